This design comes from an exercise in tuning for small area on the open sky130 flow, not from production work.
At most, simulation tests tie the RTL to the original design; equivalence was not proved.
Order is by start time. A run may have started before the one above it ended, and the first run may already hold edits.
Some runs may be left out. An edit can pass the tests and still lose a function that they never use.
No functional check of the RTL was part of run 1.
In runs 8 to 11 the design's own scripts or RTL, not TritonCTS, make the clock network.
No driver is modelled on the clock port, so clock power and skew are understated where the tree is cut down; a real chip needs a root buffer or a tree.
Power figures rest on the tool's default switching activity, not on a simulated workload.

$ cat design/flow/config.mk
export PLATFORM = sky130hd
export DESIGN_NAME = guessing_game
export DESIGN_NICKNAME = guessing_game
export VERILOG_FILES = /design/flow/design.v
export SDC_FILE = /design/flow/constraint.sdc
export NUM_CORES = 4
export LEC_CHECK = 0
export CAP_MARGIN = 20
export CORE_MARGIN = 2
export CORE_UTILIZATION = 40
export SLEW_MARGIN = 20
$ cat design/flow/constraint.sdc
create_clock -name core_clock -period 10.0 [get_ports {clk}]
set_input_delay 2.0000 -clock core_clock [delete_from_list [all_inputs] [get_ports {clk}]]
set_output_delay 2.0000 -clock core_clock [all_outputs]
set_load 0.01 [all_outputs]
$ cat design/flow/run.sh
#!/bin/bash
# synth_recipe.tcl (not shown) runs the flow's synth.tcl, then flattens the netlist and writes it again
# the make line also repeats each setting of config.mk as NAME=value (left out here)
make -C /OpenROAD-flow-scripts/flow DESIGN_CONFIG=/design/flow/config.mk WORK_HOME=/design/flow/orfs CLKGATE_MAP_FILE= SYNTH_SCRIPT=/design/flow/synth_recipe.tcl finish
$ cat design/flow/design.v
module debounce (
    input  clk,
    input  reset,
    input  in,
    output out
);
   reg        lvl, wt;
   reg [11:0] q;
   wire [11:0] d;
   genvar i;
   generate
      for (i = 1; i < 12; i = i + 1) begin : stage
         if (i % 2) assign d[i] = ~(wt & q[i-1]);
         else       assign d[i] = ~(~wt | q[i-1]);
      end
   endgenerate
   wire z9   = ~(q[0] | d[2] | q[2] | q[4] | d[6] | d[8] | q[8] | d[10] | q[10]);
   wire fb   = ~q[11] ^ (d[4] | q[6] | z9);        
   assign d[0] = wt & fb;
   wire flip = wt & z9 & ~d[4] & ~q[6] & ~q[11];   
   always @(posedge clk or posedge reset)
      if (reset) begin
         lvl <= 1'b0;
         wt  <= 1'b0;
      end else begin
         lvl <= lvl ^ flip;
         wt  <= (in ^ lvl) & ~flip;
      end
   always @(posedge clk)
      q <= d;
   assign out = lvl;
endmodule
module counter (
    input  clk,
    input  rst,
    input  hard,      
    output en
);
   reg [14:0] y;
   reg        c15;
   wire z13  = ~|y[12:0];
   wire fb   = y[14] ^ (y[13] | z13);
   wire wrap = z13 & ~y[13] & y[14];      
   always @(posedge clk or posedge rst)
      if (rst) begin
         y   <= 15'd0;
         c15 <= 1'b0;
      end else begin
         y   <= {y[13:0], fb};
         c15 <= c15 ^ wrap;
      end
   assign en = wrap & (hard | c15);
endmodule
module guess_FSM (
    input        clk,
    input        en,
    input        reset,
    input  [3:0] b,
    output       s0, s1, s2, s3,
    output       win,
    output       lose
);
   reg       p;
   reg [1:0] a;
   wire any  = |b;
   wire hit  = (b == (4'b0001 << a));     
   always @(posedge clk or posedge reset)
      if (reset) begin
         p <= 1'b0;
         a <= 2'b00;
      end else if (en) begin
         p <= any;
         if (any) begin
            if (!p) a[0] <= ~hit;
         end else begin
            a <= p ? 2'b00 : {a[1] ^ a[0], ~a[0]};
         end
      end
   assign s0   = ~p & (a == 2'd0);
   assign s1   = ~p & (a == 2'd1);
   assign s2   = ~p & (a == 2'd2);
   assign s3   = ~p & (a == 2'd3);
   assign win  = p & ~a[0];
   assign lose = p & a[0];
endmodule
module guessing_game (
    input         btnU, btnD, btnR, btnL, clk, btnC,
    input  [15:0] sw,
    output [6:0]  seg,
    output [3:0]  an,
    output [15:0] led,
    output        dp
);
   wire [3:0] b;
   wire       en;
   wire       s0, s1, s2, s3, win, lose;
   debounce db0 (.clk(clk), .reset(btnC), .in(btnR), .out(b[0]));
   debounce db1 (.clk(clk), .reset(btnC), .in(btnD), .out(b[1]));
   debounce db2 (.clk(clk), .reset(btnC), .in(btnL), .out(b[2]));
   debounce db3 (.clk(clk), .reset(btnC), .in(btnU), .out(b[3]));
   counter step (.clk(clk), .rst(btnC), .hard(sw[0]), .en(en));
   guess_FSM fsm (.clk(clk), .en(en), .reset(btnC), .b(b),
                  .s0(s0), .s1(s1), .s2(s2), .s3(s3), .win(win), .lose(lose));
   assign seg = {~s1, ~s2, 3'b111, ~s0, ~s3};
   assign led = {8{win | lose, win}};
   assign an  = 4'b1110;
   assign dp  = 1'b1;
endmodule
==> metrics.md, run 1 <==
| Metric | Value |
|---|---|
| Req. time, crit path | `8000 ps` |
| Clock power share | `41.3%` |
| Max transition margin | `63.6%` |
| Fmax | `250 MHz` |
| Syn avg cell area | `11.4 um2` |
| Reg power frac | `54.6%` |
| Wire length of the first global-routing pass | `6580 um` |
| Final setup skew | `9.20 ps` |
| DR iter-0 viols | `33` |
| GRT overflow | `0` |
| Post-route ant nets | `0` |
| Setup TNS | `0 ps` |
| Post-CTS Repair Setup Buffers | `0` |
| Most frequent cells in the layout | `48 x dfxtp_1, 36 x nand2_1, 27 x dfrtp_1, 26 x clkdlybuf4s50_1, 23 x nor2_1` |
| Residual DRC | `0` |
| Setup violations, final | `0` |
| Vias per inst | `4.45` |
| Critical path cell sequence | `inv_1 > nor2_1 > clkdlybuf4s50_1` |
| Placement Setup Slack | `6290 ps` |
| CTS root buffer | `clkbuf_8` |
| DR WL/cell | `11.1 um` |
| MaxCap Viol Count | `0` |
| Crit-path max FO | `11` |
| Multi-input gate area | `910 um2` |
| Tcrit/Tclk final | `40.1%` |
| Initial Utilization | `41.1%` |
| Top post-synthesis cells by area | `dfxtp_1 35%, dfrtp_1 24%, buf_4 6.2%, nand2_1 4.9%, nor2_1 3.1%` |
| Synth Cell Area | `2780 um2` |
| Area delta synth->final | `13.4%` |
| # IOs | `50` |
| Power density cells | `181 nW/um2` |
| DIE AREA | `7620 um2` |
| Final Hold Fails | `0` |
| Synth Warn # | `3` |
| RSZ-0062 raised after global routing | `no` |
| Port Buffer Count | `26` |
| Drt total wl | `3820 um` |
| CTS Buf Count | `9` |
| Shortest period the worst path allows | `4010 ps` |
| Leakage | `1.39 nW` |
| Crit path largest cell delay | `620 ps` |
| Gate power share | `4.0%` |
| Largest net degree at the start of global routing | `28` |
| Crit. End Element | `primary output` |
| CTS HTree Levels | `3` |
| Peak supply drop | `0.0000554 V` |
| Hold WC Path Type | `register to register` |
| Vias | `1525` |
| Post-route design area | `3150 um2` |
| Number of fillers in the final layout | `617` |
| Clock latency (worst-skew pair) | `330 ps` |
| Initial antenna violation count | `0` |
| Int Power | `0.000448 W` |
| Die width | `87.3 um` |
| Psw | `0.000121 W` |
| Die Y | `87.3 um` |
| Vias in the first global route | `1512` |
| Startpoint types | `register` |
| FP Rows | `30` |
| Clock slew at reported path FFs | `70 ps` |
| Hpwl dp | `2690 um` |
| CP arrival | `2010 ps` |
| Core area | `6760 um2` |
| GRT Total Usage | `11.1%` |
| Status | `complete, no violations` |
| Switch share | `21.2%` |
| Worst-margin pin slew | `545 ps` |
| Post-CTS Resized | `0` |
| # clock sinks | `75` |
| Area share of the largest cell type after synthesis | `34.6%` |
| Number of library cell types mapped by synthesis | `30` |
| CTS tree | `built` |
| Dpl cell area | `2940 um2` |
| Post-synthesis sequential area ratio | `59.0%` |
| Critical path's slowest cell | `clkdlybuf4s50_1` |
| Crit path kind | `register to primary output` |
| Most common cell after layout, fill and taps aside | `dfxtp_1` |
| Hold-fix buffers, CTS | `0` |
| Yosys top cell by area | `dfxtp_1` |
| N_diodes | `0` |
| Total power | `0.000569 W` |
| Cells after Synth | `243` |
| 1st-pass router iterations | `4` |
| FF+latch count, synth | `75` |
| CTS max path bufs | `2` |
| Layout Nets | `284` |
| Share of post-route cells with drive strength above 1 | `15.6%` |
| Setup WS post-layout | `5990 ps` |
| Sequential cell area | `1640 um2` |
| Utilization after layout | `46.6%` |
| Final Max Tran Viols | `0` |
| RD Place Congestion | `0.730` |
path summary, 6_finish.rpt:
kind	slack, ps	cells past startpoint	startpoint	endpoint
min in group asynchronous	2040	2	btnC	db0.wt$_DFF_PP0_
worst max-delay path	5990	3	fsm.p$_DFFE_PP0P_	led[2]
max in group asynchronous	7590	2	btnC	step.y[5]$_DFF_PP0_
worst min-delay path	380	0	step.y[10]$_DFF_PP0_	step.y[11]$_DFF_PP0_
worst min register to register	380	0	step.y[10]$_DFF_PP0_	step.y[11]$_DFF_PP0_
worst max register to register	8330	5	db2.wt$_DFF_PP0_	db2.lvl$_DFF_PP0_
logic make-up after synthesis:
logic type	share of synthesized area (%)
DFF	59.0
and+or+nand+nor	20.6
adders and majority gates	1.80
AOI/OAI and AO/OA	2.21
muxes	0.361
xor gates and xnor gates	6.76
buffers and inverters	9.06
other	0.271
worst max-delay path: cells and delay by family (launching register included):
kind	cells	cell delay [ps]
DFF	1	510
and+or+nand+nor	1	360
buffers and inverters	2	810
cell usage after synthesis:
cell type  instances
nand2_1           36
nor3_4             4
ha_1               4
and2_4             4
buf_4             23
o41ai_1            1
dfxtp_1           48
a21oi_1            2
xnor2_2            4
nor2b_4            4
a31oi_1            4
xor2_1             5
nand3_1            9
nand2b_1           4
buf_6              4
dfrtp_1           27
mux2i_1            1
or4_4              4
o21a_1             1
nor4_1             3
and4_1             1
nor2_1            23
nor3_1             1
nor3_2             4
xnor2_1            9
inv_1              8
clkbuf_1           1
nor2b_1            1
o211a_2            1
conb_1             2
through the flow:
stage,std cells,hold WS [ps]
detailed placement,327,365
floorplan,249,354
CTS,343,382
finish,343,379
global route,343,393
global placement,327,359
power by group through the flow:
stage	logic [W]	registers, W	clock network [W]
after floorplan	0.0000232	0.000315	0
after global placement	0.0000228	0.000318	0
after detailed placement	0.0000232	0.000318	0
after CTS	0.0000234	0.000311	0.000244
after global routing	0.0000260	0.000312	0.000257
final	0.0000230	0.000311	0.000235
routing by layer:
layer	up-vias	global-route usage, %	part of all wire, %
met3	7	2.09	3.8
met1	702	14.5	52
met2	38	16.9	42
met5	-	0	0
li1	778	-	-
met4	0	6.71	1.9
state kept, by name, summed over array words and instances (netlist names), 2 cells and up:
| signal | flops |
|---|---|
| step.y | 15 |
| db3.q | 12 |
| db2.q | 12 |
| db1.q | 12 |
| fsm.a | 2 |
| db0.q | 12 |
cell type report:
class,instances,area share (%)
clock buffers,11,4.85
clock inverters,5,1.87
inverters,8,0.954
multi-input cells,138,28.9
flip-flops and latches,75,52.0
well taps,80,3.18
repair buffers,26,8.27
==> inputs of run 2 (changes only) <==
--- a/design/flow/design.v
+++ b/design/flow/design.v
@@ -4,20 +4,14 @@
     input  in,
     output out
 );
+   localparam [11:0] P = 12'hAAA;
    reg        lvl, wt;
    reg [11:0] q;
-   wire [11:0] d;
-   genvar i;
-   generate
-      for (i = 1; i < 12; i = i + 1) begin : stage
-         if (i % 2) assign d[i] = ~(wt & q[i-1]);
-         else       assign d[i] = ~(~wt | q[i-1]);
-      end
-   endgenerate
-   wire z9   = ~(q[0] | d[2] | q[2] | q[4] | d[6] | d[8] | q[8] | d[10] | q[10]);
-   wire fb   = ~q[11] ^ (d[4] | q[6] | z9);        
-   assign d[0] = wt & fb;
-   wire flip = wt & z9 & ~d[4] & ~q[6] & ~q[11];   
+   wire [11:0] y    = q ^ P;
+   wire        z9   = ~|{y[10:7], y[5:4], y[2:0]};
+   wire        fb   = y[11] ^ (y[3] | y[6] | z9);
+   wire        done = z9 & ~y[3] & ~y[6] & y[11];
+   wire        flip = wt & done;
    always @(posedge clk or posedge reset)
       if (reset) begin
          lvl <= 1'b0;
@@ -27,7 +21,7 @@
          wt  <= (in ^ lvl) & ~flip;
       end
    always @(posedge clk)
-      q <= d;
+      q <= wt ? ({y[10:0], fb} ^ P) : P;
    assign out = lvl;
 endmodule
 module counter (
@@ -73,7 +67,7 @@
          if (any) begin
             if (!p) a[0] <= ~hit;
          end else begin
-            a <= p ? 2'b00 : {a[1] ^ a[0], ~a[0]};
+            a <= p ? 2'b00 : a + 2'b01;
          end
       end
    assign s0   = ~p & (a == 2'd0);
==> metrics.md, run 2 <==
| Metric | Value |
|---|---|
| Final Hold Slack | `377 ps` |
| Critical path cell sequence | `inv_1 > nor2_1 > clkdlybuf4s50_1` |
| FF+latch count, synth | `75` |
| Most common cell after layout, fill and taps aside | `dfxtp_1` |
| Hold-fix buffers, CTS | `0` |
| Post-route ant nets | `0` |
| Met1 Resource Use GR | `16.9%` |
| Post-synthesis sequential area ratio | `60.5%` |
| Yosys top cell by area | `dfxtp_1` |
| MaxCap Viol Count | `0` |
| Status | `complete, no violations` |
| Hpwl dp | `2710 um` |
| RSZ-0062 raised after global routing | `no` |
| Max transition margin | `62.7%` |
| Layout Nets | `272` |
| Multi-input gate area | `883 um2` |
| Initial Utilization | `41.9%` |
| Most frequent cells in the layout | `48 x dfxtp_1, 34 x nand2_1, 27 x dfrtp_1, 26 x clkdlybuf4s50_1, 20 x nor2b_1` |
| Startpoint types | `register` |
| Port Buffer Count | `26` |
| Initial antenna violation count | `0` |
| Clock slew at reported path FFs | `70 ps` |
| Setup TNS | `0 ps` |
| Power density cells | `195 nW/um2` |
| Critical path's slowest cell | `clkdlybuf4s50_1` |
| Core area | `6460 um2` |
| Final setup skew | `4.99 ps` |
| Number of library cell types mapped by synthesis | `31` |
| Sequential cell area | `1640 um2` |
| DIE AREA | `7430 um2` |
| CTS max path bufs | `2` |
| Clock latency (worst-skew pair) | `330 ps` |
| Vias per inst | `4.59` |
| Met2 Use GR | `16.6%` |
| FP Rows | `29` |
| Residual DRC | `0` |
| # IOs | `50` |
| Drt total wl | `3950 um` |
| Top post-synthesis cells by area | `dfxtp_1 36%, dfrtp_1 25%, buf_4 6.4%, nand2_1 4.7%, nor2b_1 4.6%` |
| CTS HTree Levels | `3` |
| Area delta synth->final | `14.3%` |
| Crit path kind | `register to primary output` |
| Number of fillers in the final layout | `619` |
| Die Y | `86.2 um` |
| Final Max Tran Viols | `0` |
| Synth Warn # | `3` |
| Worst-margin pin slew | `558 ps` |
| Top FF cell, synth | `dfxtp_1` |
| GRT busiest layer | `met1` |
| Area share of the largest cell type after synthesis | `35.5%` |
| Dpl cell area | `2890 um2` |
| Number of enable flip-flop cells after synthesis | `0` |
| Tcrit/Tclk final | `41.2%` |
| N_diodes | `0` |
| Leakage | `1.26 nW` |
| Largest net degree at the start of global routing | `28` |
| Post-CTS Repair Setup Buffers | `0` |
| Post-route design area | `3090 um2` |
| Leading cell types by count after synthesis | `48 x dfxtp_1, 34 x nand2_1, 27 x dfrtp_1` |
| Final Hold Fails | `0` |
| Die width | `86.2 um` |
| CTS Buf Count | `9` |
| Reg with most FFs | `step.y` |
| Count leader, synth | `dfxtp_1` |
| Share of post-route cells with drive strength above 1 | `9.16%` |
| GRT Total Usage | `12.4%` |
| CP arrival | `2120 ps` |
| Ys async rst share | `36.0%` |
| 1st-pass router iterations | `6` |
| CTS root buffer | `clkbuf_8` |
| Cells after Synth | `231` |
| Peak supply drop | `0.000104 V` |
| # clock sinks | `75` |
| Crit path largest cell delay | `630 ps` |
| Placed cells | `312` |
| Syn avg cell area | `11.7 um2` |
| Crit. End Element | `primary output` |
| Fmax | `243 MHz` |
| Wire length of the first global-routing pass | `6880 um` |
| Crit-path max FO | `10` |
| Met3 usage | `5.43%` |
| GRT overflow | `0` |
| Hold WC Path Type | `register to register` |
| Post-CTS Resized | `0` |
| Shortest period the worst path allows | `4120 ps` |
| Req. time, crit path | `8000 ps` |
| CTS tree | `built` |
| DR iter-0 viols | `52` |
| Vias | `1504` |
| Utilization after layout | `47.8%` |
| Vias in the first global route | `1437` |
| Synth Cell Area | `2700 um2` |
| RD Place Congestion | `0.717` |
| Setup violations, final | `0` |
| Max FFs per register | `15` |
| Final cell count without fillers | `328` |
| DR WL/cell | `12.0 um` |
## run 2: area by class of cell
class,instances,area share [%]
tap,77,3.12
clock inverter,2,1.13
timing repair buffer,26,8.42
multi-input combinational,130,28.6
inverter,4,0.486
sequential,75,53.0
clock buffer,14,5.27
## run 2: path summary, 6_finish.rpt
| check | from | endpoint | cells past startpoint | slack (ps) |
|---|---|---|---|---|
| worst max-delay path | fsm.p$_DFFE_PP0P_ | led[2] | 3 | 5880 |
| worst min-delay path | step.y[10]$_DFF_PP0_ | step.y[11]$_DFF_PP0_ | 0 | 380 |
| worst max register to register | fsm.a[0]$_DFFE_PP0P_ | fsm.a[0]$_DFFE_PP0P_ | 6 | 8080 |
| worst min register to register | step.y[10]$_DFF_PP0_ | step.y[11]$_DFF_PP0_ | 0 | 380 |
| max in group asynchronous | btnC | db3.lvl$_DFF_PP0_ | 2 | 7600 |
| min in group asynchronous | btnC | step.y[9]$_DFF_PP0_ | 2 | 2030 |
## run 2: layer usage
layer | up-vias | wire, um
li1 | 747 | -
met1 | 711 | 2080
met2 | 42 | 1610
met3 | 4 | 189
met4 | 0 | 68
met5 | - | 0
## run 2: through the flow
stage | setup slack (ps) | power [W]
floorplan | 7060 | 0.000371
global placement | 6260 | 0.000380
detailed placement | 6210 | 0.000380
CTS | 5830 | 0.000612
global route | 5640 | 0.000633
finish | 5880 | 0.000602
## run 2: where the power goes
part           internal (W)  switching (W)
registers          0.000312      0.0000117
clock network      0.000129       0.000101
logic             0.0000289      0.0000205
total              0.000470       0.000133
## run 2: cell families after synthesis
logic type               Yosys count  share of synthesized area (%)
AO/OA/AOI/OAI                      9                           2.45
XOR/XNOR                          18                           5.83
other                              2                          0.278
buffers and inverters             32                           7.64
flip-flops                        75                           60.5
AND/OR/NAND/NOR                   90                           21.1
adder cells (fa/ha/maj)            4                           1.85
multiplexers                       1                          0.370
## run 2: worst max-delay path, delay by kind of cell, from the launching register on
family | cells | cell delay (ps)
flip-flops | 1 | 530
buffers and inverters | 2 | 840
AND/OR/NAND/NOR | 1 | 420
==> inputs of run 3 (changes only) <==
--- a/design/flow/config.mk
+++ b/design/flow/config.mk
@@ -8,4 +8,6 @@
 export CAP_MARGIN = 20
 export CORE_MARGIN = 2
 export CORE_UTILIZATION = 40
+export CTS_BUF_LIST = sky130_fd_sc_hd__clkbuf_4
+export CTS_CLUSTER_SIZE = 30
 export SLEW_MARGIN = 20
==> metrics.md, run 3 <==
| Metric | Value |
|---|---|
| Wire length of the first global-routing pass | `6770 um` |
| 1st-pass router iterations | `4` |
| Top post-synthesis cells by area | `dfxtp_1 36%, dfrtp_1 25%, buf_4 6.4%, nand2_1 4.7%, nor2b_1 4.6%` |
| Vias in the first global route | `1415` |
| Most frequent cells in the layout | `48 x dfxtp_1, 34 x nand2_1, 27 x dfrtp_1, 26 x clkdlybuf4s50_1, 20 x nor2b_1` |
| Synth Warn # | `3` |
| FF+latch count, synth | `75` |
| Post-synthesis sequential area ratio | `60.5%` |
| Reg with most FFs | `step.y` |
| Setup WS post-layout | `5810 ps` |
| Final setup skew | `12.0 ps` |
| Worst-margin pin slew | `551 ps` |
| FP Rows | `29` |
| Status | `complete, no violations` |
| Layout Nets | `272` |
| Max FFs per register | `15` |
| N_diodes | `0` |
| DR WL/cell | `11.8 um` |
| Final Hold Fails | `0` |
| Count leader, synth | `dfxtp_1` |
| Port Buffer Count | `26` |
| CTS HTree Levels | `3` |
| Vias per inst | `4.59` |
| Core area | `6460 um2` |
| MaxCap Viol Count | `0` |
| Post-route ant nets | `0` |
| Setup violations, final | `0` |
| Area delta synth->final | `11.8%` |
| Setup TNS | `0 ps` |
| Critical path cell sequence | `inv_1 > nor2_1 > clkdlybuf4s50_1` |
| Leakage | `1.24 nW` |
| # IOs | `50` |
| Clock slew at reported path FFs | `120 ps` |
| Residual DRC | `0` |
| Placement Setup Slack | `6210 ps` |
| Hold-fix buffers, CTS | `0` |
| Req. time, crit path | `8000 ps` |
| Met2 Use GR | `16.5%` |
| Fmax | `239 MHz` |
| Placed cells | `312` |
| Hold WC Path Type | `register to register` |
| Final cell count without fillers | `328` |
| GRT busiest layer | `met1` |
| Crit-path max FO | `10` |
| GRT overflow | `0` |
| # clock sinks | `75` |
| Clock latency (worst-skew pair) | `400 ps` |
| Tcrit/Tclk final | `41.9%` |
| Cells after Synth | `231` |
| Final Max Tran Viols | `0` |
| CTS Buf Count | `9` |
| Yosys top cell by area | `dfxtp_1` |
| Synth Cell Area | `2700 um2` |
| RSZ-0062 raised after global routing | `no` |
| Largest net degree at the start of global routing | `28` |
| Met1 Resource Use GR | `16.8%` |
| Die Y | `86.2 um` |
| CP arrival | `2190 ps` |
| DR iter-0 viols | `40` |
| Syn avg cell area | `11.7 um2` |
| Top FF cell, synth | `dfxtp_1` |
| Met3 usage | `5.14%` |
| CTS max path bufs | `2` |
| Startpoint types | `register` |
| Drt total wl | `3880 um` |
| Number of library cell types mapped by synthesis | `31` |
| Max transition margin | `63.2%` |
| Power density cells | `182 nW/um2` |
| Hpwl dp | `2710 um` |
| Initial antenna violation count | `0` |
| Post-CTS Resized | `0` |
| Share of post-route cells with drive strength above 1 | `9.56%` |
| Ys async rst share | `36.0%` |
| Crit. End Element | `primary output` |
| Crit path largest cell delay | `630 ps` |
| Initial Utilization | `41.9%` |
| Leading cell types by count after synthesis | `48 x dfxtp_1, 34 x nand2_1, 27 x dfrtp_1` |
| CTS root buffer | `clkbuf_4` |
| GRT Total Usage | `12.0%` |
| CTS tree | `built` |
| Crit path kind | `register to primary output` |
| Die width | `86.2 um` |
| Shortest period the worst path allows | `4190 ps` |
| Vias | `1507` |
| Peak supply drop | `0.000116 V` |
| Number of enable flip-flop cells after synthesis | `0` |
| DIE AREA | `7430 um2` |
| Area share of the largest cell type after synthesis | `35.5%` |
| Post-CTS Repair Setup Buffers | `0` |
| Most common cell after layout, fill and taps aside | `dfxtp_1` |
| Critical path's slowest cell | `clkdlybuf4s50_1` |
| RD Place Congestion | `0.717` |
## run 3: cell types whose count changed in the layout (fill, tap and decap cells not counted)
cell,change
clkbuf_1,-3
clkbuf_4,+12
clkbuf_8,-11
clkinv_1,+2
## run 3: kinds of logic (layout without fill, tap and decap cells)
logic type / Yosys count / after routing / share of synthesized area [%]
AND/OR/NAND/NOR: 90 / 90 / 21.1
flip-flops: 75 / 75 / 60.5
buffers and inverters: 32 / 46 / 7.64
XOR/XNOR: 18 / 18 / 5.83
AO/OA/AOI/OAI: 9 / 9 / 2.45
adder cells (fa/ha/maj): 4 / 4 / 1.85
other: 2 / 8 / 0.278
multiplexers: 1 / 1 / 0.370
## run 3: path summary, 6_finish.rpt
| path | slack [ps] | from | depth (start not counted) | to |
|---|---|---|---|---|
| setup / recovery | 5810 | fsm.p$_DFFE_PP0P_ | 3 | led[2] |
| hold / removal | 380 | step.y[10]$_DFF_PP0_ | 0 | step.y[11]$_DFF_PP0_ |
| setup reg to reg | 8080 | fsm.a[0]$_DFFE_PP0P_ | 6 | fsm.a[0]$_DFFE_PP0P_ |
| max in group asynchronous | 7670 | btnC | 2 | db0.lvl$_DFF_PP0_ |
| hold reg to reg | 380 | step.y[10]$_DFF_PP0_ | 0 | step.y[11]$_DFF_PP0_ |
| min in group asynchronous | 1950 | btnC | 2 | step.y[9]$_DFF_PP0_ |
## run 3: per-layer routing
metal | vias up | wire length (um)
li1 | 752 | -
met1 | 712 | 2060
met2 | 38 | 1580
met3 | 5 | 184
met4 | 0 | 56
met5 | - | 0
## run 3: area by class of cell
| type | instances | area (um2) |
|---|---|---|
| clock buffers | 12 | 90.1 |
| flip-flops and latches | 75 | 1640 |
| repair buffers | 26 | 260 |
| multi-input cells | 130 | 883 |
| inverters | 4 | 15.0 |
| clock inverters | 4 | 42.5 |
| fillers | 622 | 3430 |
| well taps | 77 | 96.3 |
## run 3: worst max-delay path, delay by kind of cell (launching register included)
kind,cells,cell delay (ps)
simple gates,1,420
buf+inv,2,840
flops,1,540
## run 3: power breakdown
part           switching (W)  internal, W  leakage, nW   total, W
sequential         0.0000117     0.000312        0.725   0.000323
combinational      0.0000206    0.0000289        0.439  0.0000495
clock              0.0000936    0.0000830       0.0764   0.000177
## run 3: stage by stage
stage	instance area (um2)	util, %	hold WS [ps]	power (W)
3_5_place_dp	2890	44.8	365	0.000380
6_report	3020	46.8	377	0.000550
5_1_grt	3020	46.8	381	0.000579
3_3_place_gp	2890	44.8	362	0.000380
4_1_cts	3020	46.8	378	0.000559
2_1_floorplan	2730	-	353	0.000371
==> inputs of run 4 (changes only) <==
--- a/design/flow/design.v
+++ b/design/flow/design.v
@@ -56,8 +56,17 @@
 );
    reg       p;
    reg [1:0] a;
-   wire any  = |b;
-   wire hit  = (b == (4'b0001 << a));     
+   assign s0   = ~p & ~a[1] & ~a[0];
+   assign s1   = ~p & ~a[1] &  a[0];
+   assign s2   = ~p &  a[1] &  a[0];
+   assign s3   = ~p &  a[1] & ~a[0];
+   assign win  =  p & ~a[0];
+   assign lose =  p &  a[0];
+   wire any = |b;
+   wire hit = (~a[1] & ~a[0] & (b == 4'b0001)) |
+              (~a[1] &  a[0] & (b == 4'b0010)) |
+              ( a[1] &  a[0] & (b == 4'b0100)) |
+              ( a[1] & ~a[0] & (b == 4'b1000));
    always @(posedge clk or posedge reset)
       if (reset) begin
          p <= 1'b0;
@@ -67,15 +76,9 @@
          if (any) begin
             if (!p) a[0] <= ~hit;
          end else begin
-            a <= p ? 2'b00 : a + 2'b01;
+            a <= p ? 2'b00 : {a[0], ~a[1]};
          end
       end
-   assign s0   = ~p & (a == 2'd0);
-   assign s1   = ~p & (a == 2'd1);
-   assign s2   = ~p & (a == 2'd2);
-   assign s3   = ~p & (a == 2'd3);
-   assign win  = p & ~a[0];
-   assign lose = p & a[0];
 endmodule
 module guessing_game (
     input         btnU, btnD, btnR, btnL, clk, btnC,
==> design/flow/flow/run.sh (new file) <==
#!/bin/bash
# Own layout flow: the standard ORFS flow, with three changes that only
# affect cell sizes and the clock tree:
#  1. after the standard synthesis, every logic cell is set to its smallest
#     drive strength (the repair steps later upsize where timing or slew needs it);
#  2. ports are buffered with sky130_fd_sc_hd__buf_1;
#  3. CTS uses clkbuf_4 buffers and inserts no dummy loads.
# Each tool's output goes to a log file of its own in this folder.
set -euo pipefail
WORK=$(pwd)
RES=$WORK/orfs/results/$FLOW_PLATFORM/guessing_game/base

bash standard.sh synth > "$WORK/log_1_synth.txt" 2>&1

WORK_RES=$RES openroad -no_init -exit "$WORK/flow/downsize.tcl" > "$WORK/log_1_downsize.txt" 2>&1

bash standard.sh \
  "BUFFER_PORTS_ARGS=-buffer_cell sky130_fd_sc_hd__buf_1" \
  "CTS_ARGS=-sink_clustering_enable -repair_clock_nets -dont_use_dummy_load -buf_list sky130_fd_sc_hd__clkbuf_4" \
  finish > "$WORK/log_2_layout.txt" 2>&1
==> design/flow/flow/downsize.tcl (new file) <==
# Set every combinational cell of the synthesized netlist to the smallest
# drive strength of its kind.  Registers keep their cell type.
set res $::env(WORK_RES)
read_db $res/1_synth.odb
set db [ord::get_db]
set libs [$db getLibs]
array set area {}
foreach lib $libs {
  foreach m [$lib getMasters] {
    set area([$m getName]) [expr {[$m getWidth] * [$m getHeight]}]
  }
}
set n 0
foreach inst [[ord::get_db_block] getInsts] {
  set mname [[$inst getMaster] getName]
  if {![regexp {^(sky130_fd_sc_hd__[a-z0-9]+)_([0-9]+)$} $mname -> base drive]} { continue }
  if {[regexp {^sky130_fd_sc_hd__(df|sdf|edf|dl|sdl|conb|tap|fill|decap)} $base]} { continue }
  set best $mname
  foreach cand [array names area ${base}_*] {
    if {![regexp "^${base}_\[0-9\]+\$" $cand]} { continue }
    if {$area($cand) < $area($best)} { set best $cand }
  }
  if {$best ne $mname} {
    set newm [$db findMaster $best]
    if {[$inst swapMaster $newm]} {
      puts "downsize [$inst getName] $mname -> $best"
      incr n
    } else {
      puts "could not swap [$inst getName] $mname -> $best"
    }
  }
}
puts "downsized $n cells"
write_db $res/1_synth.odb
==> design/flow/standard.sh (new file) <==
#!/bin/bash
# synth_recipe.tcl (not shown) runs the flow's synth.tcl, then flattens the netlist and writes it again
# the make line also repeats each setting of config.mk as NAME=value (left out here)
make -C /OpenROAD-flow-scripts/flow DESIGN_CONFIG=/design/flow/config.mk WORK_HOME=/design/flow/orfs CLKGATE_MAP_FILE= SYNTH_SCRIPT=/design/flow/synth_recipe.tcl "${@:-finish}"
--- a/design/flow/config.mk
+++ b/design/flow/config.mk
@@ -8,6 +8,4 @@
 export CAP_MARGIN = 20
 export CORE_MARGIN = 2
 export CORE_UTILIZATION = 40
-export CTS_BUF_LIST = sky130_fd_sc_hd__clkbuf_4
-export CTS_CLUSTER_SIZE = 30
 export SLEW_MARGIN = 20
removed: design/flow/run.sh
==> metrics.md, run 4 <==
| Metric | Value |
|---|---|
| Area delta synth->final | `7.49%` |
| Delay-heaviest family, CP | `flip-flops` |
| Req. time, crit path | `8000 ps` |
| Port Buffer Count | `26` |
| WP depth | `3` |
| CP arrival | `1580 ps` |
| Hold-fix buffers, CTS | `0` |
| Share of post-route cells with drive strength above 1 | `4.03%` |
| Startpoint types | `register` |
| Post-route ant nets | `0` |
| Status | `complete, no violations` |
| DR WL/cell | `11.1 um` |
| CTS root buffer | `clkbuf_4` |
| Clock slew at reported path FFs | `120 ps` |
| Peak supply drop | `0.0000993 V` |
| Final Max Tran Viols | `0` |
| Cells after Synth | `233` |
| Wire length of the first global-routing pass | `6090 um` |
| RD Place Congestion | `0.726` |
| Most common cell after layout, fill and taps aside | `dfxtp_1` |
| Fmax | `279 MHz` |
| 1st-pass router iterations | `4` |
| Vias | `1448` |
| Placed cells | `314` |
| Leakage | `1.09 nW` |
| CTS tree | `built` |
| CTS max path bufs | `2` |
| Crit. End Element | `primary output` |
| N_diodes | `0` |
| WP buf/inv | `2` |
| Post-CTS Resized | `0` |
| R2R cell count | `4` |
| Final cell count without fillers | `323` |
| Largest net degree at the start of global routing | `28` |
| Worst-margin pin slew | `933 ps` |
| DR iter-0 viols | `47` |
| CTS HTree Levels | `3` |
| DIE AREA | `6780 um2` |
| Synth Warn # | `3` |
| Crit path kind | `register to primary output` |
| Tcrit/Tclk final | `35.8%` |
| Vias per inst | `4.48` |
| Die width | `82.3 um` |
| Power density cells | `194 nW/um2` |
| Initial Utilization | `41.5%` |
| # IOs | `50` |
| Final setup skew | `31.0 ps` |
| FP Rows | `28` |
| Utilization after layout | `44.6%` |
| Syn avg cell area | `10.5 um2` |
| GRT overflow | `0` |
| Synth Cell Area | `2450 um2` |
| Layout Nets | `272` |
| Max transition margin | `37.4%` |
| Drt total wl | `3600 um` |
| Shortest period the worst path allows | `3580 ps` |
| Setup violations, final | `0` |
| RSZ-0062 raised after global routing | `no` |
| Reg with most FFs | `step.y` |
| Final Hold Fails | `0` |
| GRT Total Usage | `12.4%` |
| Clock latency (worst-skew pair) | `400 ps` |
| Crit-path max FO | `14` |
| Hpwl dp | `2570 um` |
| Crit path largest cell delay | `560 ps` |
| CTS Buf Count | `9` |
| Setup TNS | `0 ps` |
| # clock sinks | `75` |
| Hold depth | `0` |
| Most frequent cells in the layout | `48 x dfxtp_1, 29 x nor2_1, 28 x nand2_1, 27 x dfrtp_1, 26 x buf_1` |
| Critical path's slowest cell | `dfrtp_1` |
| Hold WC Path Type | `register to register` |
| Initial antenna violation count | `0` |
| Vias in the first global route | `1381` |
| Residual DRC | `0` |
| MaxCap Viol Count | `0` |
| Max FFs per register | `15` |
| Critical path cell sequence | `inv_1 > nor2_1 > buf_1` |
| Die Y | `82.3 um` |
| Core area | `5920 um2` |
| Post-CTS Repair Setup Buffers | `0` |
## run 4: cell count changes in the layout (fill, tap and decap cells not counted), moves of 5 or more
| cell | delta |
|---|---|
| buf_1 | +26 |
| nor2b_1 | -10 |
| nand2_1 | -6 |
| clkdlybuf4s50_1 | -26 |
| nor2_1 | +26 |
| a21oi_1 | -5 |
| nand2b_1 | +5 |
| nor4_1 | +7 |
## run 4: worst paths after layout
| check | from | endpoint | slack, ps |
|---|---|---|---|
| worst max-delay path | fsm.p$_DFFE_PP0P_ | led[2] | 6420 |
| worst min-delay path | step.y[3]$_DFF_PP0_ | step.y[4]$_DFF_PP0_ | 360 |
| worst max register to register | step.y[1]$_DFF_PP0_ | fsm.a[0]$_DFFE_PP0P_ | 8190 |
| worst min register to register | step.y[3]$_DFF_PP0_ | step.y[4]$_DFF_PP0_ | 360 |
| max in group asynchronous | btnC | db3.lvl$_DFF_PP0_ | 7890 |
| min in group asynchronous | btnC | step.y[12]$_DFF_PP0_ | 1640 |
## run 4: power breakdown
group	internal (W)	total (W)	switching, W
Sequential	0.000318	0.000334	0.0000155
Clock	0.0000419	0.000125	0.0000834
Combinational	0.0000250	0.0000538	0.0000288
Total	0.000385	0.000513	0.000128
## run 4: cell type report
cell class | count | area, um2
timing repair buffer | 26 | 97.6
clock buffer | 9 | 67.6
sequential | 75 | 1640
inverter | 6 | 22.5
tap | 75 | 93.8
fill | 555 | 3280
multi-input combinational | 132 | 721
## run 4: stage by stage
step	setup WS, ps	total power, W	hold slack [ps]	area, um2
6_report	6420	0.000513	358	2640
5_1_grt	6130	0.000545	364	2640
4_1_cts	6370	0.000521	368	2640
3_5_place_dp	6830	0.000395	365	2570
3_3_place_gp	6850	0.000394	358	2570
2_1_floorplan	7030	0.000384	353	2480
## run 4: layer usage
metal	track usage (%)	wire length (um)
met5	0	0
met2	17.7	1590
met3	6.85	148
met1	15.9	1820
met4	4.00	39
==> inputs of run 5 (changes only) <==
==> design/flow/flow/run.sh (replaced) <==
#!/bin/bash
# Own layout flow: the standard ORFS flow (standard.sh), with changes that
# only affect how the logic is mapped to cells, cell sizes and the clock tree:
#  1. synthesis is ORFS's standard synthesis (synth_recipe.tcl) with an
#     area-oriented ABC script (flow/abc_area.script); the registers are
#     untouched, as ABC maps only the logic between them;
#  2. after synthesis every logic cell is set to its smallest drive strength
#     (the repair steps later upsize where timing or slew needs it);
#  3. ports are buffered with sky130_fd_sc_hd__buf_1;
#  4. CTS uses clkbuf_4 buffers and inserts no dummy loads.
# Each tool's output goes to a log file of its own in this folder.
set -euo pipefail
WORK=$(pwd)
RES=$WORK/orfs/results/$FLOW_PLATFORM/guessing_game/base

# ORFS's scripts with the area ABC script replaced
rm -rf "$WORK/scripts"
cp -r "$FLOW_HOME/scripts" "$WORK/scripts"
cp "$WORK/flow/abc_area.script" "$WORK/scripts/abc_area.script"

bash standard.sh "SCRIPTS_DIR=$WORK/scripts" ABC_AREA=1 synth > "$WORK/log_1_synth.txt" 2>&1

WORK_RES=$RES openroad -no_init -exit "$WORK/flow/downsize.tcl" > "$WORK/log_1_downsize.txt" 2>&1

bash standard.sh \
  "BUFFER_PORTS_ARGS=-buffer_cell sky130_fd_sc_hd__buf_1" \
  "CTS_ARGS=-sink_clustering_enable -repair_clock_nets -dont_use_dummy_load -buf_list sky130_fd_sc_hd__clkbuf_4" \
  finish > "$WORK/log_2_layout.txt" 2>&1
==> design/flow/flow/abc_area.script (new file) <==
strash
dc2
dch -f
amap
topo
==> metrics.md, run 5 <==
| Metric | Value |
|---|---|
| CTS tree | `built` |
| Status | `complete, no violations` |
| Post-CTS Resized | `0` |
| Die width | `81.3 um` |
| Clock power share | `26.8%` |
| RD Place Congestion | `0.742` |
| Max FFs per register | `15` |
| Reg power frac | `67.6%` |
| Crit. End Element | `primary output` |
| Psw | `0.000107 W` |
| Req. time, crit path | `8000 ps` |
| Residual DRC | `0` |
| Area delta synth->final | `8.01%` |
| Gate power share | `5.6%` |
| Vias in the first global route | `1367` |
| DR iter-0 viols | `96` |
| Post-route design area | `2580 um2` |
| Crit path from | `fsm.p$_DFFE_PP0P_` |
| Final Max Tran Viols | `0` |
| Int Power | `0.000362 W` |
| Post-route ant nets | `0` |
| Crit Reg-Reg Startpoint | `step.y[1]$_DFF_PP0_` |
| Crit path kind | `register to primary output` |
| Sequential cell area | `1640 um2` |
| N_diodes | `0` |
| Die Y | `81.3 um` |
| Number of fillers in the final layout | `564` |
| Final Hold Fails | `0` |
| CTS Buf Count | `9` |
| # clock sinks | `75` |
| Critical path's slowest cell | `dfrtp_1` |
| CP arrival | `1770 ps` |
| GRT Total Usage | `13.0%` |
| CTS max path bufs | `2` |
| Startpoint types | `register` |
| Most frequent cells in the layout | `48 x dfxtp_1, 34 x nor2_1, 30 x nand2_1, 27 x dfrtp_1, 26 x buf_1` |
| MaxCap Viol Count | `0` |
| Leakage | `1.05 nW` |
| Max transition margin | `63.6%` |
| Synth Cell Area | `2390 um2` |
| 1st-pass router iterations | `4` |
| FP Rows | `28` |
| Post-CTS Repair Setup Buffers | `0` |
| Critical path cell sequence | `clkinv_1 > nor2_1 > buf_1` |
| Port Buffer Count | `26` |
| Worst-margin pin slew | `545 ps` |
| Vias per inst | `4.74` |
| Switch share | `22.8%` |
| Clock latency (worst-skew pair) | `410 ps` |
| Setup TNS | `0 ps` |
| Initial Utilization | `40.9%` |
| Shortest period the worst path allows | `3770 ps` |
| Setup violations, final | `0` |
| Most common cell after layout, fill and taps aside | `dfxtp_1` |
| DIE AREA | `6610 um2` |
| Tcrit/Tclk final | `37.7%` |
| GRT overflow | `0` |
| Reg with most FFs | `step.y` |
| CTS HTree Levels | `3` |
| Power density cells | `182 nW/um2` |
| Wire length of the first global-routing pass | `6140 um` |
| Fmax | `266 MHz` |
| Multi-input gate area | `649 um2` |
| Total power | `0.000469 W` |
| Final setup skew | `28.0 ps` |
| Hpwl dp | `2570 um` |
| CTS root buffer | `clkbuf_4` |
| Cells after Synth | `231` |
| Dpl cell area | `2510 um2` |
| Share of post-route cells with drive strength above 1 | `4.03%` |
| Peak supply drop | `0.0000918 V` |
| Clock slew at reported path FFs | `90 ps` |
| Largest net degree at the start of global routing | `28` |
| Hold Path Origin | `step.y[2]$_DFF_PP0_` |
| Syn avg cell area | `10.4 um2` |
| Utilization after layout | `44.1%` |
| Core area | `5850 um2` |
| Vias | `1530` |
| Drt total wl | `3610 um` |
| Crit path largest cell delay | `580 ps` |
| Initial antenna violation count | `0` |
| Synth Warn # | `3` |
| RSZ-0062 raised after global routing | `no` |
| Layout Nets | `272` |
| Hold WC Path Type | `register to register` |
| DR WL/cell | `11.2 um` |
| Crit-path max FO | `12` |
| # IOs | `50` |
| Hold-fix buffers, CTS | `0` |
run 5: layout make-up:
| cell class | instances | share of cell area [%] |
|---|---|---|
| Inverter | 10 | 1.45 |
| Timing Repair Buffer | 26 | 3.78 |
| Sequential cell | 75 | 63.4 |
| Clock buffer | 9 | 2.62 |
| Tap cell | 75 | 3.63 |
| Multi-Input combinational cell | 128 | 25.1 |
run 5: worst max-delay path: cells and delay by family (launching register included):
kind                   cells  cell delay [ps]
AND/OR/NAND/NOR            1              390
flip-flops                 1              580
buffers and inverters      2              420
run 5: path summary, 6_finish.rpt:
kind                                        endpoint  slack, ps  cells after the start
worst min-delay path             step.y[3]$_DFF_PP0_        380                      0
worst max register to register  fsm.a[0]$_DFFE_PP0P_       8120                      7
worst min register to register   step.y[3]$_DFF_PP0_        380                      0
min in group asynchronous           db3.wt$_DFF_PP0_       1600                      2
worst max-delay path                          led[4]       6230                      3
max in group asynchronous          db3.lvl$_DFF_PP0_       8010                      2
run 5: stage by stage:
stage / std cells / hold WS [ps] / setup WS (ps)
after global routing: 323 / 396 / 5960
after detailed placement: 314 / 360 / 6610
after floorplan: 237 / 353 / 7060
after CTS: 323 / 384 / 6170
final: 323 / 378 / 6230
after global placement: 314 / 362 / 6670
run 5: routing by layer:
metal	GRT usage [%]	wire, um	up-vias
li1	-	-	778
met1	17.9	1880	704
met2	16.6	1420	37
met3	4.67	187	11
met4	9.66	118	0
met5	0	0	-
run 5: power groups by stage:
| stage | Sequential, W | Combinational [W] | Clock [W] |
|---|---|---|---|
| 3_5_place_dp | 0.000324 | 0.0000265 | 0 |
| 3_3_place_gp | 0.000324 | 0.0000259 | 0 |
| 6_report | 0.000317 | 0.0000261 | 0.000126 |
| 5_1_grt | 0.000319 | 0.0000303 | 0.000144 |
| 2_1_floorplan | 0.000322 | 0.0000221 | 0 |
| 4_1_cts | 0.000317 | 0.0000266 | 0.000133 |
==> inputs of run 6 (changes only) <==
--- a/design/flow/flow/run.sh
+++ b/design/flow/flow/run.sh
@@ -24,5 +24,5 @@
 
 bash standard.sh \
   "BUFFER_PORTS_ARGS=-buffer_cell sky130_fd_sc_hd__buf_1" \
-  "CTS_ARGS=-sink_clustering_enable -repair_clock_nets -dont_use_dummy_load -buf_list sky130_fd_sc_hd__clkbuf_4" \
+  "CTS_ARGS=-sink_clustering_enable -repair_clock_nets -dont_use_dummy_load -buf_list sky130_fd_sc_hd__clkbuf_16 -sink_clustering_size 40 -sink_clustering_max_diameter 300" \
   finish > "$WORK/log_2_layout.txt" 2>&1
==> metrics.md, run 6 <==
| Metric | Value |
|---|---|
| Status | `complete, no violations` |
| Final setup skew | `11.3 ps` |
| Wire length of the first global-routing pass | `6200 um` |
| R2R cell count | `7` |
| Residual DRC | `0` |
| Synth Cell Area | `2390 um2` |
| Startpoint types | `register` |
| # clock sinks | `75` |
| Share of post-route cells with drive strength above 1 | `4.03%` |
| Crit path kind | `register to primary output` |
| Post-CTS Repair Setup Buffers | `0` |
| Max transition margin | `63.8%` |
| Fmax | `272 MHz` |
| CTS tree | `built` |
| DR WL/cell | `11.3 um` |
| Hold depth | `1` |
| Shortest period the worst path allows | `3680 ps` |
| Largest net degree at the start of global routing | `28` |
| GRT Total Usage | `13.2%` |
| Die width | `81.3 um` |
| Cells after Synth | `231` |
| Critical path's slowest cell | `dfrtp_1` |
| DIE AREA | `6610 um2` |
| Synth Warn # | `3` |
| CTS root buffer | `clkbuf_16` |
| WP depth | `3` |
| Setup violations, final | `0` |
| Power density cells | `219 nW/um2` |
| FP Rows | `28` |
| Hold-fix buffers, CTS | `0` |
| Final Max Tran Viols | `0` |
| Crit path largest cell delay | `560 ps` |
| Area delta synth->final | `14.6%` |
| MaxCap Viol Count | `0` |
| Hold WC Path Type | `register to register` |
| CP arrival | `1680 ps` |
| Hpwl dp | `2570 um` |
| Syn avg cell area | `10.4 um2` |
| Leakage | `1.11 nW` |
| Post-route ant nets | `0` |
| Req. time, crit path | `8000 ps` |
| Post-route design area | `2740 um2` |
| Initial antenna violation count | `0` |
| Vias per inst | `4.66` |
| Utilization after layout | `46.8%` |
| 1st-pass router iterations | `4` |
| Clock latency (worst-skew pair) | `330 ps` |
| Most common cell after layout, fill and taps aside | `dfxtp_1` |
| Initial Utilization | `40.9%` |
| Setup TNS | `0 ps` |
| Drt total wl | `3650 um` |
| Core area | `5850 um2` |
| Total power | `0.000600 W` |
| Reg with most FFs | `step.y` |
| RSZ-0062 raised after global routing | `no` |
| Crit. End Element | `primary output` |
| GRT overflow | `0` |
| Final Hold Fails | `0` |
| RD Place Congestion | `0.742` |
| Number of fillers in the final layout | `545` |
| Port Buffer Count | `26` |
| Critical path cell sequence | `clkinv_1 > nor2_1 > buf_1` |
| Vias in the first global route | `1380` |
| Post-CTS Resized | `0` |
| Dpl cell area | `2510 um2` |
| CTS Buf Count | `9` |
| Tcrit/Tclk final | `36.8%` |
| DR iter-0 viols | `66` |
| Die Y | `81.3 um` |
| Clock slew at reported path FFs | `50 ps` |
| # IOs | `50` |
| CTS HTree Levels | `3` |
| Crit-path max FO | `12` |
| Peak supply drop | `0.000107 V` |
| CTS max path bufs | `2` |
| Layout Nets | `272` |
| Most frequent cells in the layout | `48 x dfxtp_1, 34 x nor2_1, 30 x nand2_1, 27 x dfrtp_1, 26 x buf_1` |
| Delay-heaviest family, CP | `flip-flops` |
| Worst-margin pin slew | `543 ps` |
| N_diodes | `0` |
| Max FFs per register | `15` |
| Vias | `1506` |
| WP buf/inv | `2` |
==> run 6: path summary, 6_finish.rpt <==
kind / endpoint / startpoint / slack, ps
max in group asynchronous: db0.lvl$_DFF_PP0_ / btnC / 7930
setup / recovery: led[4] / fsm.p$_DFFE_PP0P_ / 6320
setup reg to reg: fsm.a[0]$_DFFE_PP0P_ / step.y[1]$_DFF_PP0_ / 8120
hold / removal: db3.q[5]$_SDFF_PN1_ / db3.q[4]$_SDFF_PN0_ / 380
hold reg to reg: db3.q[5]$_SDFF_PN1_ / db3.q[4]$_SDFF_PN0_ / 380
min in group asynchronous: db3.wt$_DFF_PP0_ / btnC / 1700
==> run 6: layout make-up <==
type	count	area, um2	share of cell area [%]
tap	75	93.8	3.42
multi-input combinational	128	649	23.7
inverter	10	37.5	1.37
timing repair buffer	26	97.6	3.56
sequential	75	1640	59.7
clock buffer	9	225	8.22
==> run 6: metal layers <==
layer  GRT usage [%]  share of wire, %  up-vias
met4            12.2               3.5        0
li1                -                 -      777
met3            3.33               4.4        9
met5               0                 0        -
met2            16.9                40       30
met1            17.9                53      690
==> run 6: per-stage QoR <==
stage	hold WS (ps)	cells	setup WS (ps)
floorplan	353	237	7060
global placement	362	314	6670
detailed placement	360	314	6610
CTS	376	323	6270
global route	384	323	6070
finish	376	323	6320
==> run 6: worst register-to-register path, stage by stage (launching register included) <==
cell	delay, ps
dfrtp_1	370
nor4_1	270
nand4_1	140
nor3b_1	310
o21ai_0	260
a21oi_1	230
clkinv_1	90
o22ai_1	120
==> run 6: power by group <==
part	switching, W	internal, W	total, W
Combinational	0.0000160	0.0000102	0.0000262
Sequential	0.00000719	0.000311	0.000318
Clock	0.0000984	0.000157	0.000255
Total	0.000122	0.000478	0.000600
==> inputs of run 7 (changes only) <==
--- a/design/flow/flow/run.sh
+++ b/design/flow/flow/run.sh
@@ -24,5 +24,5 @@
 
 bash standard.sh \
   "BUFFER_PORTS_ARGS=-buffer_cell sky130_fd_sc_hd__buf_1" \
-  "CTS_ARGS=-sink_clustering_enable -repair_clock_nets -dont_use_dummy_load -buf_list sky130_fd_sc_hd__clkbuf_16 -sink_clustering_size 40 -sink_clustering_max_diameter 300" \
+  "CTS_ARGS=-sink_clustering_enable -repair_clock_nets -dont_use_dummy_load -buf_list sky130_fd_sc_hd__clkbuf_8 -sink_clustering_size 25" \
   finish > "$WORK/log_2_layout.txt" 2>&1
==> metrics.md, run 7 <==
| Metric | Value |
|---|---|
| WP buf/inv | `2` |
| Most common cell after layout, fill and taps aside | `dfxtp_1` |
| Die Y | `81.3 um` |
| Crit. End Element | `primary output` |
| Post-CTS Repair Setup Buffers | `0` |
| Setup violations, final | `0` |
| Placement Setup Slack | `6610 ps` |
| CTS max path bufs | `2` |
| Residual DRC | `0` |
| Hold WC Path Type | `register to register` |
| Synth Warn # | `3` |
| Share of post-route cells with drive strength above 1 | `4.03%` |
| Final Hold Fails | `0` |
| Core area | `5850 um2` |
| Vias per inst | `4.68` |
| # clock sinks | `75` |
| CTS root buffer | `clkbuf_8` |
| Crit-path max FO | `12` |
| Shortest period the worst path allows | `3710 ps` |
| Max transition margin | `63.6%` |
| RSZ-0062 raised after global routing | `no` |
| GRT Total Usage | `13.0%` |
| Hpwl dp | `2570 um` |
| Synth Cell Area | `2390 um2` |
| Cells after Synth | `231` |
| Port Buffer Count | `26` |
| Initial Utilization | `40.9%` |
| Max FFs per register | `15` |
| CTS tree | `built` |
| MaxCap Viol Count | `0` |
| Req. time, crit path | `8000 ps` |
| Layout Nets | `272` |
| Startpoint types | `register` |
| Area delta synth->final | `10.4%` |
| Worst R2R Setup Slack | `8130 ps` |
| RD Place Congestion | `0.742` |
| Critical path cell sequence | `clkinv_1 > nor2_1 > buf_1` |
| Final Max Tran Viols | `0` |
| Clock slew at reported path FFs | `60 ps` |
| Power density cells | `194 nW/um2` |
| Clock latency (worst-skew pair) | `340 ps` |
| Fmax | `269 MHz` |
| Crit path to | `led[4]` |
| FF-to-FF End | `fsm.a[0]$_DFFE_PP0P_` |
| Wire length of the first global-routing pass | `6180 um` |
| DR WL/cell | `11.2 um` |
| Hold depth | `0` |
| Drt total wl | `3630 um` |
| DIE AREA | `6610 um2` |
| Critical path's slowest cell | `dfrtp_1` |
| Tcrit/Tclk final | `37.1%` |
| Setup TNS | `0 ps` |
| WP depth | `3` |
| Peak supply drop | `0.000108 V` |
| Post-route ant nets | `0` |
| Syn avg cell area | `10.4 um2` |
| Final setup skew | `17.0 ps` |
| Delay-heaviest family, CP | `flip-flops` |
| Setup WS post-layout | `6290 ps` |
| DR iter-0 viols | `88` |
| Vias | `1513` |
| Final Hold Slack | `377 ps` |
| N_diodes | `0` |
| Leakage | `1.07 nW` |
| Initial antenna violation count | `0` |
| Total power | `0.000512 W` |
| R2R cell count | `7` |
| Reg with most FFs | `step.y` |
| Crit path largest cell delay | `580 ps` |
| CP arrival | `1710 ps` |
| # IOs | `50` |
| Crit path kind | `register to primary output` |
| Most frequent cells in the layout | `48 x dfxtp_1, 34 x nor2_1, 30 x nand2_1, 27 x dfrtp_1, 26 x buf_1` |
| Largest net degree at the start of global routing | `28` |
| CTS Buf Count | `9` |
| Status | `complete, no violations` |
| Worst-margin pin slew | `545 ps` |
| Die width | `81.3 um` |
| GRT overflow | `0` |
| FP Rows | `28` |
| Hold-fix buffers, CTS | `0` |
| Vias in the first global route | `1374` |
| CTS HTree Levels | `3` |
| Crit path from | `fsm.p$_DFFE_PP0P_` |
| Number of fillers in the final layout | `562` |
| Post-CTS Resized | `0` |
| 1st-pass router iterations | `4` |
| Crit Reg-Reg Startpoint | `step.y[1]$_DFF_PP0_` |
run 7: worst min-delay path by stage:
stage / start / endpoint / slack (ps)
global route: step.y[5]$_DFF_PP0_ / step.y[6]$_DFF_PP0_ / 390
CTS: step.y[2]$_DFF_PP0_ / step.y[3]$_DFF_PP0_ / 380
floorplan: db3.q[0]$_SDFF_PN0_ / db3.q[1]$_SDFF_PN1_ / 350
global placement: step.y[11]$_DFF_PP0_ / step.y[12]$_DFF_PP0_ / 360
finish: step.y[2]$_DFF_PP0_ / step.y[3]$_DFF_PP0_ / 380
detailed placement: step.y[1]$_DFF_PP0_ / step.y[2]$_DFF_PP0_ / 360
run 7: cell type report:
class / instances / area, um2 / area share (%)
sequential: 75 / 1640 / 62.0
multi-input combinational: 128 / 649 / 24.6
clock buffer: 9 / 124 / 4.69
timing repair buffer: 26 / 97.6 / 3.70
tap: 75 / 93.8 / 3.56
inverter: 10 / 37.5 / 1.42
run 7: power by group:
group,internal (W),total (W),switching [W]
combinational,0.0000102,0.0000264,0.0000162
clock,0.0000802,0.000168,0.0000882
sequential,0.000310,0.000318,0.00000710
total,0.000401,0.000512,0.000112
run 7: per-stage QoR:
step	instances	utilization, %	instance area [um2]
6_report	323	45.1	2640
5_1_grt	323	45.1	2640
4_1_cts	323	45.1	2640
3_5_place_dp	314	43.0	2510
3_3_place_gp	314	43.0	2510
2_1_floorplan	237	-	2410
run 7: metal layers:
layer / wire length (um) / GRT usage (%) / up-vias
met5: 0 / 0 / -
met4: 118 / 9.15 / 0
met3: 174 / 4.67 / 10
met2: 1460 / 16.9 / 28
met1: 1870 / 17.8 / 699
li1: - / - / 776
==> inputs of run 8 (changes only) <==
--- a/design/flow/design.v
+++ b/design/flow/design.v
@@ -50,23 +50,20 @@
     input        en,
     input        reset,
     input  [3:0] b,
-    output       s0, s1, s2, s3,
+    output       n0, n1, n2, n3,
     output       win,
     output       lose
 );
    reg       p;
    reg [1:0] a;
-   assign s0   = ~p & ~a[1] & ~a[0];
-   assign s1   = ~p & ~a[1] &  a[0];
-   assign s2   = ~p &  a[1] &  a[0];
-   assign s3   = ~p &  a[1] & ~a[0];
-   assign win  =  p & ~a[0];
-   assign lose =  p &  a[0];
-   wire any = |b;
-   wire hit = (~a[1] & ~a[0] & (b == 4'b0001)) |
-              (~a[1] &  a[0] & (b == 4'b0010)) |
-              ( a[1] &  a[0] & (b == 4'b0100)) |
-              ( a[1] & ~a[0] & (b == 4'b1000));
+   assign n0   = p |  a[1] |  a[0];
+   assign n1   = p |  a[1] | ~a[0];
+   assign n2   = p | ~a[1] | ~a[0];
+   assign n3   = p | ~a[1] |  a[0];
+   assign win  = p & ~a[0];
+   assign lose = p &  a[0];
+   wire any   = |b;
+   wire other = (b[0] & n0) | (b[1] & n1) | (b[2] & n2) | (b[3] & n3);
    always @(posedge clk or posedge reset)
       if (reset) begin
          p <= 1'b0;
@@ -74,7 +71,7 @@
       end else if (en) begin
          p <= any;
          if (any) begin
-            if (!p) a[0] <= ~hit;
+            if (!p) a[0] <= other;
          end else begin
             a <= p ? 2'b00 : {a[0], ~a[1]};
          end
@@ -90,15 +87,15 @@
 );
    wire [3:0] b;
    wire       en;
-   wire       s0, s1, s2, s3, win, lose;
+   wire       n0, n1, n2, n3, win, lose;
    debounce db0 (.clk(clk), .reset(btnC), .in(btnR), .out(b[0]));
    debounce db1 (.clk(clk), .reset(btnC), .in(btnD), .out(b[1]));
    debounce db2 (.clk(clk), .reset(btnC), .in(btnL), .out(b[2]));
    debounce db3 (.clk(clk), .reset(btnC), .in(btnU), .out(b[3]));
    counter step (.clk(clk), .rst(btnC), .hard(sw[0]), .en(en));
    guess_FSM fsm (.clk(clk), .en(en), .reset(btnC), .b(b),
-                  .s0(s0), .s1(s1), .s2(s2), .s3(s3), .win(win), .lose(lose));
-   assign seg = {~s1, ~s2, 3'b111, ~s0, ~s3};
+                  .n0(n0), .n1(n1), .n2(n2), .n3(n3), .win(win), .lose(lose));
+   assign seg = {n1, n2, 3'b111, n0, n3};
    assign led = {8{win | lose, win}};
    assign an  = 4'b1110;
    assign dp  = 1'b1;
--- a/design/flow/flow/run.sh
+++ b/design/flow/flow/run.sh
@@ -7,7 +7,8 @@
 #  2. after synthesis every logic cell is set to its smallest drive strength
 #     (the repair steps later upsize where timing or slew needs it);
 #  3. ports are buffered with sky130_fd_sc_hd__buf_1;
-#  4. CTS uses clkbuf_4 buffers and inserts no dummy loads.
+#  4. the clock tree is built by flow/cts_hook.tcl: 4 clkbuf_8, each driving
+#     the flip-flops of one part of the core, straight from the clock port.
 # Each tool's output goes to a log file of its own in this folder.
 set -euo pipefail
 WORK=$(pwd)
@@ -24,5 +25,5 @@
 
 bash standard.sh \
   "BUFFER_PORTS_ARGS=-buffer_cell sky130_fd_sc_hd__buf_1" \
-  "CTS_ARGS=-sink_clustering_enable -repair_clock_nets -dont_use_dummy_load -buf_list sky130_fd_sc_hd__clkbuf_8 -sink_clustering_size 25" \
+  "PRE_CTS_TCL=$WORK/flow/cts_hook.tcl" CTS_NLEAF=4 CTS_LEAF_BUF=sky130_fd_sc_hd__clkbuf_8 \
   finish > "$WORK/log_2_layout.txt" 2>&1
==> design/flow/flow/abc_area.script (replaced) <==
strash
dc2
dch -f
amap -F 4 -A 8
topo
==> design/flow/flow/cts_hook.tcl (new file) <==
# PRE_CTS hook: a small balanced clock tree built by hand in place of
# TritonCTS.  The flip-flops are split by position into NLEAF groups; each
# group gets one clock buffer at its centre, driven straight from the clock
# port.  Every flip-flop's clock thus passes through exactly one buffer.
set nleaf  $::env(CTS_NLEAF)
set master [[ord::get_db] findMaster $::env(CTS_LEAF_BUF)]
set block  [ord::get_db_block]
set clk    [$block findNet clk]

set sinks {}
foreach it [$clk getITerms] {
  if {[[$it getMTerm] getName] eq "CLK"} { lappend sinks $it }
}
proc loc {it} {
  set inst [$it getInst]
  set b [$inst getBBox]
  return [list [expr {([$b xMin] + [$b xMax]) / 2}] [expr {([$b yMin] + [$b yMax]) / 2}]]
}
# k-means on the flip-flop positions, seeded along the sorted x (then y) order
set pts {}
foreach it $sinks { lappend pts [concat [loc $it] [list $it]] }
set pts [lsort -real -index 0 $pts]
set n [llength $pts]
set cent {}
for {set k 0} {$k < $nleaf} {incr k} {
  set p [lindex $pts [expr {int(($k + 0.5) * $n / $nleaf)}]]
  lappend cent [list [lindex $p 0] [lindex $p 1]]
}
for {set iter 0} {$iter < 50} {incr iter} {
  # balanced assignment: each group takes at most ceil(n/nleaf) sinks,
  # assigned greedily by distance
  set cap [expr {($n + $nleaf - 1) / $nleaf}]
  set pairs {}
  set i 0
  foreach p $pts {
    for {set k 0} {$k < $nleaf} {incr k} {
      set c [lindex $cent $k]
      set d [expr {abs([lindex $p 0] - [lindex $c 0]) + abs([lindex $p 1] - [lindex $c 1])}]
      lappend pairs [list $d $i $k]
    }
    incr i
  }
  set pairs [lsort -real -index 0 $pairs]
  array unset asg
  array unset cnt
  for {set k 0} {$k < $nleaf} {incr k} { set cnt($k) 0 }
  foreach pr $pairs {
    lassign $pr d i k
    if {[info exists asg($i)] || $cnt($k) >= $cap} { continue }
    set asg($i) $k
    incr cnt($k)
  }
  set newc {}
  for {set k 0} {$k < $nleaf} {incr k} {
    set sx 0; set sy 0; set m 0
    for {set i 0} {$i < $n} {incr i} {
      if {$asg($i) == $k} {
        set p [lindex $pts $i]
        set sx [expr {$sx + [lindex $p 0]}]; set sy [expr {$sy + [lindex $p 1]}]; incr m
      }
    }
    if {$m > 0} { lappend newc [list [expr {$sx / $m}] [expr {$sy / $m}]] } else { lappend newc [lindex $cent $k] }
  }
  set cent $newc
}
for {set k 0} {$k < $nleaf} {incr k} {
  set inst [odb::dbInst_create $block $master "clkleaf_$k"]
  set net  [odb::dbNet_create $block "clknet_leaf_$k"]
  $net setSigType CLOCK
  [$inst findITerm A] connect $clk
  [$inst findITerm X] connect $net
  set c [lindex $cent $k]
  $inst setLocation [expr {int([lindex $c 0])}] [expr {int([lindex $c 1])}]
  $inst setPlacementStatus PLACED
  for {set i 0} {$i < $n} {incr i} {
    if {$asg($i) == $k} {
      set it [lindex [lindex $pts $i] 2]
      $it disconnect
      $it connect $net
    }
  }
  puts "clock leaf $k: $cnt($k) sinks at [lindex $cent $k]"
}
set_propagated_clock [all_clocks]
# the tree is built: TritonCTS is not run
proc clock_tree_synthesis {args} { puts "clock_tree_synthesis skipped: tree built by cts_hook.tcl" }
==> metrics.md, run 8 <==
| Metric | Value |
|---|---|
| Status | `complete, no violations` |
| Tcrit/Tclk final | `35.4%` |
| DIE AREA | `6610 um2` |
| Die width | `81.3 um` |
| Largest net degree at the start of global routing | `28` |
| Share of post-route cells with drive strength above 1 | `2.03%` |
| Synth Cell Area | `2390 um2` |
| CP arrival | `1540 ps` |
| Startpoint types | `register` |
| Drt total wl | `3690 um` |
| # IOs | `50` |
| Number of fillers in the final layout | `564` |
| Worst-margin pin slew | `488 ps` |
| Fmax | `283 MHz` |
| Crit. End Element | `primary output` |
| Syn avg cell area | `10.1 um2` |
| WHS Endpoint | `step.y[10]$_DFF_PP0_` |
| Reg with most FFs | `step.y` |
| Vias per inst | `4.59` |
| Synth Warn # | `3` |
| Hold depth | `0` |
| Layout Nets | `270` |
| DR WL/cell | `11.5 um` |
| RSZ-0062 raised after global routing | `no` |
| Hpwl dp | `2710 um` |
| DR iter-0 viols | `60` |
| Final Hold Fails | `0` |
| 1st-pass router iterations | `4` |
| GRT Total Usage | `11.7%` |
| Wire length of the first global-routing pass | `6290 um` |
| Most common cell after layout, fill and taps aside | `dfxtp_1` |
| Crit-path max FO | `12` |
| Die Y | `81.3 um` |
| Crit path kind | `register to primary output` |
| RD Place Congestion | `0.741` |
| Post-CTS Resized | `0` |
| Utilization after layout | `44.1%` |
| Crit Reg-Reg Startpoint | `step.y[12]$_DFF_PP0_` |
| Vias in the first global route | `1379` |
| Post-CTS Repair Setup Buffers | `0` |
| Clock latency (worst-skew pair) | `160 ps` |
| Hold-fix buffers, CTS | `0` |
| Area delta synth->final | `8.01%` |
| Multi-input gate area | `629 um2` |
| Leakage | `1.05 nW` |
| Max transition margin | `67.1%` |
| Max FFs per register | `15` |
| MaxCap Viol Count | `0` |
| Shortest period the worst path allows | `3540 ps` |
| N_diodes | `0` |
| Vias | `1473` |
| Worst R2R Setup Slack | `8180 ps` |
| Most frequent cells in the layout | `48 x dfxtp_1, 32 x nor2_1, 30 x nand2_1, 27 x dfrtp_1, 26 x buf_1` |
| Hold Path Origin | `step.y[9]$_DFF_PP0_` |
| Setup violations, final | `0` |
| Residual DRC | `0` |
| GRT overflow | `0` |
| Initial Utilization | `40.8%` |
| Clock slew at reported path FFs | `100 ps` |
| Port Buffer Count | `26` |
| Power density cells | `186 nW/um2` |
| Cells after Synth | `237` |
| Hold WC Path Type | `register to register` |
| Final Max Tran Viols | `0` |
| Req. time, crit path | `8000 ps` |
| Post-route ant nets | `0` |
| Initial antenna violation count | `0` |
| R2R cell count | `7` |
| FF-to-FF End | `fsm.a[0]$_DFFE_PP0P_` |
| FP Rows | `28` |
| Setup TNS | `0 ps` |
| Sequential cell area | `1640 um2` |
| Peak supply drop | `0.000112 V` |
| Core area | `5850 um2` |
| Final setup skew | `7.94 ps` |
-- run 8: cell count changes in the layout (fill, tap and decap cells not counted), moves of 2 or more --
| cell | previous run | this run |
|---|---|---|
| a22oi_1 | 0 | 2 |
| a311oi_1 | 4 | 0 |
| and3_1 | 0 | 3 |
| clkbuf_8 | 9 | 4 |
| clkinv_1 | 9 | 11 |
| nand3_1 | 4 | 8 |
| nor2_1 | 34 | 32 |
| nor2b_1 | 5 | 1 |
| nor4_1 | 1 | 5 |
| nor4b_1 | 4 | 1 |
| o21ai_0 | 5 | 8 |
| or3_1 | 0 | 3 |
-- run 8: metrics by stage --
| step | hold slack [ps] | setup WS, ps | power [W] | std cells | instance area, um2 |
|---|---|---|---|---|---|
| detailed placement | 361 | 6610 | 0.000380 | 316 | 2500 |
| finish | 384 | 6460 | 0.000481 | 321 | 2580 |
| floorplan | 353 | 7020 | 0.000369 | 243 | 2410 |
| global route | 399 | 6220 | 0.000507 | 321 | 2580 |
| global placement | 361 | 6640 | 0.000378 | 316 | 2500 |
| CTS | 386 | 6410 | 0.000487 | 320 | 2550 |
-- run 8: layout make-up --
cell class	instances	share of cell area, %
Buffer	4	2.13
Multi-Input combinational cell	129	24.4
Sequential cell	75	63.4
Tap cell	75	3.64
Timing Repair Buffer	27	4.85
Inverter	11	1.60
-- run 8: how the worst max path moves through the flow --
stage	start	end	slack, ps	cells after the start
after floorplan	fsm.p$_DFFE_PP0P_	led[0]	7020	3
after detailed placement	fsm.p$_DFFE_PP0P_	led[2]	6610	3
after CTS	fsm.p$_DFFE_PP0P_	led[2]	6410	3
after global placement	fsm.p$_DFFE_PP0P_	led[0]	6640	3
final	fsm.p$_DFFE_PP0P_	led[2]	6460	3
after global routing	fsm.p$_DFFE_PP0P_	led[8]	6220	3
-- run 8: metal layers --
layer	global-route usage, %	up-vias	wire [um]
met2	19.4	18	1720
li1	-	762	-
met1	16.6	686	1770
met4	1.69	0	68
met5	0	-	0
met3	1.56	7	142
-- run 8: power by group --
group / total [W] / internal [W] / switching (W) / leakage, nW
Combinational: 0.0000426 / 0.0000202 / 0.0000224 / 0.300
Sequential: 0.000331 / 0.000318 / 0.0000133 / 0.721
Clock: 0.000107 / 0.0000373 / 0.0000696 / 0.0288
Total: 0.000481 / 0.000375 / 0.000105 / 1.05
-- run 8: critical path, cell delays in order, from the launching register on --
cell      delay [ps]
dfrtp_1          550
clkinv_1         240
nor2_1           380
buf_1            200
==> inputs of run 9 (changes only) <==
--- a/design/flow/flow/downsize.tcl
+++ b/design/flow/flow/downsize.tcl
@@ -1,5 +1,6 @@
 # Set every combinational cell of the synthesized netlist to the smallest
-# drive strength of its kind.  Registers keep their cell type.
+# drive strength of its kind, except that a cell driving 20 or more pins
+# (the reset inverter) gets drive strength 2.  Registers keep their cell type.
 set res $::env(WORK_RES)
 read_db $res/1_synth.odb
 set db [ord::get_db]
@@ -15,6 +16,21 @@
   set mname [[$inst getMaster] getName]
   if {![regexp {^(sky130_fd_sc_hd__[a-z0-9]+)_([0-9]+)$} $mname -> base drive]} { continue }
   if {[regexp {^sky130_fd_sc_hd__(df|sdf|edf|dl|sdl|conb|tap|fill|decap)} $base]} { continue }
+  set fanout 0
+  foreach it [$inst getITerms] {
+    if {[$it isOutputSignal] && [$it getNet] ne "NULL"} {
+      set fanout [expr {[llength [[$it getNet] getITerms]] - 1}]
+    }
+  }
+  if {$fanout >= 20 && [info exists area(${base}_2)]} {
+    set best ${base}_2
+    if {$best ne $mname} {
+      $inst swapMaster [$db findMaster $best]
+      puts "strong [$inst getName] $mname -> $best (fanout $fanout)"
+      incr n
+    }
+    continue
+  }
   set best $mname
   foreach cand [array names area ${base}_*] {
     if {![regexp "^${base}_\[0-9\]+\$" $cand]} { continue }
==> metrics.md, run 9 <==
| Metric | Value |
|---|---|
| Clock slew at reported path FFs | `110 ps` |
| R2R cell count | `7` |
| Port Buffer Count | `26` |
| Vias in the first global route | `1317` |
| Reg with most FFs | `step.y` |
| 1st-pass router iterations | `4` |
| Startpoint types | `register` |
| Share of post-route cells with drive strength above 1 | `2.04%` |
| Post-route ant nets | `0` |
| Final Hold Fails | `0` |
| FP Rows | `28` |
| Power density cells | `188 nW/um2` |
| Hpwl dp | `2580 um` |
| MaxCap Viol Count | `0` |
| Switch share | `22.1%` |
| Shortest period the worst path allows | `3530 ps` |
| Setup TNS | `0 ps` |
| Hold Path Origin | `step.y[9]$_DFF_PP0_` |
| Fmax | `283 MHz` |
| Post-CTS Repair Setup Buffers | `0` |
| Final Hold Slack | `384 ps` |
| Gate power share | `8.5%` |
| Crit Reg-Reg Startpoint | `step.y[1]$_DFF_PP0_` |
| WHS Endpoint | `step.y[10]$_DFF_PP0_` |
| Hold depth | `0` |
| CP arrival | `1530 ps` |
| Residual DRC | `0` |
| Clock power share | `22.4%` |
| N_diodes | `0` |
| Most frequent cells in the layout | `48 x dfxtp_1, 32 x nor2_1, 30 x nand2_1, 27 x dfrtp_1, 26 x buf_1` |
| Peak supply drop | `0.000110 V` |
| Sequential cell area | `1640 um2` |
| Die Y | `81.3 um` |
| Most common cell after layout, fill and taps aside | `dfxtp_1` |
| RSZ-0062 raised after global routing | `no` |
| FF-to-FF End | `fsm.a[0]$_DFFE_PP0P_` |
| Drt total wl | `3570 um` |
| RD Place Congestion | `0.749` |
| Crit-path max FO | `12` |
| Int Power | `0.000374 W` |
| GRT overflow | `0` |
| Vias per inst | `4.56` |
| Status | `complete, no violations` |
| Max FFs per register | `15` |
| Layout Nets | `269` |
| Core area | `5850 um2` |
| Reg power frac | `69.0%` |
| Synth Warn # | `3` |
| Post-CTS Resized | `0` |
| Initial antenna violation count | `0` |
| DR iter-0 viols | `78` |
| Synth Cell Area | `2390 um2` |
| Largest net degree at the start of global routing | `28` |
| Psw | `0.000106 W` |
| Crit. End Element | `primary output` |
| Hold-fix buffers, CTS | `0` |
| Final setup skew | `7.18 ps` |
| DR WL/cell | `11.1 um` |
| Setup violations, final | `0` |
| Syn avg cell area | `10.1 um2` |
| Crit path kind | `register to primary output` |
| # IOs | `50` |
| Wire length of the first global-routing pass | `6040 um` |
| Hold WC Path Type | `register to register` |
| DIE AREA | `6610 um2` |
| Req. time, crit path | `8000 ps` |
| Tcrit/Tclk final | `35.3%` |
| Final Max Tran Viols | `0` |
| Area delta synth->final | `6.86%` |
| Leakage | `1.04 nW` |
| Die width | `81.3 um` |
| Multi-input gate area | `629 um2` |
| Vias | `1458` |
| Number of fillers in the final layout | `559` |
| Clock latency (worst-skew pair) | `160 ps` |
| Initial Utilization | `40.9%` |
| Worst R2R Setup Slack | `8110 ps` |
| Cells after Synth | `237` |
| GRT Total Usage | `11.2%` |
-- run 9: stage by stage --
step                      instances  area (um2)  utilization [%]  power [W]  setup slack [ps]
final                           320        2550             43.7   0.000480              6470
after detailed placement        316        2500             42.7   0.000380              6640
after floorplan                 243        2410                -   0.000369              7020
after CTS                       320        2550             43.7   0.000486              6430
after global placement          316        2500             42.7   0.000379              6670
after global routing            320        2550             43.7   0.000507              6250
-- run 9: final cells by class --
cell class                      count  area share (%)
Sequential cell                    75            64.1
Multi-Input combinational cell    129            24.6
Timing Repair Buffer               26            3.82
Tap cell                           75            3.67
Buffer                              4            2.15
Inverter                           11            1.67
-- run 9: power groups by stage --
| stage | registers, W | clock network, W | logic [W] |
|---|---|---|---|
| 3_5_place_dp | 0.000338 | 0 | 0.0000420 |
| 4_1_cts | 0.000331 | 0.000113 | 0.0000418 |
| 3_3_place_gp | 0.000338 | 0 | 0.0000407 |
| 5_1_grt | 0.000334 | 0.000124 | 0.0000487 |
| 6_report | 0.000331 | 0.000108 | 0.0000411 |
| 2_1_floorplan | 0.000334 | 0 | 0.0000352 |
-- run 9: routing by layer --
metal	share of wire, %	track usage (%)	up-vias	wire length [um]
li1	-	-	765	-
met1	51	17.7	665	1810
met2	42	16.4	20	1510
met3	4.4	1.78	8	158
met4	2.4	2.03	0	85
met5	0	0	-	0
-- run 9: how the worst max path moves through the flow --
stage,startpoint,end,slack (ps),cells past startpoint
finish,fsm.p$_DFFE_PP0P_,led[6],6470,3
global route,fsm.p$_DFFE_PP0P_,led[8],6250,3
CTS,fsm.p$_DFFE_PP0P_,led[6],6430,3
detailed placement,fsm.p$_DFFE_PP0P_,led[6],6640,3
global placement,fsm.p$_DFFE_PP0P_,led[0],6670,3
floorplan,fsm.p$_DFFE_PP0P_,led[0],7020,3
-- run 9: worst max-delay path: stages, from the launching register on --
cell      delay, ps
dfrtp_1         540
clkinv_1        240
nor2_1          380
buf_1           200
==> inputs of run 10 (changes only) <==
--- a/design/flow/flow/run.sh
+++ b/design/flow/flow/run.sh
@@ -25,5 +25,5 @@
 
 bash standard.sh \
   "BUFFER_PORTS_ARGS=-buffer_cell sky130_fd_sc_hd__buf_1" \
-  "PRE_CTS_TCL=$WORK/flow/cts_hook.tcl" CTS_NLEAF=4 CTS_LEAF_BUF=sky130_fd_sc_hd__clkbuf_8 \
+  "PRE_CTS_TCL=$WORK/flow/cts_hook.tcl" CTS_NLEAF=2 CTS_LEAF_BUF=sky130_fd_sc_hd__clkbuf_16 \
   finish > "$WORK/log_2_layout.txt" 2>&1
==> metrics.md, run 10 <==
| Metric | Value |
|---|---|
| # IOs | `50` |
| Initial antenna violation count | `0` |
| Vias in the first global route | `1295` |
| Leakage | `1.03 nW` |
| Total power | `0.000480 W` |
| Port Buffer Count | `26` |
| Residual DRC | `0` |
| Wire length of the first global-routing pass | `5920 um` |
| DR WL/cell | `11.1 um` |
| Post-CTS Resized | `0` |
| Hpwl dp | `2580 um` |
| CP arrival | `1560 ps` |
| FP Rows | `28` |
| Final Hold Fails | `0` |
| Utilization after layout | `43.6%` |
| Cells after Synth | `237` |
| Crit-path max FO | `12` |
| Hold depth | `0` |
| Critical path's slowest cell | `dfrtp_1` |
| Placed cells | `316` |
| Final setup skew | `4.91 ps` |
| Setup TNS | `0 ps` |
| Placement Setup Slack | `6640 ps` |
| Synth Warn # | `3` |
| Synth Cell Area | `2390 um2` |
| Max FFs per register | `15` |
| Hold WC Path Type | `register to register` |
| Vias per inst | `4.58` |
| Final Max Tran Viols | `0` |
| Final cell count without fillers | `318` |
| Critical path cell sequence | `clkinv_1 > nor2_1 > buf_1` |
| Area delta synth->final | `6.65%` |
| GRT overflow | `0` |
| Req. time, crit path | `8000 ps` |
| Hold-fix buffers, CTS | `0` |
| Tcrit/Tclk final | `35.6%` |
| Crit path kind | `register to primary output` |
| FF-to-FF End | `fsm.a[0]$_DFFE_PP0P_` |
| DR iter-0 viols | `67` |
| MaxCap Viol Count | `0` |
| Clock latency (worst-skew pair) | `180 ps` |
| Setup violations, final | `0` |
| 1st-pass router iterations | `4` |
| GRT Total Usage | `11.0%` |
| DIE AREA | `6610 um2` |
| Die width | `81.3 um` |
| Crit Reg-Reg Startpoint | `step.y[1]$_DFF_PP0_` |
| Hold Path Origin | `step.y[8]$_DFF_PP0_` |
| WHS Endpoint | `step.y[9]$_DFF_PP0_` |
| Initial Utilization | `40.9%` |
| R2R cell count | `7` |
| N_diodes | `0` |
| RD Place Congestion | `0.749` |
| Die Y | `81.3 um` |
| Post-route ant nets | `0` |
| Layout Nets | `267` |
| Largest net degree at the start of global routing | `39` |
| Crit. End Element | `primary output` |
| Fmax | `281 MHz` |
| Vias | `1458` |
| Most common cell after layout, fill and taps aside | `dfxtp_1` |
| Drt total wl | `3520 um` |
| Shortest period the worst path allows | `3560 ps` |
| Peak supply drop | `0.000122 V` |
| Syn avg cell area | `10.1 um2` |
| Crit path largest cell delay | `550 ps` |
| Reg with most FFs | `step.y` |
| Post-CTS Repair Setup Buffers | `0` |
| Core area | `5850 um2` |
| Startpoint types | `register` |
| Power density cells | `188 nW/um2` |
| Share of post-route cells with drive strength above 1 | `1.23%` |
| Status | `complete, no violations` |
| Worst R2R Setup Slack | `8090 ps` |
| Clock slew at reported path FFs | `120 ps` |
| RSZ-0062 raised after global routing | `no` |
| Setup WS post-layout | `6440 ps` |
| Most frequent cells in the layout | `48 x dfxtp_1, 32 x nor2_1, 30 x nand2_1, 27 x dfrtp_1, 26 x buf_1` |
| WP buf/inv | `2` |
| Delay-heaviest family, CP | `flip-flops` |
## run 10: cell count changes in the layout (fill, tap and decap cells not counted), sizes merged
cell | before | now
clkbuf | 4 | 2
## run 10: cell type report
| cell class | count | area [um2] |
|---|---|---|
| tap | 75 | 93.8 |
| fill | 558 | 3300 |
| sequential | 75 | 1640 |
| multi-input combinational | 129 | 629 |
| buffer | 2 | 50.0 |
| timing repair buffer | 26 | 97.6 |
| inverter | 11 | 42.5 |
## run 10: metrics by stage
step / area, um2 / hold WS, ps
global placement: 2500 / 360
finish: 2550 / 390
CTS: 2550 / 391
global route: 2550 / 404
detailed placement: 2500 / 361
floorplan: 2410 / 353
## run 10: worst max-delay path by stage
stage,start,endpoint,depth (start not counted)
2_1_floorplan,fsm.p$_DFFE_PP0P_,led[0],3
3_3_place_gp,fsm.p$_DFFE_PP0P_,led[0],3
3_5_place_dp,fsm.p$_DFFE_PP0P_,led[6],3
4_1_cts,fsm.p$_DFFE_PP0P_,led[6],3
5_1_grt,fsm.p$_DFFE_PP0P_,led[8],3
6_report,fsm.p$_DFFE_PP0P_,led[6],3
## run 10: report_power, final
group	switching (W)	leakage [nW]	internal, W	total, W
logic	0.0000219	0.289	0.0000191	0.0000410
clock network	0.0000704	0.0246	0.0000376	0.000108
registers	0.0000135	0.721	0.000318	0.000331
## run 10: per-layer routing
metal	share of wire, %	vias up	GRT usage, %
met3	4.4	7	1.67
met4	2.3	0	1.69
met2	43	16	16.4
met1	51	676	17.1
li1	-	759	-
met5	0	-	0
==> inputs of run 11 (changes only) <==
--- a/design/flow/design.v
+++ b/design/flow/design.v
@@ -4,7 +4,7 @@
     input  in,
     output out
 );
-   localparam [11:0] P = 12'hAAA;
+   localparam [11:0] P = 12'h555;
    reg        lvl, wt;
    reg [11:0] q;
    wire [11:0] y    = q ^ P;
--- a/design/flow/flow/run.sh
+++ b/design/flow/flow/run.sh
@@ -25,5 +25,5 @@
 
 bash standard.sh \
   "BUFFER_PORTS_ARGS=-buffer_cell sky130_fd_sc_hd__buf_1" \
-  "PRE_CTS_TCL=$WORK/flow/cts_hook.tcl" CTS_NLEAF=2 CTS_LEAF_BUF=sky130_fd_sc_hd__clkbuf_16 \
+  "PRE_CTS_TCL=$WORK/flow/cts_hook.tcl" CTS_NLEAF=4 CTS_LEAF_BUF=sky130_fd_sc_hd__clkbuf_8 \
   finish > "$WORK/log_2_layout.txt" 2>&1
==> metrics.md, run 11 <==
| Metric | Value |
|---|---|
| Hold-fix buffers, CTS | `0` |
| Number of fillers in the final layout | `565` |
| Final Max Tran Viols | `0` |
| Drt total wl | `3650 um` |
| Hold WC Path Type | `register to register` |
| Peak supply drop | `0.0000798 V` |
| DR WL/cell | `11.4 um` |
| Status | `complete, no violations` |
| Final Hold Fails | `0` |
| Die width | `81.2 um` |
| DIE AREA | `6600 um2` |
| Die Y | `81.2 um` |
| WHS Endpoint | `step.y[9]$_DFF_PP0_` |
| Critical path's slowest cell | `dfrtp_1` |
| Vias in the first global route | `1319` |
| Most common cell after layout, fill and taps aside | `dfxtp_1` |
| Core area | `5850 um2` |
| Vias | `1434` |
| Shortest period the worst path allows | `3490 ps` |
| Multi-input gate area | `624 um2` |
| RD Place Congestion | `0.711` |
| Vias per inst | `4.50` |
| Synth Cell Area | `2390 um2` |
| Hold Path Origin | `step.y[8]$_DFF_PP0_` |
| 1st-pass router iterations | `4` |
| R2R cell count | `6` |
| Synth Warn # | `3` |
| FP Rows | `28` |
| Clock latency (worst-skew pair) | `170 ps` |
| MaxCap Viol Count | `0` |
| Final Hold Slack | `380 ps` |
| WP buf/inv | `2` |
| Fmax | `286 MHz` |
| Largest net degree at the start of global routing | `28` |
| Hold depth | `0` |
| N_diodes | `0` |
| Setup violations, final | `0` |
| Worst-margin pin slew | `546 ps` |
| Layout Nets | `268` |
| Delay-heaviest family, CP | `flip-flops` |
| RSZ-0062 raised after global routing | `no` |
| # IOs | `50` |
| Crit. End Element | `primary output` |
| Max FFs per register | `15` |
| Most frequent cells in the layout | `48 x dfxtp_1, 36 x nor2_1, 27 x dfrtp_1, 26 x buf_1, 21 x nand2_1` |
| Reg with most FFs | `step.y` |
| Setup TNS | `0 ps` |
| Total power | `0.000473 W` |
| Power density cells | `185 nW/um2` |
| Residual DRC | `0` |
| Startpoint types | `register` |
| Clock slew at reported path FFs | `110 ps` |
| Crit Reg-Reg Startpoint | `db3.q[8]$_SDFF_PN1_` |
| Post-CTS Repair Setup Buffers | `0` |
| Leakage | `0.996 nW` |
| Crit-path max FO | `12` |
| Post-route ant nets | `0` |
| GRT overflow | `0` |
| FF-to-FF End | `db3.lvl$_DFF_PP0_` |
| DR iter-0 viols | `51` |
| Area delta synth->final | `6.87%` |
| Crit path kind | `register to primary output` |
| Hpwl dp | `2670 um` |
| Wire length of the first global-routing pass | `6250 um` |
| Share of post-route cells with drive strength above 1 | `2.05%` |
| GRT Total Usage | `11.8%` |
| Worst R2R Setup Slack | `8130 ps` |
| Critical path cell sequence | `clkinv_1 > nor2_1 > buf_1` |
| Max transition margin | `63.1%` |
| Port Buffer Count | `26` |
| Tcrit/Tclk final | `34.9%` |
| Initial antenna violation count | `0` |
| Crit path largest cell delay | `530 ps` |
| CP arrival | `1490 ps` |
| Sequential cell area | `1640 um2` |
| Syn avg cell area | `10.1 um2` |
| Crit path from | `fsm.p$_DFFE_PP0P_` |
| Cells after Synth | `236` |
| Final setup skew | `10.8 ps` |
| Req. time, crit path | `8000 ps` |
| Post-CTS Resized | `0` |
| Initial Utilization | `40.8%` |
-- run 11: cell type report --
cell class                      instances  area share (%)
Timing Repair Buffer                   26            3.83
Tap cell                               75            3.68
Buffer                                  4            2.16
Sequential cell                        75            64.2
Multi-Input combinational cell        128            24.5
Inverter                               11            1.67
-- run 11: metal layers --
metal,routed length (um),track usage (%),vias up,share of wire [%]
met5,0,0,-,0
met4,36,1.19,0,0.99
met3,132,1.56,3,3.6
met2,1620,17.9,17,44
met1,1860,18.4,648,51
li1,-,-,766,-
-- run 11: worst max path at each step --
stage                   end  cells past startpoint
finish              led[12]                      3
global route        led[14]                      3
CTS                 led[12]                      3
detailed placement  led[12]                      3
global placement     led[0]                      3
floorplan            led[0]                      3
-- run 11: report_power, final --
part	switching, W	internal (W)	leakage, nW
sequential	0.0000110	0.000316	0.720
combinational	0.0000214	0.0000167	0.247
clock	0.0000700	0.0000373	0.0288
total	0.000103	0.000370	0.996
-- run 11: through the flow --
step | worst slack [ps] | std cells | area [um2] | util [%]
floorplan | 7020 | 242 | 2410 | -
global placement | 6720 | 315 | 2490 | 42.6
detailed placement | 6690 | 315 | 2490 | 42.6
CTS | 6480 | 319 | 2550 | 43.6
global route | 6270 | 319 | 2550 | 43.6
finish | 6510 | 319 | 2550 | 43.6

[re-timing with driven ports]
In the flow no input, the clock included, has a driving cell. The finished layouts below were timed again as built, in two steps.
Step 1 (the two cells are an assumption about what drives the block):
set clk [get_ports {clk}]
set_driving_cell -lib_cell sky130_fd_sc_hd__clkbuf_16 $clk
set_driving_cell -lib_cell sky130_fd_sc_hd__buf_2 [delete_from_list [all_inputs] $clk]
Step 2 moves the port delays by t, midway between the first and last clock arrival at a register: inputs arrive t later, outputs are due t later. That takes back most of the time a late clock gives input paths.
a / b / c = ideal ports / drivers / drivers and shift; a / b = the first two.
run	shift t [ns]	slack for setup (ns)	worst register clock-pin slew, ns	cell pins on the clock port's net
run 1	0.348	5.995 / 5.970 / 6.318	0.08 / 0.08	1
run 2	0.363	5.884 / 5.854 / 6.217	0.07 / 0.07	1
run 3	0.416	5.811 / 5.785 / 6.201	0.12 / 0.12	1
run 4	0.410	6.417 / 6.392 / 6.803	0.12 / 0.12	1
run 5	0.421	6.234 / 6.209 / 6.630	0.11 / 0.11	1
run 6	0.355	6.324 / 6.292 / 6.647	0.06 / 0.06	1
run 7	0.359	6.289 / 6.262 / 6.621	0.07 / 0.07	1
run 8	0.216	6.465 / 6.408 / 6.624	0.11 / 0.11	4
run 9	0.212	6.469 / 6.415 / 6.628	0.11 / 0.11	4
run 10	0.228	6.441 / 6.393 / 6.620	0.12 / 0.12	2
run 11	0.216	6.509 / 6.455 / 6.671	0.11 / 0.11	4
After both steps every run listed still meets setup and hold.
